What follows belongs to an exercise in optimizing a design on an open flow for small area; a production flow would make more cautious choices.
Function was checked by simulation only, so behaviour that the tests miss may differ from the original.
The runs stand in the order in which they began. Some may have run side by side, so a run need not build on the results above it, and the first need not be the original design.
The series may have gaps, and a smaller design here may also do less where the tests do not look.
The clock port is modelled as an ideal driver; clocking choices that lean on that would not hold on a real chip.
Power figures rest on the tool's default switching activity, not on a simulated workload.

<file path="flow/config.mk">
export PLATFORM = sky130hd
export DESIGN_NAME = lab_3_register_file
export DESIGN_NICKNAME = lab_3_register_file
export VERILOG_FILES = /design/flow/design.v
export SDC_FILE = /design/flow/constraint.sdc
export NUM_CORES = 4
export LEC_CHECK = 0
export CAP_MARGIN = 20
export CORE_MARGIN = 2
export CORE_UTILIZATION = 30
export SETUP_SLACK_MARGIN = 0.3
export SLEW_MARGIN = 20
</file>
<file path="flow/run.sh">
#!/bin/bash
# synth_recipe.tcl (not shown) runs the flow's synth.tcl, then flattens the netlist and writes it again
# the make line also repeats each setting of config.mk as NAME=value (left out here)
make -C /OpenROAD-flow-scripts/flow DESIGN_CONFIG=/design/flow/config.mk WORK_HOME=/design/flow/orfs CLKGATE_MAP_FILE= SYNTH_SCRIPT=/design/flow/synth_recipe.tcl finish
</file>
<file path="flow/constraint.sdc">
create_clock -name core_clock -period 6.0 [get_ports {CLK}]
set_input_delay 1.2000 -clock core_clock [delete_from_list [all_inputs] [get_ports {CLK}]]
set_output_delay 1.2000 -clock core_clock [all_outputs]
set_load 0.01 [all_outputs]
</file>
<file path="flow/design.v">
module decoder (d0, d1, d2, d3, d4, d5, d6, d7,
                d8, d9, d10, d11, d12, d13, d14, d15, 
                d16, d17, d18, d19, d20, d21, d22, d23,
		d24, d25, d26, d27, d28, d29, d30, d31, 
		selector, enable);
 input enable;					 
 input  [4:0] selector;
 output reg     d0, d1, d2, d3, d4, d5, d6, d7,
  	        d8, d9, d10, d11, d12, d13, d14, d15, 
   	        d16, d17, d18, d19, d20, d21, d22, d23,
	        d24, d25, d26, d27, d28, d29, d30, d31;
 always @(*) begin
  {d31,d30,d29,d28,d27,d26,d25,d24,d23,d22,d21,d20,d19,d18,d17,d16,d15,d14,d13,d12,d11,d10,d9,d8,d7,d6,d5,d4,d3,d2,d1,d0} = 32'b00000000000000000000000000000000;
  if (enable == 1'b1)
  case({selector})
        5'b00000: {d31,d30,d29,d28,d27,d26,d25,d24,d23,d22,d21,d20,d19,d18,d17,d16,d15,d14,d13,d12,d11,d10,d9,d8,d7,d6,d5,d4,d3,d2,d1,d0} = 32'b00000000000000000000000000000000;
	5'b00001: {d31,d30,d29,d28,d27,d26,d25,d24,d23,d22,d21,d20,d19,d18,d17,d16,d15,d14,d13,d12,d11,d10,d9,d8,d7,d6,d5,d4,d3,d2,d1,d0} = 32'b00000000000000000000000000000010;
	5'b00010: {d31,d30,d29,d28,d27,d26,d25,d24,d23,d22,d21,d20,d19,d18,d17,d16,d15,d14,d13,d12,d11,d10,d9,d8,d7,d6,d5,d4,d3,d2,d1,d0} = 32'b00000000000000000000000000000100;
	5'b00011: {d31,d30,d29,d28,d27,d26,d25,d24,d23,d22,d21,d20,d19,d18,d17,d16,d15,d14,d13,d12,d11,d10,d9,d8,d7,d6,d5,d4,d3,d2,d1,d0} = 32'b00000000000000000000000000001000;
	5'b00100: {d31,d30,d29,d28,d27,d26,d25,d24,d23,d22,d21,d20,d19,d18,d17,d16,d15,d14,d13,d12,d11,d10,d9,d8,d7,d6,d5,d4,d3,d2,d1,d0} = 32'b00000000000000000000000000010000;
	5'b00101: {d31,d30,d29,d28,d27,d26,d25,d24,d23,d22,d21,d20,d19,d18,d17,d16,d15,d14,d13,d12,d11,d10,d9,d8,d7,d6,d5,d4,d3,d2,d1,d0} = 32'b00000000000000000000000000100000;
	5'b00110: {d31,d30,d29,d28,d27,d26,d25,d24,d23,d22,d21,d20,d19,d18,d17,d16,d15,d14,d13,d12,d11,d10,d9,d8,d7,d6,d5,d4,d3,d2,d1,d0} = 32'b00000000000000000000000001000000;
	5'b00111: {d31,d30,d29,d28,d27,d26,d25,d24,d23,d22,d21,d20,d19,d18,d17,d16,d15,d14,d13,d12,d11,d10,d9,d8,d7,d6,d5,d4,d3,d2,d1,d0} = 32'b00000000000000000000000010000000;
	5'b01000: {d31,d30,d29,d28,d27,d26,d25,d24,d23,d22,d21,d20,d19,d18,d17,d16,d15,d14,d13,d12,d11,d10,d9,d8,d7,d6,d5,d4,d3,d2,d1,d0} = 32'b00000000000000000000000100000000;
	5'b01001: {d31,d30,d29,d28,d27,d26,d25,d24,d23,d22,d21,d20,d19,d18,d17,d16,d15,d14,d13,d12,d11,d10,d9,d8,d7,d6,d5,d4,d3,d2,d1,d0} = 32'b00000000000000000000001000000000;
	5'b01010: {d31,d30,d29,d28,d27,d26,d25,d24,d23,d22,d21,d20,d19,d18,d17,d16,d15,d14,d13,d12,d11,d10,d9,d8,d7,d6,d5,d4,d3,d2,d1,d0} = 32'b00000000000000000000010000000000;
	5'b01011: {d31,d30,d29,d28,d27,d26,d25,d24,d23,d22,d21,d20,d19,d18,d17,d16,d15,d14,d13,d12,d11,d10,d9,d8,d7,d6,d5,d4,d3,d2,d1,d0} = 32'b00000000000000000000100000000000;
	5'b01100: {d31,d30,d29,d28,d27,d26,d25,d24,d23,d22,d21,d20,d19,d18,d17,d16,d15,d14,d13,d12,d11,d10,d9,d8,d7,d6,d5,d4,d3,d2,d1,d0} = 32'b00000000000000000001000000000000;
	5'b01101: {d31,d30,d29,d28,d27,d26,d25,d24,d23,d22,d21,d20,d19,d18,d17,d16,d15,d14,d13,d12,d11,d10,d9,d8,d7,d6,d5,d4,d3,d2,d1,d0} = 32'b00000000000000000010000000000000;
	5'b01110: {d31,d30,d29,d28,d27,d26,d25,d24,d23,d22,d21,d20,d19,d18,d17,d16,d15,d14,d13,d12,d11,d10,d9,d8,d7,d6,d5,d4,d3,d2,d1,d0} = 32'b00000000000000000100000000000000;
	5'b01111: {d31,d30,d29,d28,d27,d26,d25,d24,d23,d22,d21,d20,d19,d18,d17,d16,d15,d14,d13,d12,d11,d10,d9,d8,d7,d6,d5,d4,d3,d2,d1,d0} = 32'b00000000000000001000000000000000;
	5'b10000: {d31,d30,d29,d28,d27,d26,d25,d24,d23,d22,d21,d20,d19,d18,d17,d16,d15,d14,d13,d12,d11,d10,d9,d8,d7,d6,d5,d4,d3,d2,d1,d0} = 32'b00000000000000010000000000000000;
	5'b10001: {d31,d30,d29,d28,d27,d26,d25,d24,d23,d22,d21,d20,d19,d18,d17,d16,d15,d14,d13,d12,d11,d10,d9,d8,d7,d6,d5,d4,d3,d2,d1,d0} = 32'b00000000000000100000000000000000;
	5'b10010: {d31,d30,d29,d28,d27,d26,d25,d24,d23,d22,d21,d20,d19,d18,d17,d16,d15,d14,d13,d12,d11,d10,d9,d8,d7,d6,d5,d4,d3,d2,d1,d0} = 32'b00000000000001000000000000000000;
	5'b10011: {d31,d30,d29,d28,d27,d26,d25,d24,d23,d22,d21,d20,d19,d18,d17,d16,d15,d14,d13,d12,d11,d10,d9,d8,d7,d6,d5,d4,d3,d2,d1,d0} = 32'b00000000000010000000000000000000;
	5'b10100: {d31,d30,d29,d28,d27,d26,d25,d24,d23,d22,d21,d20,d19,d18,d17,d16,d15,d14,d13,d12,d11,d10,d9,d8,d7,d6,d5,d4,d3,d2,d1,d0} = 32'b00000000000100000000000000000000;
	5'b10101: {d31,d30,d29,d28,d27,d26,d25,d24,d23,d22,d21,d20,d19,d18,d17,d16,d15,d14,d13,d12,d11,d10,d9,d8,d7,d6,d5,d4,d3,d2,d1,d0} = 32'b00000000001000000000000000000000;
	5'b10110: {d31,d30,d29,d28,d27,d26,d25,d24,d23,d22,d21,d20,d19,d18,d17,d16,d15,d14,d13,d12,d11,d10,d9,d8,d7,d6,d5,d4,d3,d2,d1,d0} = 32'b00000000010000000000000000000000;
	5'b10111: {d31,d30,d29,d28,d27,d26,d25,d24,d23,d22,d21,d20,d19,d18,d17,d16,d15,d14,d13,d12,d11,d10,d9,d8,d7,d6,d5,d4,d3,d2,d1,d0} = 32'b00000000100000000000000000000000;
	5'b11000: {d31,d30,d29,d28,d27,d26,d25,d24,d23,d22,d21,d20,d19,d18,d17,d16,d15,d14,d13,d12,d11,d10,d9,d8,d7,d6,d5,d4,d3,d2,d1,d0} = 32'b00000001000000000000000000000000;
	5'b11001: {d31,d30,d29,d28,d27,d26,d25,d24,d23,d22,d21,d20,d19,d18,d17,d16,d15,d14,d13,d12,d11,d10,d9,d8,d7,d6,d5,d4,d3,d2,d1,d0} = 32'b00000010000000000000000000000000;
	5'b11010: {d31,d30,d29,d28,d27,d26,d25,d24,d23,d22,d21,d20,d19,d18,d17,d16,d15,d14,d13,d12,d11,d10,d9,d8,d7,d6,d5,d4,d3,d2,d1,d0} = 32'b00000100000000000000000000000000;
	5'b11011: {d31,d30,d29,d28,d27,d26,d25,d24,d23,d22,d21,d20,d19,d18,d17,d16,d15,d14,d13,d12,d11,d10,d9,d8,d7,d6,d5,d4,d3,d2,d1,d0} = 32'b00001000000000000000000000000000;
	5'b11100: {d31,d30,d29,d28,d27,d26,d25,d24,d23,d22,d21,d20,d19,d18,d17,d16,d15,d14,d13,d12,d11,d10,d9,d8,d7,d6,d5,d4,d3,d2,d1,d0} = 32'b00010000000000000000000000000000;
	5'b11101: {d31,d30,d29,d28,d27,d26,d25,d24,d23,d22,d21,d20,d19,d18,d17,d16,d15,d14,d13,d12,d11,d10,d9,d8,d7,d6,d5,d4,d3,d2,d1,d0} = 32'b00100000000000000000000000000000;
	5'b11110: {d31,d30,d29,d28,d27,d26,d25,d24,d23,d22,d21,d20,d19,d18,d17,d16,d15,d14,d13,d12,d11,d10,d9,d8,d7,d6,d5,d4,d3,d2,d1,d0} = 32'b01000000000000000000000000000000;
	5'b11111: {d31,d30,d29,d28,d27,d26,d25,d24,d23,d22,d21,d20,d19,d18,d17,d16,d15,d14,d13,d12,d11,d10,d9,d8,d7,d6,d5,d4,d3,d2,d1,d0} = 32'b10000000000000000000000000000000;
	default: {d31,d30,d29,d28,d27,d26,d25,d24,d23,d22,d21,d20,d19,d18,d17,d16,d15,d14,d13,d12,d11,d10,d9,d8,d7,d6,d5,d4,d3,d2,d1,d0} = 32'bxxxxxxxxxxxxxxxxxxxxxxxxxxxxxxxx;
	endcase
	if (enable == 0) {d31,d30,d29,d28,d27,d26,d25,d24,d23,d22,d21,d20,d19,d18,d17,d16,d15,d14,d13,d12,d11,d10,d9,d8,d7,d6,d5,d4,d3,d2,d1,d0} = 32'b00000000000000000000000000000000;
	end
endmodule 
module register (Dout, Din, load, CLK, reset);
 input  	      CLK, reset;
 input 		[31:0]Din, load;
 output reg     [31:0]Dout;
  always @(posedge CLK or posedge reset) begin
    if (reset)
	  Dout[31:0] <= 0;
	else if (load)
	  Dout[31:0] <= Din[31:0];
	else
	  Dout[31:0] <= Dout[31:0];
  end
endmodule
module mux (mux_out, selector, reg0,reg1,reg2,reg3,reg4,reg5,reg6,reg7,
			       reg8,reg9,reg10,reg11,reg12,reg13,reg14,reg15,
			       reg16,reg17,reg18,reg19,reg20,reg21,reg22,reg23,
			       reg24,reg25,reg26,reg27,reg28,reg29,reg30,reg31);
 input      [31:0] reg0,reg1,reg2,reg3,reg4,reg5,reg6,reg7,
		   reg8,reg9,reg10,reg11,reg12,reg13,reg14,reg15,
		   reg16,reg17,reg18,reg19,reg20,reg21,reg22,reg23,
		   reg24,reg25,reg26,reg27,reg28,reg29,reg30,reg31;
 input      [4:0]  selector;
 output reg [31:0] mux_out;
 always @(*) begin
 case (selector)
  5'b00000 : mux_out =  reg0;
  5'b00001 : mux_out =  reg1;
  5'b00010 : mux_out =  reg2;
  5'b00011 : mux_out =  reg3;
  5'b00100 : mux_out =  reg4;
  5'b00101 : mux_out =  reg5;
  5'b00110 : mux_out =  reg6;
  5'b00111 : mux_out =  reg7;
  5'b01000 : mux_out =  reg8;
  5'b01001 : mux_out =  reg9;
  5'b01010 : mux_out = reg10;
  5'b01011 : mux_out = reg11;
  5'b01100 : mux_out = reg12;
  5'b01101 : mux_out = reg13;
  5'b01110 : mux_out = reg14;
  5'b01111 : mux_out = reg15;
  5'b10000 : mux_out = reg16;
  5'b10001 : mux_out = reg17;
  5'b10010 : mux_out = reg18;
  5'b10011 : mux_out = reg19;
  5'b10100 : mux_out = reg20;
  5'b10101 : mux_out = reg21;
  5'b10110 : mux_out = reg22;
  5'b10111 : mux_out = reg23;
  5'b11000 : mux_out = reg24;
  5'b11001 : mux_out = reg25;
  5'b11010 : mux_out = reg26;
  5'b11011 : mux_out = reg27;
  5'b11100 : mux_out = reg28;
  5'b11101 : mux_out = reg29;
  5'b11110 : mux_out = reg30;
  5'b11111 : mux_out = reg31;
 endcase
 end
endmodule 
module lab_3_register_file (Da, Db, Dc, CLK, reset, rs1, rs2, rd, wenable);
 input  wire CLK, reset, wenable;
 input  wire [4:0] rs1, rs2, rd;
 input  wire [31:0] Dc;
 output wire [31:0] Da, Db;
 wire        load0, load1, load2, load3, load4, load5, load6, load7,
	     load8, load9, load10, load11, load12, load13, load14, load15,
	     load16, load17, load18, load19, load20, load21, load22, load23,
	     load24, load25, load26, load27, load28, load29, load30, load31;
 wire [31:0] reg0, reg1, reg2, reg3, reg4, reg5, reg6, reg7,
	     reg8, reg9, reg10, reg11, reg12, reg13, reg14, reg15,
	     reg16, reg17, reg18, reg19, reg20, reg21, reg22, reg23,
   	     reg24, reg25, reg26, reg27, reg28, reg29, reg30, reg31;
 decoder decoder1 (.d0(load0), .d1(load1), .d2(load2), .d3(load3), .d4(load4), .d5(load5), .d6(load6), .d7(load7),
						 .d8(load8), .d9(load9), .d10(load10), .d11(load11), .d12(load12), .d13(load13), .d14(load14), .d15(load15), 
						 .d16(load16), .d17(load17), .d18(load18), .d19(load19), .d20(load20), .d21(load21), .d22(load22), .d23(load23),
						 .d24(load24), .d25(load25), .d26(load26), .d27(load27), .d28(load28), .d29(load29), .d30(load30), .d31(load31), 
						 .selector(rd), .enable(wenable));
 register register00 (.Dout(reg0),  .Din(Dc), .load(load0),  .CLK(CLK), .reset(reset));
 register register01 (.Dout(reg1),  .Din(Dc), .load(load1),  .CLK(CLK), .reset(reset));
 register register02 (.Dout(reg2),  .Din(Dc), .load(load2),  .CLK(CLK), .reset(reset));
 register register03 (.Dout(reg3),  .Din(Dc), .load(load3),  .CLK(CLK), .reset(reset));
 register register04 (.Dout(reg4),  .Din(Dc), .load(load4),  .CLK(CLK), .reset(reset));
 register register05 (.Dout(reg5),  .Din(Dc), .load(load5),  .CLK(CLK), .reset(reset));
 register register06 (.Dout(reg6),  .Din(Dc), .load(load6),  .CLK(CLK), .reset(reset));
 register register07 (.Dout(reg7),  .Din(Dc), .load(load7),  .CLK(CLK), .reset(reset));
 register register08 (.Dout(reg8),  .Din(Dc), .load(load8),  .CLK(CLK), .reset(reset));
 register register09 (.Dout(reg9),  .Din(Dc), .load(load9),  .CLK(CLK), .reset(reset));
 register register10 (.Dout(reg10), .Din(Dc), .load(load10), .CLK(CLK), .reset(reset));
 register register11 (.Dout(reg11), .Din(Dc), .load(load11), .CLK(CLK), .reset(reset));
 register register12 (.Dout(reg12), .Din(Dc), .load(load12), .CLK(CLK), .reset(reset));
 register register13 (.Dout(reg13), .Din(Dc), .load(load13), .CLK(CLK), .reset(reset));
 register register14 (.Dout(reg14), .Din(Dc), .load(load14), .CLK(CLK), .reset(reset));
 register register15 (.Dout(reg15), .Din(Dc), .load(load15), .CLK(CLK), .reset(reset));
 register register16 (.Dout(reg16), .Din(Dc), .load(load16), .CLK(CLK), .reset(reset));
 register register17 (.Dout(reg17), .Din(Dc), .load(load17), .CLK(CLK), .reset(reset));
 register register18 (.Dout(reg18), .Din(Dc), .load(load18), .CLK(CLK), .reset(reset));
 register register19 (.Dout(reg19), .Din(Dc), .load(load19), .CLK(CLK), .reset(reset));
 register register20 (.Dout(reg20), .Din(Dc), .load(load20), .CLK(CLK), .reset(reset));
 register register21 (.Dout(reg21), .Din(Dc), .load(load21), .CLK(CLK), .reset(reset));
 register register22 (.Dout(reg22), .Din(Dc), .load(load22), .CLK(CLK), .reset(reset));
 register register23 (.Dout(reg23), .Din(Dc), .load(load23), .CLK(CLK), .reset(reset));
 register register24 (.Dout(reg24), .Din(Dc), .load(load24), .CLK(CLK), .reset(reset));
 register register25 (.Dout(reg25), .Din(Dc), .load(load25), .CLK(CLK), .reset(reset));
 register register26 (.Dout(reg26), .Din(Dc), .load(load26), .CLK(CLK), .reset(reset));
 register register27 (.Dout(reg27), .Din(Dc), .load(load27), .CLK(CLK), .reset(reset));
 register register28 (.Dout(reg28), .Din(Dc), .load(load28), .CLK(CLK), .reset(reset));
 register register29 (.Dout(reg29), .Din(Dc), .load(load29), .CLK(CLK), .reset(reset));
 register register30 (.Dout(reg30), .Din(Dc), .load(load30), .CLK(CLK), .reset(reset));
 register register31 (.Dout(reg31), .Din(Dc), .load(load31), .CLK(CLK), .reset(reset));
 mux muxA (.mux_out(Da), .selector(rs1), .reg0(reg0),.reg1(reg1),.reg2(reg2),.reg3(reg3),.reg4(reg4),.reg5(reg5),.reg6(reg6),.reg7(reg7),
													  .reg8(reg8),.reg9(reg9),.reg10(reg10),.reg11(reg11),.reg12(reg12),.reg13(reg13),.reg14(reg14),.reg15(reg15),
											        .reg16(reg16),.reg17(reg17),.reg18(reg18),.reg19(reg19),.reg20(reg20),.reg21(reg21),.reg22(reg22),.reg23(reg23),
													  .reg24(reg24),.reg25(reg25),.reg26(reg26),.reg27(reg27),.reg28(reg28),.reg29(reg29),.reg30(reg30),.reg31(reg31));
 mux muxB (.mux_out(Db), .selector(rs2), .reg0(reg0),.reg1(reg1),.reg2(reg2),.reg3(reg3),.reg4(reg4),.reg5(reg5),.reg6(reg6),.reg7(reg7),
													  .reg8(reg8),.reg9(reg9),.reg10(reg10),.reg11(reg11),.reg12(reg12),.reg13(reg13),.reg14(reg14),.reg15(reg15),
													  .reg16(reg16),.reg17(reg17),.reg18(reg18),.reg19(reg19),.reg20(reg20),.reg21(reg21),.reg22(reg22),.reg23(reg23),
													  .reg24(reg24),.reg25(reg25),.reg26(reg26),.reg27(reg27),.reg28(reg28),.reg29(reg29),.reg30(reg30),.reg31(reg31));
endmodule 
</file>
==> run summary, run 1 <==
The maximum number of pins on one net before global-route repair is 140. Relative to the synthesized area, the layout overhead comes to 18.8%. In this run the critical register-to-register path is captured at register01.Dout[28]$_DFFE_PP0P_.

On the final layout, the worst clock skew is 0 ns. The async set-reset flop share out of synthesis is 1.00. Setup repair after global routing could not meet its margin everywhere. The flow ran to the end and the layout has no timing, DRC or antenna violations. CTS placed an instance of sky130_fd_sc_hd__clkbuf_16 at the clock tree root.

The CTS H-tree depth came out at 3. The final setup violation count is 0. STA classifies the critical path endpoint as an output pin. Wires add up to 253000 µm. The average routed wire per standard cell is 38.1 µm.

The number of CTS-inserted buffers came out at 104. The post-route minimum period came out at 5.76 ns. Each instance of the synthesized netlist takes up on average 11.8 µm².

The share of synthesized area occupied by flip-flops and latches is 0.493. After global routing the overflow that remains totals 0. The synthesized design contains 0 enable-type register cells. The arrival time reported for the critical path endpoint is 4.56 ns.

The total routing usage reported by global routing is 0.289. The path with the worst hold slack has its endpoint at register23.Dout[23]$_DFFE_PP0P_. Of the available clock period, the critical path in the final layout requires 0.960. The synthesized flop and latch total is 992. The height of the die came out at 414 µm. Of all nets on the critical path, the largest fanout is 28. The number of cells on the worst reg-to-reg path came out at 1. The via count of the first global-routing pass came out at 43.1k. The hold-fix buffer count after cts came out at 0. The global placer's final weighted congestion is 0.994.

The post-route DRC violation count came out at 0. STA classifies the critical path startpoint as a primary input. The beginning of the worst hold path is register23.Dout[23]$_DFFE_PP0P_.

The worst setup path startpoint is rs1[2]. In the final timing run, aggregate negative setup slack is 0 ns. The worst register-to-register path begins at register01.Dout[28]$_DFFE_PP0P_. The I/O pin count is 114. sky130_fd_sc_hd__dfrtp_1 takes more of the synthesized area than any other cell.

The clock latency of the later-clocked register in the worst-skew pair is 0.76 ns. The floorplan has 150 rows. The total vias in the final route is 44.6k. For the pin with the worst max-slew slack, the measured transition is 1.19 ns. sky130_fd_sc_hd__mux2_2 is the most common cell in the netlist. The post-route non-filler standard cell count came out at 6652.

The wire length of the first global-routing pass came out at 349000 µm. In the synthesized netlist the dominant register cell turns out to be sky130_fd_sc_hd__dfrtp_1. The number of cells on the worst hold path is 1.

The critical path class is primary input to output pin. After clock tree synthesis, the clock-pin slew on the worst setup and hold paths is 0.06 ns. The number of input and output port buffers inserted came out at 113. In this run the power density over the cells is 318 mW/mm². The average via count per standard cell is 6.71. In the synthesized netlist, the cells that appear most often are sky130_fd_sc_hd__mux2_2 (1001), sky130_fd_sc_hd__dfrtp_1 (992), sky130_fd_sc_hd__a22oi_1 (600). The initial standard-cell utilization of the core is 0.302.

The die area came out at 0.171 mm². The static leakage power is 0.0269 µW. The maximum resistive drop on vdd is 0.253 mV. The register-to-register setup slack came out at 5.14 ns.

The number of antenna violations at the first check in global routing is 23. Ranked by total cell area, the synthesized netlist is headed by sky130_fd_sc_hd__dfrtp_1 (49%), sky130_fd_sc_hd__mux2_2 (22%), sky130_fd_sc_hd__a22oi_1 (8.9%), sky130_fd_sc_hd__and3_1 (4.7%), sky130_fd_sc_hd__clkbuf_1 (2.6%). In this run the worst hold path is classified as register to register. The floorplan core area is 0.167 mm².

The final number of max-transition violations came out at 0. The die width is 414 µm. The post-synthesis instance total came out at 4254.

The number of hold violations in the final report is 0. The share of Yosys cell area claimed by the top area cell type came out at 0.493. Before antenna repair, the detailed router went through 10 iterations. The share of cells above drive strength 1 is 0.372. The worst path required time came out at 4.80 ns. The tightest slew margin relative to the limit came out at 0.204. The remaining antenna violation count after routing is 0.

The clock tree from TritonCTS is done. The net count of the finished layout came out at 4390. Once detailed placement completed, the half-perimeter wirelength came to 158000 µm.

The number of placed instances, taps included is 6404. For this design, the sink count on the clock tree is 992. Max-cap violations in this run came to 0. The largest buffer count on any clock path is 3. The combined area of all synthesized cells came out at 0.0504 mm². After synthesis, the netlist uses 65 different library cells. The total of warnings raised by yosys came out at 35. The maximum clock frequency came out at 0.174 GHz. The detailed router finished its first iteration with 6920 violations.
-- timing repair --
action	in CTS	in global routing
pin swaps	6	7
buffers inserted	18	12
cloned	0	2
resized for setup	25	47
setup endpoints to repair	55	53
-- report_power, final --
part / switching [µW] / leakage (µW) / internal (µW)
logic: 1440 / 0.0125 / 1540
clock network: 2980 / 0.00170 / 3800
registers: 1260 / 0.0127 / 8000
-- per-stage QoR --
| step | util | power (µW) | area (µm²) | setup WS [ns] | hold slack (ns) |
|---|---|---|---|---|---|
| 6_report | 0.358 | 19000 | 59800 | 0.240 | 0.518 |
| 5_1_grt | 0.358 | 19600 | 59800 | 0.255 | 0.532 |
| 2_1_floorplan | - | 10700 | 50400 | -8.87 | 0.485 |
| 3_3_place_gp | 0.333 | 12100 | 55700 | -0.252 | 0.496 |
| 4_1_cts | 0.356 | 18900 | 59500 | 0.257 | 0.516 |
| 3_5_place_dp | 0.333 | 12200 | 55700 | -0.248 | 0.502 |
-- cells in the final DEF (no fill, tap or decap), types with 7 or more instances in the layout --
cell,instances
sky130_fd_sc_hd__mux2i_1,9
sky130_fd_sc_hd__nor3_2,8
sky130_fd_sc_hd__nand3b_1,16
sky130_fd_sc_hd__and3_1,377
sky130_fd_sc_hd__a32oi_1,9
sky130_fd_sc_hd__nand4_1,72
sky130_fd_sc_hd__buf_2,7
sky130_fd_sc_hd__nand3_1,206
sky130_fd_sc_hd__dfrtp_1,992
sky130_fd_sc_hd__clkinv_2,13
sky130_fd_sc_hd__a2111oi_1,23
sky130_fd_sc_hd__and2_2,19
sky130_fd_sc_hd__mux2_2,1001
sky130_fd_sc_hd__buf_4,252
sky130_fd_sc_hd__buf_12,61
sky130_fd_sc_hd__bufinv_16,7
sky130_fd_sc_hd__o21ai_0,8
sky130_fd_sc_hd__nand2_2,13
sky130_fd_sc_hd__or4_4,11
sky130_fd_sc_hd__a22oi_1,600
sky130_fd_sc_hd__clkbuf_16,105
sky130_fd_sc_hd__a2bb2oi_1,16
sky130_fd_sc_hd__a22o_1,17
sky130_fd_sc_hd__clkinvlp_4,8
sky130_fd_sc_hd__clkbuf_1,30
sky130_fd_sc_hd__a222oi_1,31
sky130_fd_sc_hd__nand2_1,42
sky130_fd_sc_hd__a21oi_1,9
sky130_fd_sc_hd__nor2_4,38
sky130_fd_sc_hd__diode_2,21
sky130_fd_sc_hd__clkbuf_8,22
sky130_fd_sc_hd__a2111oi_2,19
sky130_fd_sc_hd__clkdlybuf4s50_1,104
sky130_fd_sc_hd__or4_1,51
sky130_fd_sc_hd__a2111oi_0,83
-- kinds of logic (layout without fill, tap and decap cells) --
kind of cell / Yosys count / in the layout / synth area share
DFF: 992 / 992 / 0.493
and+or+nand+nor: 942 / 943 / 0.111
AOI/OAI and AO/OA: 849 / 849 / 0.133
muxes: 1010 / 1010 / 0.226
buffers and inverters: 461 / 633 / 0.0378
other: 0 / 21 / 0
-- worst max-delay path, cell delays in order --
cell	delay [ns]
sky130_fd_sc_hd__clkdlybuf4s50_1	0.45
sky130_fd_sc_hd__buf_12	0.18
sky130_fd_sc_hd__and2_4	0.34
sky130_fd_sc_hd__and2_2	0.31
sky130_fd_sc_hd__buf_12	0.20
sky130_fd_sc_hd__a2111oi_1	0.62
sky130_fd_sc_hd__nand3_1	0.16
sky130_fd_sc_hd__or4_1	0.50
sky130_fd_sc_hd__clkdlybuf4s50_1	0.51
-- layout make-up --
| cell class | count | area, µm² |
|---|---|---|
| fill | 16356 | 107000 |
| multi-input combinational | 2802 | 24300 |
| inverter | 6 | 26.3 |
| clock inverter | 37 | 490 |
| timing repair buffer | 434 | 4330 |
| tap | 2204 | 2760 |
| clock buffer | 156 | 3020 |
| sequential | 992 | 24800 |
| antenna | 21 | 52.6 |
-- per-layer routing --
layer  part of all wire  vias up  GRT usage
met1               0.36    22792      0.354
met4              0.089       20      0.211
li1                   -    16692          -
met2               0.42     3849      0.416
met5             0.0011        -    0.00735
met3               0.13     1289      0.104
-- worst max path at each step --
| stage | end | slack (ns) | depth (start not counted) |
|---|---|---|---|
| global route | Db[13] | 0.26 | 8 |
| finish | Da[27] | 0.24 | 9 |
| global placement | Da[20] | -0.25 | 9 |
| floorplan | register01.Dout[0]$_DFFE_PP0P_ | -8.87 | 1 |
| detailed placement | Da[20] | -0.25 | 9 |
| CTS | Db[30] | 0.26 | 10 |
==> run 2: changes to the inputs <==
==> flow/design.v (replaced) <==
module wdec (
  input  wire        enable,
  input  wire [4:0]  selector,
  output wire [31:1] load,
  output wire [31:1] load_n
);
  genvar i;
  generate
    for (i = 1; i < 32; i = i + 1) begin : g
      assign load[i]   = enable & (selector == i);
      assign load_n[i] = ~(enable & (selector == i));
    end
  endgenerate
endmodule
module rdec (
  input  wire [4:0]  selector,
  input  wire [31:1] valid,
  output wire [31:1] sel
);
  genvar i;
  generate
    for (i = 1; i < 32; i = i + 1) begin : g
      assign sel[i] = valid[i] & (selector == i);
    end
  endgenerate
endmodule
module hold_bit (
  input  wire load,
  input  wire load_n,
  input  wire din,
  input  wire q,
  output wire d
);
  assign d = (load & din) | (load_n & q);
endmodule
module aoi3 (
  input  wire s0, d0, s1, d1, s2, d2,
  output wire y
);
  assign y = ~((s0 & d0) | (s1 & d1) | (s2 & d2));
endmodule
module nand_1 (
  input  wire s0, d0,
  output wire y
);
  assign y = ~(s0 & d0);
endmodule
module nand11 (
  input  wire [10:0] a,
  output wire        y
);
  assign y = ~(&a);
endmodule
module mux_bit (
  input  wire [31:1] sel,
  input  wire [31:1] data,
  output wire        y
);
  wire [10:0] t;
  genvar k;
  generate
    for (k = 0; k < 10; k = k + 1) begin : g
      aoi3 u (.s0(sel[3*k+1]), .d0(data[3*k+1]),
               .s1(sel[3*k+2]), .d1(data[3*k+2]),
               .s2(sel[3*k+3]), .d2(data[3*k+3]), .y(t[k]));
    end
  endgenerate
  nand_1 u31 (.s0(sel[31]), .d0(data[31]), .y(t[10]));
  nand11 uo (.a(t), .y(y));
endmodule
module lab_3_register_file (Da, Db, Dc, CLK, reset, rs1, rs2, rd, wenable);
 input  wire CLK, reset, wenable;
 input  wire [4:0] rs1, rs2, rd;
 input  wire [31:0] Dc;
 output wire [31:0] Da, Db;
 wire [31:1] load, load_n, sel1, sel2;
 reg  [31:1] valid;
 wdec decw (.enable(wenable), .selector(rd), .load(load), .load_n(load_n));
 rdec dec1 (.selector(rs1), .valid(valid), .sel(sel1));
 rdec dec2 (.selector(rs2), .valid(valid), .sel(sel2));
 always @(posedge CLK or posedge reset)
   if (reset) valid <= 31'd0;
   else       valid <= valid | load;
 wire [31:1] col [0:31];
 genvar i, b;
 generate
   for (i = 1; i < 32; i = i + 1) begin : r
     reg  [31:0] q;
     wire [31:0] d;
     for (b = 0; b < 32; b = b + 1) begin : h
       hold_bit hb (.load(load[i]), .load_n(load_n[i]), .din(Dc[b]), .q(q[b]), .d(d[b]));
       assign col[b][i] = q[b];
     end
     always @(posedge CLK) q <= d;
   end
   for (b = 0; b < 32; b = b + 1) begin : c
     mux_bit ma (.sel(sel1), .data(col[b]), .y(Da[b]));
     mux_bit mb (.sel(sel2), .data(col[b]), .y(Db[b]));
   end
 endgenerate
endmodule
--- a/flow/config.mk
+++ b/flow/config.mk
@@ -7,6 +7,8 @@
 export LEC_CHECK = 0
 export CAP_MARGIN = 20
 export CORE_MARGIN = 2
-export CORE_UTILIZATION = 30
+export CORE_UTILIZATION = 50
 export SETUP_SLACK_MARGIN = 0.3
 export SLEW_MARGIN = 20
+export SYNTH_HIERARCHICAL = 1
+export SYNTH_MINIMUM_KEEP_SIZE = 0
==> run 2 against run 1 <==
Net effect: sequential power is essentially flat; worst setup slack gained 0.15 ns; cell count shrank 29%; critical endpoint is now Db[4]; total power shrank 2.2%; wire length shrank 23%; final area shrank 21%; die area shrank 53%; maximum frequency grew 2.8%; sequential cell count grew 31; critical path depth shrank 1; largest power group unchanged; hold slack lost 0.048 ns.
==> run summary, run 2 <==
Buffers inserted during clock tree synthesis total 105. The final setup violation count came out at 0. The number of hold buffers added after CTS was 0. For this run, asynchronously set or reset flops after synthesis account for 0.0303. The arrival time reported for the critical path endpoint came out at 4.41 ns. The flow ran to the end and the layout has no timing, DRC or antenna violations.

The final wirelength came out at 195000 µm. The overflow left after global routing is 0. The class of the tightest hold or removal check is register to register.

The share of synthesized area occupied by flip-flops and latches came out at 0.532. The clock passes through at most 3 buffers. The final core utilization came out at 0.612. The portion of the clock cycle consumed by the worst path in the final layout is 0.934.

The die area is 0.0799 mm². The routed length on met3 is 31100 µm. The worst path needs 5.61 ns of the cycle, external delays included.

The synthesized design spends more area on one cell type than any other, namely sky130_fd_sc_hd__dfxtp_1. The global placer's final weighted congestion came out at 0.948. In the final design database the tool counted 3642 nets. The number of hold violations in the final report came out at 0. The routed metal-1 wirelength came out at 68300 µm. The total routing usage reported by global routing came out at 0.470. The pre-CTS worst setup slack is 0.0982 ns. After filler insertion, the fill cell instance count of the layout stands at 6087. In this run, the number of DRC markers left after iteration 0 of detailed routing was 10.5k. The combined area of all synthesized cells came out at 0.0388 mm².

The leading register cell type out of synthesis is sky130_fd_sc_hd__dfxtp_1. The setup check on the worst reg-to-reg path leaves a slack of 5.23 ns. The clock net in this run drives a total of 1023 sinks.

The power density over cell area is 393 mW/mm². The growth of design area from synthesis to finish came out at 21.8%. The final number of max-transition violations is 0. In this run the remaining antenna-violating nets after routing total 0. For the worst-skew pair, the clock arrives at the later sink with an insertion delay of 0.67 ns.

The average via count per standard cell came out at 8.56. The root buffer cell is sky130_fd_sc_hd__clkbuf_16. The via count of the first global-routing pass came out at 38.7k. The post-synthesis instance total is 3197. The average routed wire per standard cell is 41.3 µm. The design draws 18600 µW. The analysis attributes to cell leakage a power of 0.0193 µW. The share of synthesized area in the top cell type comes to 0.512. Setup repair after global routing left no endpoint under its margin.

The highest metal layer used by the detailed router is met5. r.q holds more flip-flops than any other register. In this run the worst path has a maximum fanout of 32.

The clock-pin slew reported for the worst setup and hold paths after clock tree synthesis is 0.06 ns. The synthesized netlist contains 30 unique library cells. The total vias in the final route is 40.5k.

The maximum clock frequency came out at 0.178 GHz. The critical path class is primary input to output pin. The number of antenna violations at the first check in global routing is 15. The tightest hold margin came out at 0.469 ns.

The smallest setup slack after layout is 0.395 ns. The largest registers in the layout are r.q (992), valid (31). The height of the die came out at 283 µm. The worst clock skew on the final layout came out at 0 ns.

During I/O placement, the number of pins put on the boundary was 114. The first detailed-routing pass took 13 iterations. The wire-length estimate of the detail-placed layout is 109000 µm.

STA classifies the critical path endpoint as an output pin. The number of rows in the core area came out at 102. The sequential cell area is 0.0206 mm². The share of cells above drive strength 1 is 0.122. The die width is 283 µm. Setup total negative slack on the finished layout was measured at 0 ns. The worst path required time came out at 4.80 ns. The register with the most flip-flops in the layout has 992 of them. The worst setup path is launched from a primary input. After detailed routing, the number of remaining DRC violations is 0.

The average instance in the mapped netlist occupies 12.1 µm². Leaving out fill and tap cells, the most frequent cells in the layout are sky130_fd_sc_hd__a22o_1 (992), sky130_fd_sc_hd__dfxtp_1 (992), sky130_fd_sc_hd__a222oi_1 (640), sky130_fd_sc_hd__buf_4 (139), sky130_fd_sc_hd__nand4_1 (129). Wire segments on met2 add up to 78900 µm in the final route. The number of synthesized flops with an enable pin came out at 0. The H-tree was split into 3 levels.

Summing all multi-input logic gate instances after layout gives 0.0184 mm². In this run the post-CTS setup repair buffer count came out at 0. The floorplan core area came out at 0.0772 mm². The maximum number of pins on one net before global-route repair is 34. After synthesis, the cell types taking the most area are sky130_fd_sc_hd__dfxtp_1 (51%), sky130_fd_sc_hd__a22o_1 (22%), sky130_fd_sc_hd__a222oi_1 (17%), sky130_fd_sc_hd__nand4_1 (2.1%), sky130_fd_sc_hd__dfrtp_1 (2.0%). The number of input and output port buffers inserted came out at 113.

The synthesized flop and latch total is 1023. The maximum resistive drop on vdd is 0.287 mV. TritonCTS built the clock tree.

The first global-routing pass estimated 272000 µm of wire. For this configuration, the core starts out at a cell density of 0.503. Ranked by instance count, the synthesized netlist is headed by sky130_fd_sc_hd__a22o_1 (992), sky130_fd_sc_hd__dfxtp_1 (992), sky130_fd_sc_hd__a222oi_1 (640). The max-cap violation count is 0. The worst pin sits at a relative slew slack of 0.158.

For the pin with the worst max-slew slack, the measured transition is 1.26 ns. The total of warnings raised by yosys is 7.
run 2: cell count changes after synthesis, moves of 348 or more:
cell and change:
sky130_fd_sc_hd__a222oi_1 +609, sky130_fd_sc_hd__a22o_1 +975, sky130_fd_sc_hd__a22oi_1 -600, sky130_fd_sc_hd__clkbuf_1 -348, sky130_fd_sc_hd__dfrtp_1 -961, sky130_fd_sc_hd__dfxtp_1 +992
sky130_fd_sc_hd__mux2_2 -1001
run 2: stage by stage:
step | instances | cell area (µm²)
2_1_floorplan | 3197 | 38800
3_3_place_gp | 4515 | 43200
3_5_place_dp | 4519 | 43300
4_1_cts | 4713 | 47000
5_1_grt | 4719 | 47300
6_report | 4729 | 47300
run 2: path summary, 6_finish.rpt:
kind,depth (start not counted),endpoint,from
worst min register to register,1,valid[26]$_DFF_PP0_,valid[26]$_DFF_PP0_
min in group asynchronous,3,valid[15]$_DFF_PP0_,reset
worst max register to register,1,valid[8]$_DFF_PP0_,valid[8]$_DFF_PP0_
max in group asynchronous,3,valid[10]$_DFF_PP0_,reset
worst min-delay path,1,valid[26]$_DFF_PP0_,valid[26]$_DFF_PP0_
worst max-delay path,8,Db[4],rs2[1]
run 2: power by group:
| part | total (µW) | switching (µW) | internal, µW | leakage (µW) |
|---|---|---|---|---|
| clock network | 7110 | 2880 | 4230 | 0.00184 |
| registers | 9290 | 1130 | 8170 | 0.00861 |
| logic | 2200 | 1000 | 1200 | 0.00882 |
run 2: layout make-up:
type | instances | area share
Tap cell | 1040 | 0.0275
Clock inverter | 43 | 0.0127
Timing Repair Buffer | 298 | 0.0663
Antenna cell | 10 | 0.000529
Clock buffer | 151 | 0.0663
Multi-Input combinational cell | 2163 | 0.390
Inverter | 1 | 0.0000794
Sequential cell | 1023 | 0.436
run 2: per-layer routing:
metal / vias to the layer above / GRT usage
met5: - / 0.00183
met4: 12 / 0.356
met3: 1130 / 0.174
met2: 4223 / 0.659
met1: 19514 / 0.584
li1: 15623 / -
run 2: timing repair:
item / CTS / global route
pin swaps: 6 / 5
cloned: 0 / 0
gates resized for setup: 5 / 20
endpoints found under the setup margin: 19 / 39
run 2: cell families after synthesis:
| logic type | after synthesis | share of synthesized area |
|---|---|---|
| and+or+nand+nor | 531 | 0.0783 |
| DFF | 1023 | 0.532 |
| buffers and inverters | 11 | 0.00119 |
| AOI/OAI and AO/OA | 1632 | 0.389 |
run 2: per-module statistics from Yosys (local to each module, per instance), excerpt:
module               area [µm²]  copies in the design
wdec                        492                     1
aoi3                       10.0                   640
nand11                     23.8                    64
rdec                        318                     2
hold_bit                   8.76                   992
lab_3_register_file       20800                     1
nand_1                     3.75                    64
run 2: critical path, stage by stage:
cell and delay, ns:
sky130_fd_sc_hd__dlymetal6s2s_1 0.24, sky130_fd_sc_hd__and3b_2 0.29, sky130_fd_sc_hd__and3_1 0.17, sky130_fd_sc_hd__buf_4 0.29
sky130_fd_sc_hd__a222oi_1 0.41, sky130_fd_sc_hd__nand4_1 0.69, sky130_fd_sc_hd__or3_1 0.60, sky130_fd_sc_hd__clkdlybuf4s50_1 0.49
==> run 3: changes to the inputs <==
==> flow/flow/run.sh (new file) <==
#!/bin/bash
# Layout flow: the standard synthesis and layout (standard.sh), with
#  - port buffers of the smallest buffer cell instead of the default choice,
#  - clock tree synthesis without dummy loads and with larger leaf clusters
#    of clkbuf_8, and no repair_timing right after CTS (the design has
#    slack; later stages still repair timing as usual).
# Each step's full output goes to its own log here; ORFS also keeps its
# per-stage logs under orfs/logs.
set -euo pipefail
bash standard.sh synth > synth.log 2>&1
bash standard.sh \
  "BUFFER_PORTS_ARGS=-buffer_cell sky130_fd_sc_hd__buf_1" \
  "CTS_ARGS=-sink_clustering_enable -repair_clock_nets -dont_use_dummy_load -buf_list sky130_fd_sc_hd__clkbuf_8 -sink_clustering_size 18 -sink_clustering_max_diameter 80" \
  SKIP_CTS_REPAIR_TIMING=1 \
  finish > layout.log 2>&1
==> flow/standard.sh (new file) <==
#!/bin/bash
# synth_recipe.tcl (not shown) runs the flow's synth.tcl, then flattens the netlist and writes it again
# the make line also repeats each setting of config.mk as NAME=value (left out here)
make -C /OpenROAD-flow-scripts/flow DESIGN_CONFIG=/design/flow/config.mk WORK_HOME=/design/flow/orfs CLKGATE_MAP_FILE= SYNTH_SCRIPT=/design/flow/synth_recipe.tcl "${@:-finish}"
--- a/flow/config.mk
+++ b/flow/config.mk
@@ -5,10 +5,11 @@
 export SDC_FILE = /design/flow/constraint.sdc
 export NUM_CORES = 4
 export LEC_CHECK = 0
-export CAP_MARGIN = 20
+export CAP_MARGIN = 10
 export CORE_MARGIN = 2
 export CORE_UTILIZATION = 50
-export SETUP_SLACK_MARGIN = 0.3
-export SLEW_MARGIN = 20
+export GPL_TIMING_DRIVEN = 0
+export SETUP_SLACK_MARGIN = 0.1
+export SLEW_MARGIN = 10
 export SYNTH_HIERARCHICAL = 1
 export SYNTH_MINIMUM_KEEP_SIZE = 0
removed: flow/run.sh
==> run 3 against run 2 <==
Net effect: clock skew unchanged; sequential power is 0.5% lower; hold slack better by 0.015 ns; worst setup slack gained 0.26 ns; final area down 5.1%; cell count fell by 3.6%; non-clock buffer count decreased by 46; synthesized area did not move; critical path type unchanged; maximum frequency grew 4.9%; die area is the same; synthesized cell count did not move; register-to-register slack hardly changed.
==> run summary, run 3 <==
The run finished with no timing, DRC or antenna violations. The tightest hold margin came out at 0.484 ns. The path with the worst hold slack has its endpoint at valid[9]$_DFF_PP0_. Of all nets on the critical path, the largest fanout is 19. Among all stages on the critical path, the largest delay is contributed by sky130_fd_sc_hd__nand4_1.

The post-route minimum period came out at 5.34 ns. Setup total negative slack on the finished layout was measured at 0 ns. Relative to the synthesized area, the layout overhead comes to 15.6%. The number of distinct library cell variants in the gate-level netlist after synthesis is 30. The worst hold path begins at valid[9]$_DFF_PP0_. The worst setup path is captured at an output pin.

In this run the clock root is driven by a sky130_fd_sc_hd__clkbuf_8. For this run the aggregate overflow at the end of global routing stands at 0. The critical path class is primary input to output pin. The I/O pin count came out at 114. The critical path starts at rs1[1]. Traced cell by cell, the critical path runs through buf_1, and3b_2, and3_2, buf_12, a222oi_1, nand4_1, or3_1, buf_1. The total chip power is 14600 µW. The share of synthesized area occupied by flip-flops and latches came out at 0.532. The leading register cell type out of synthesis is sky130_fd_sc_hd__dfxtp_1. The synthesized flop and latch total came out at 1023. The height of the die is 283 µm.

The async set-reset flop share out of synthesis is 0.0303. The register-to-register setup slack is 5.23 ns. The largest registers in the layout are r.q (992), valid (31). TritonCTS built the clock tree. The number of cells on the worst reg-to-reg path is 1. After detailed routing, the total wire length is 195000 µm.

The final core utilization came out at 0.581. Yosys printed 7 warnings. The clock latency of the later-clocked register in the worst-skew pair came out at 0.70 ns. Routability-driven placement finished with a final weighted congestion of 0.929. Dividing the final minimum period by the clock period gives 0.890. The detail route stage leaves a number of antenna-violating nets equal to 0.

The startpoint identified for the worst register-to-register timing path is valid[12]$_DFF_PP0_. On the critical path the largest part of the delay comes from simple AND/OR/NAND/NOR gates. The number of hold violations in the final report is 0.

The die width is 283 µm. The CTS H-tree depth is 3. The pre-antenna-repair detailed-routing pass consisted of 15 iterations. The endpoint identified for the worst register-to-register timing path is valid[12]$_DFF_PP0_. The first global-routing pass estimated 271000 µm of wire. The max-cap violation count is 0. The number of clock sinks is 1023. The average routed wire per standard cell came out at 42.7 µm. The die area is 0.0799 mm².

The final number of max-transition violations came out at 0. The final non-filler cell area came out at 0.0449 mm². r.q holds more flip-flops than any other register.

The library cells used most frequently in the layout, excluding fill and tap cells, are sky130_fd_sc_hd__a22o_1 (992), sky130_fd_sc_hd__dfxtp_1 (992), sky130_fd_sc_hd__a222oi_1 (640), sky130_fd_sc_hd__nand4_1 (129), sky130_fd_sc_hd__buf_1 (82). The sum of net half-perimeters after detailed placement is 126000 µm. The kind of start point of the critical path is a primary input.

The per-instance average area after synthesis came out at 12.1 µm². The number of cells on the worst hold path came out at 1. The class of the tightest hold or removal check is register to register. The power density over cell area came out at 325 mW/mm².

For this configuration, the core starts out at a cell density of 0.503. The total vias in the final route came out at 39.8k. Setup repair after global routing left no endpoint under its margin.

The clock passes through at most 3 buffers. The total area inside the core boundary comes to 0.0772 mm². Based on the critical path, the design can be clocked at up to 0.187 GHz.

The number of CTS-inserted buffers is 67. In the post-synthesis netlist, the biggest area contributors are sky130_fd_sc_hd__dfxtp_1 (51%), sky130_fd_sc_hd__a22o_1 (22%), sky130_fd_sc_hd__a222oi_1 (17%), sky130_fd_sc_hd__nand4_1 (2.1%), sky130_fd_sc_hd__dfrtp_1 (2.0%). The number of input and output port buffers inserted is 113.

For the pin with the worst max-slew slack, the measured transition is 1.11 ns. The average via count per standard cell is 8.74. The post-route DRC violation count came out at 0.

The number of DRC markers in iteration 0 is 9815. The number of synthesized flops with an enable pin is 0. The final setup violation count is 0.

The largest total area in the synthesized netlist belongs to sky130_fd_sc_hd__dfxtp_1. The delay of the slowest critical-path stage is 0.61 ns. The combined area of all synthesized cells is 0.0388 mm². The sum of buffers and inverters on the critical path came out at 3. The worst path required time came out at 4.80 ns. The flip-flop count of the largest register after layout came out at 992. The cell seen most often among critical-path stages is sky130_fd_sc_hd__buf_1.

Entering global routing, the biggest net connects 32 pins. The tightest slew margin relative to the limit came out at 0.261. The via count of the first global-routing pass came out at 38.9k. The arrival time reported for the critical path endpoint is 4.14 ns. The share of Yosys cell area claimed by the top area cell type came out at 0.512. The number of rows in the core area is 102. The commonest cells after synthesis are sky130_fd_sc_hd__a22o_1 (992), sky130_fd_sc_hd__dfxtp_1 (992), sky130_fd_sc_hd__a222oi_1 (640). The clock arrives with 0 ns of skew. The clock-pin slew reported for the worst setup and hold paths after clock tree synthesis is 0.11 ns.

The post-synthesis instance total came out at 3197. The maximum resistive drop on vdd is 0.185 mV. The share of cells above drive strength 1 is 0.107. The net count of the finished layout is 3558. The number of antenna violations at the first check in global routing was 16. For this run, the total global-route usage over all layers was measured as 0.468.

The static leakage power is 0.0178 µW. The cell area after placement is 0.0439 mm².
-- run 3: worst max-delay path by stage --
stage	end	slack, ns	cells after the start
2_1_floorplan	Da[0]	2.06	5
3_3_place_gp	Db[14]	0.18	7
3_5_place_dp	Db[16]	0.87	8
4_1_cts	Db[16]	0.87	8
5_1_grt	Db[29]	0.60	8
6_report	Da[1]	0.66	8
-- run 3: layout make-up --
| cell class | count | area, µm² |
|---|---|---|
| inverter | 1 | 3.75 |
| fill | 6332 | 32300 |
| multi-input combinational | 2163 | 18500 |
| sequential | 1023 | 20600 |
| tap | 1040 | 1300 |
| clock buffer | 67 | 922 |
| timing repair buffer | 242 | 3410 |
| antenna | 13 | 32.5 |
| buffer | 10 | 42.5 |
-- run 3: Yosys stat by module (local to each module, per instance), a selection --
module / copies in the design / cells / cell area, µm²
nand11: 64 / 4 / 23.8
hold_bit: 992 / 1 / 8.76
lab_3_register_file: 1 / 1055 / 20800
aoi3: 640 / 1 / 10.0
wdec: 1 / 96 / 492
rdec: 2 / 47 / 318
nand_1: 64 / 1 / 3.75
-- run 3: routing by layer --
layer / routed length, µm / part of all wire / track usage / up-vias
met4: 16200 / 0.083 / 0.340 / 12
met5: 81 / 0.00042 / 0.00672 / -
li1: - / - / - / 15346
met1: 67300 / 0.35 / 0.575 / 19476
met3: 32300 / 0.17 / 0.195 / 944
met2: 78800 / 0.40 / 0.653 / 4045
-- run 3: per-stage QoR --
stage | cells | worst slack, ns
after floorplan | 3197 | 2.06
after global placement | 4350 | 0.176
after detailed placement | 4479 | 0.873
after CTS | 4546 | 0.865
after global routing | 4548 | 0.602
final | 4559 | 0.659
-- run 3: cells by family after synthesis --
kind of cell | count (synthesis) | share of synthesized area
AND/OR/NAND/NOR | 531 | 0.0783
buffers and inverters | 11 | 0.00119
AO/OA/AOI/OAI | 1632 | 0.389
flip-flops | 1023 | 0.532
-- run 3: where the power goes --
group	leakage [µW]	total [µW]	internal (µW)	switching, µW
sequential	0.00861	9240	8150	1090
clock	0.000482	3240	1010	2230
combinational	0.00875	2100	1090	1010
total	0.0178	14600	10300	4320
==> run 4: changes to the inputs <==
==> flow/design.v (replaced) <==
module pre4 (
  input  wire       en,
  input  wire [1:0] a,
  output wire [3:0] y
);
  assign y[0] = en & ~a[1] & ~a[0];
  assign y[1] = en & ~a[1] &  a[0];
  assign y[2] = en &  a[1] & ~a[0];
  assign y[3] = en &  a[1] &  a[0];
endmodule
module pre8 (
  input  wire [2:0] a,
  output wire [7:0] y
);
  genvar j;
  generate
    for (j = 0; j < 8; j = j + 1) begin : g
      assign y[j] = (a == j);
    end
  endgenerate
endmodule
module wline (
  input  wire hi,
  input  wire lo,
  output wire load,
  output wire load_n
);
  assign load_n = ~(hi & lo);
  assign load   = ~load_n;
endmodule
module rline (
  input  wire hi,
  input  wire lo,
  input  wire valid,
  output wire sel
);
  assign sel = hi & lo & valid;
endmodule
module wdec (
  input  wire        enable,
  input  wire [4:0]  selector,
  output wire [31:1] load,
  output wire [31:1] load_n
);
  wire [3:0] hi;
  wire [7:0] lo;
  pre4 ph (.en(enable), .a(selector[4:3]), .y(hi));
  pre8 pl (.a(selector[2:0]), .y(lo));
  genvar i;
  generate
    for (i = 1; i < 32; i = i + 1) begin : g
      wline u (.hi(hi[i/8]), .lo(lo[i%8]), .load(load[i]), .load_n(load_n[i]));
    end
  endgenerate
endmodule
module or31 (
  input  wire [31:1] a,
  output wire        y
);
  assign y = |a;
endmodule
module and2m (
  input  wire a,
  input  wire b,
  output wire y
);
  assign y = a & b;
endmodule
module rdec (
  input  wire [4:0]  selector,
  input  wire [31:1] valid,
  input  wire        phase,
  output wire [31:1] sel,
  output wire        flip
);
  wire [3:0] hi;
  wire [7:0] lo;
  wire       any;
  pre4 ph (.en(1'b1), .a(selector[4:3]), .y(hi));
  pre8 pl (.a(selector[2:0]), .y(lo));
  genvar i;
  generate
    for (i = 1; i < 32; i = i + 1) begin : g
      rline u (.hi(hi[i/8]), .lo(lo[i%8]), .valid(valid[i]), .sel(sel[i]));
    end
  endgenerate
  or31 uo (.a(sel), .y(any));
  and2m uf (.a(phase), .b(any), .y(flip));
endmodule
module hold_bit (
  input  wire load,
  input  wire load_n,
  input  wire din,
  input  wire q,
  output wire d
);
  assign d = ~((load_n | din) & (load | q));
endmodule
module wpol (
  input  wire a,
  input  wire phase,
  output wire y
);
  assign y = a ^ phase;
endmodule
module aoi3 (
  input  wire s0, d0, s1, d1, s2, d2,
  output wire y
);
  assign y = ~((s0 & d0) | (s1 & d1) | (s2 & d2));
endmodule
module nand_1 (
  input  wire s0, d0,
  output wire y
);
  assign y = ~(s0 & d0);
endmodule
module nand4m (
  input  wire [3:0] a,
  output wire       y
);
  assign y = ~(&a);
endmodule
module nand3m (
  input  wire [2:0] a,
  output wire       y
);
  assign y = ~(&a);
endmodule
module nor3m (
  input  wire [2:0] a,
  output wire       y
);
  assign y = ~(|a);
endmodule
module xnor2m (
  input  wire a,
  input  wire b,
  output wire y
);
  assign y = ~(a ^ b);
endmodule
module mux_bit (
  input  wire [31:1] sel,
  input  wire [31:1] data,
  input  wire        flip,
  output wire        y
);
  wire [10:0] t;
  genvar k;
  generate
    for (k = 0; k < 10; k = k + 1) begin : g
      aoi3 u (.s0(sel[3*k+1]), .d0(data[3*k+1]),
               .s1(sel[3*k+2]), .d1(data[3*k+2]),
               .s2(sel[3*k+3]), .d2(data[3*k+3]), .y(t[k]));
    end
  endgenerate
  nand_1 u31 (.s0(sel[31]), .d0(data[31]), .y(t[10]));
  wire [2:0] u;
  wire       n;
  nand4m o0 (.a(t[3:0]),  .y(u[0]));
  nand4m o1 (.a(t[7:4]),  .y(u[1]));
  nand3m o2 (.a(t[10:8]), .y(u[2]));
  nor3m  o3 (.a(u), .y(n));
  xnor2m o4 (.a(n), .b(flip), .y(y));
endmodule
module lab_3_register_file (Da, Db, Dc, CLK, reset, rs1, rs2, rd, wenable);
 input  wire CLK, reset, wenable;
 input  wire [4:0] rs1, rs2, rd;
 input  wire [31:0] Dc;
 output wire [31:0] Da, Db;
 wire [31:1] load, load_n, sel1, sel2;
 wire        flip1, flip2;
 wire [31:0] wd;
 reg  [31:1] valid;
 reg         phase;
 wdec decw (.enable(wenable), .selector(rd), .load(load), .load_n(load_n));
 rdec dec1 (.selector(rs1), .valid(valid), .phase(phase), .sel(sel1), .flip(flip1));
 rdec dec2 (.selector(rs2), .valid(valid), .phase(phase), .sel(sel2), .flip(flip2));
 always @(posedge CLK or posedge reset)
   if (reset) begin
     valid <= 31'd0;
     phase <= 1'b0;
   end else begin
     valid <= valid | load;
     phase <= ~phase;
   end
 wire [31:1] col [0:31];
 genvar i, b;
 generate
   for (b = 0; b < 32; b = b + 1) begin : w
     wpol wp (.a(Dc[b]), .phase(phase), .y(wd[b]));
   end
   for (i = 1; i < 32; i = i + 1) begin : r
     reg  [31:0] q;
     wire [31:0] d;
     for (b = 0; b < 32; b = b + 1) begin : h
       hold_bit hb (.load(load[i]), .load_n(load_n[i]), .din(wd[b]), .q(q[b]), .d(d[b]));
       assign col[b][i] = q[b];
     end
     always @(posedge CLK) q <= d;
   end
   for (b = 0; b < 32; b = b + 1) begin : c
     mux_bit ma (.sel(sel1), .data(col[b]), .flip(flip1), .y(Da[b]));
     mux_bit mb (.sel(sel2), .data(col[b]), .flip(flip2), .y(Db[b]));
   end
 endgenerate
endmodule
==> flow/flow/run.sh (replaced) <==
#!/bin/bash
# Layout flow: the standard synthesis and layout (standard.sh), with
#  - before floorplanning, combinational cells that synthesis upsized are
#    set back to their smallest drive strength (flow/downsize.tcl),
#  - port buffers of the smallest buffer cell instead of the default choice,
#  - before ORFS's repair_design, slow nets are fixed by sizing their
#    drivers within their cell family (flow/fixnets.tcl),
#  - clock tree synthesis without dummy loads, with leaf clusters of up to
#    8 flip-flops on clkbuf_4, no repair_timing right after CTS (the design
#    has slack; later stages still repair timing), and clock buffers whose
#    flip-flops see a slow clock edge upsized (flow/clkfix.tcl).
# Each step's full output goes to its own log here; ORFS also keeps its
# per-stage logs under orfs/logs.
set -euo pipefail
F=$(pwd)/flow
bash standard.sh synth > synth.log 2>&1
bash standard.sh \
  "PRE_FLOORPLAN_TCL=$F/downsize.tcl" \
  "BUFFER_PORTS_ARGS=-buffer_cell sky130_fd_sc_hd__buf_1" \
  "PRE_RESIZE_TCL=$F/fixnets.tcl" \
  "CTS_ARGS=-sink_clustering_enable -repair_clock_nets -dont_use_dummy_load -buf_list sky130_fd_sc_hd__clkbuf_4 -sink_clustering_size 8 -sink_clustering_max_diameter 50" \
  "POST_CTS_TCL=$F/clkfix.tcl" \
  SKIP_CTS_REPAIR_TIMING=1 \
  finish > layout.log 2>&1
==> flow/flow/clkfix.tcl (new file) <==
# After CTS: upsize (within the clkbuf family) each clock buffer that
# drives a flip-flop clock pin whose estimated slew is above the target,
# then legalize the placement again.
set clk_target 0.100
set db [ord::get_db]
proc clk_next {name} {
  set order {sky130_fd_sc_hd__clkbuf_1 sky130_fd_sc_hd__clkbuf_2 sky130_fd_sc_hd__clkbuf_4 sky130_fd_sc_hd__clkbuf_8 sky130_fd_sc_hd__clkbuf_16}
  set i [lsearch $order $name]
  if {$i < 0 || $i == [llength $order] - 1} { return "" }
  return [lindex $order [expr {$i + 1}]]
}
set total 0
for {set it 0} {$it < 4} {incr it} {
  estimate_parasitics -placement
  array unset drv
  foreach pin [all_registers -clock_pins] {
    set s 0
    foreach e {rise fall} { set x [get_property $pin slew_max_$e]; if {$x > $s} { set s $x } }
    if {$s <= $clk_target} continue
    set net [get_nets -of $pin]
    foreach d [get_pins -of $net -filter "direction==output"] { set drv([get_full_name [get_cells -of $d]]) 1 }
  }
  set n 0
  foreach i [array names drv] {
    set c [get_cells $i]
    set nx [clk_next [get_property $c ref_name]]
    if {$nx eq ""} continue
    replace_cell $c $nx
    incr n
  }
  puts "clkfix: pass $it upsized $n clock buffers"
  incr total $n
  if {$n == 0} break
}
estimate_parasitics -placement
puts "clkfix: upsized $total in all"
detailed_placement
check_placement -verbose
==> flow/flow/downsize.tcl (new file) <==
# Before floorplanning: give every combinational cell that synthesis
# upsized the smallest drive strength of its cell family (same function
# and pins). The later repair steps resize again wherever timing, slew or
# capacitance need it. Flip-flops and latches are left as synthesized.
set db [ord::get_db]
set block [ord::get_db_block]
array set best {}
foreach lib [$db getLibs] {
  foreach m [$lib getMasters] {
    set n [$m getName]
    if {![regexp {^(sky130_fd_sc_hd__[a-z0-9]+)_([0-9]+)$} $n -> base sz]} continue
    set a [expr {[$m getWidth] * [$m getHeight]}]
    if {![info exists best($base)] || $a < [lindex $best($base) 1] ||
        ($a == [lindex $best($base) 1] && $sz == 1)} {
      set best($base) [list $m $a]
    }
  }
}
set dont [list]
foreach c $::env(DONT_USE_CELLS) { lappend dont $c }
set n 0
foreach inst [$block getInsts] {
  set m [$inst getMaster]
  set name [$m getName]
  if {![regexp {^(sky130_fd_sc_hd__[a-z0-9]+)_([0-9]+)$} $name -> base sz]} continue
  if {[regexp {__(df|dl|sdf|edf|sedf|conb|clk)} $name]} continue
  set b [lindex $best($base) 0]
  if {$b eq "" || [$b getName] eq $name} continue
  if {[lsearch -exact $dont [$b getName]] >= 0} continue
  if {[lindex $best($base) 1] >= [expr {[$m getWidth] * [$m getHeight]}]} continue
  $inst swapMaster $b
  incr n
}
puts "downsize: $n cells swapped to a smaller drive strength"
==> flow/flow/fixnets.tcl (new file) <==
# Before ORFS's repair_design (after global placement): for every
# single-output cell whose output slew is above 75% of the library's
# 1.5 ns max_transition, give it the smallest drive strength of its own
# cell family that brings the slew under that. ORFS's repair_design then
# handles whatever is left (it otherwise buffers these nets with chains of
# very large buffers). Flip-flops are left as synthesized.
estimate_parasitics -placement
set fix_slew [expr {1.5 * 0.75}]
set db [ord::get_db]
proc fam_sizes {name} {
  global db
  if {![regexp {^(sky130_fd_sc_hd__[a-z0-9]+)_([0-9]+)$} $name -> base sz]} { return {} }
  set l {}
  foreach lib [$db getLibs] {
    foreach m [$lib getMasters] {
      if {[regexp "^${base}_(\[0-9\]+)\$" [$m getName] -> s]} {
        lappend l [list $s [$m getName] [expr {[$m getWidth] * [$m getHeight]}]]
      }
    }
  }
  return [lsort -integer -index 2 [lsort -integer -index 0 $l]]
}
proc slew_ok {pin} {
  global fix_slew
  return [expr {[get_property $pin slew_max] <= $fix_slew}]
}
set fixed 0
set left 0
foreach inst [get_cells *] {
  set ref [get_property $inst ref_name]
  if {[regexp {__(df|dl|sdf|edf|sedf|conb|tap|fill|decap)} $ref]} continue
  set outs [get_pins -of $inst -filter "direction==output"]
  if {[llength $outs] != 1} continue
  set op [lindex $outs 0]
  if {[slew_ok $op]} continue
  set done 0
  foreach f [fam_sizes $ref] {
    replace_cell $inst [lindex $f 1]
    if {[slew_ok $op]} { set done 1; break }
  }
  if {$done} { incr fixed } else { incr left }
}
puts "fixnets: resized $fixed drivers, $left left to repair_design"
==> run 4 against run 3 <==
Net effect: the flow now stops in placement repair (3_4_place_resized); synthesized cell count increased by 2.9%.
==> run summary, run 4 <==
The flow did not finish. The flow stopped in placement repair (3_4_place_resized). The first error in the log reads "Error: resize.tcl, 5 can't read ”fix_slew”: no such variable". The number of distinct library cell variants in the gate-level netlist after synthesis is 25. By area the synthesized netlist is led by sky130_fd_sc_hd__dfxtp_1 (53%), sky130_fd_sc_hd__a222oi_1 (17%), sky130_fd_sc_hd__o22ai_1 (17%), sky130_fd_sc_hd__nand4_1 (2.2%), sky130_fd_sc_hd__dfrtp_1 (2.1%). Summed over all instances, the cell type with the most area after synthesis is sky130_fd_sc_hd__dfxtp_1. The post-synthesis instance total is 3289. From left edge to right edge, the die measures 276 µm. Counting flops and latches in the post-synthesis netlist gives 1024. The initial standard-cell utilization of the core came out at 0.507.

The number of input and output port buffers inserted came out at 113. The total of warnings raised by yosys is 7. By count the netlist is led by sky130_fd_sc_hd__dfxtp_1 (992), sky130_fd_sc_hd__o22ai_1 (992), sky130_fd_sc_hd__a222oi_1 (640). The share of Yosys cell area claimed by the top area cell type came out at 0.530. The area figure in the yosys stat output came out at 0.0375 mm².

Of all flip-flops after synthesis, the portion carrying an async set or reset was 0.0313. The I/O pin count is 114. The height of the die came out at 276 µm. The share of synthesized area occupied by flip-flops and latches came out at 0.551. The number of synthesized flops with an enable pin came out at 0. For this run, the leading register cell type out of synthesis is sky130_fd_sc_hd__dfxtp_1. The global placer's final weighted congestion is 0.945.

After floorplanning, the core was divided into 99 placement rows.
[run 4: cell count changes after synthesis, moves of 9 or more]
| cell | change |
|---|---|
| sky130_fd_sc_hd__nor2_1 | -36 |
| sky130_fd_sc_hd__and2_1 | +28 |
| sky130_fd_sc_hd__nor3b_1 | +9 |
| sky130_fd_sc_hd__nor2b_1 | -10 |
| sky130_fd_sc_hd__xor2_1 | +32 |
| sky130_fd_sc_hd__or3_1 | -64 |
| sky130_fd_sc_hd__a22o_1 | -992 |
| sky130_fd_sc_hd__nor4_1 | +12 |
| sky130_fd_sc_hd__o22ai_1 | +992 |
| sky130_fd_sc_hd__nor3_2 | +64 |
| sky130_fd_sc_hd__xnor2_1 | +64 |
[run 4: cell families after synthesis]
logic type / after synthesis / share of synthesized area
compound gates: 1632 / 0.336
xor+xnor: 96 / 0.0224
buf+inv: 2 / 0.000200
flops: 1024 / 0.551
other cells: 2 / 0.000200
simple gates: 533 / 0.0896
[run 4: through the flow]
stage / instance area (µm²) / worst slack [ns] / hold slack [ns]
after floorplan: 37100 / 0.754 / 0.439
after global placement: 38800 / -2.68 / 0.448
[run 4: worst max-delay path by stage]
stage,startpoint,cells after the start,endpoint
after floorplan,rs1[3],7,Da[0]
after global placement,rs1[2],9,Da[13]
[run 4: power groups by stage]
stage / Combinational [µW] / Clock [µW] / Sequential, µW
3_3_place_gp: 1960 / 0 / 9640
2_1_floorplan: 1380 / 0 / 9480
[run 4: per-module statistics from Yosys (local to each module, per instance), excerpt]
module,flip-flops and latches,cells inside,cell area (µm²)
rline,0,1,6.26
pre8,0,8,65.1
wpol,0,1,8.76
rdec,0,1,3.75
or31,0,10,72.6
nand_1,0,1,3.75
nand3m,0,1,5.00
nand4m,0,1,6.26
hold_bit,0,1,6.26
wline,0,2,10.0
==> run 5: changes to the inputs <==
--- a/flow/flow/clkfix.tcl
+++ b/flow/flow/clkfix.tcl
@@ -2,7 +2,7 @@
 # drives a flip-flop clock pin whose estimated slew is above the target,
 # then legalize the placement again.
 set clk_target 0.100
-set db [ord::get_db]
+
 proc clk_next {name} {
   set order {sky130_fd_sc_hd__clkbuf_1 sky130_fd_sc_hd__clkbuf_2 sky130_fd_sc_hd__clkbuf_4 sky130_fd_sc_hd__clkbuf_8 sky130_fd_sc_hd__clkbuf_16}
   set i [lsearch $order $name]
--- a/flow/flow/fixnets.tcl
+++ b/flow/flow/fixnets.tcl
@@ -5,13 +5,12 @@
 # handles whatever is left (it otherwise buffers these nets with chains of
 # very large buffers). Flip-flops are left as synthesized.
 estimate_parasitics -placement
-set fix_slew [expr {1.5 * 0.75}]
-set db [ord::get_db]
+set ::fix_slew [expr {1.5 * 0.75}]
+set ::db [ord::get_db]
 proc fam_sizes {name} {
-  global db
   if {![regexp {^(sky130_fd_sc_hd__[a-z0-9]+)_([0-9]+)$} $name -> base sz]} { return {} }
   set l {}
-  foreach lib [$db getLibs] {
+  foreach lib [$::db getLibs] {
     foreach m [$lib getMasters] {
       if {[regexp "^${base}_(\[0-9\]+)\$" [$m getName] -> s]} {
         lappend l [list $s [$m getName] [expr {[$m getWidth] * [$m getHeight]}]]
@@ -21,8 +20,7 @@
   return [lsort -integer -index 2 [lsort -integer -index 0 $l]]
 }
 proc slew_ok {pin} {
-  global fix_slew
-  return [expr {[get_property $pin slew_max] <= $fix_slew}]
+  return [expr {[get_property $pin slew_max] <= $::fix_slew}]
 }
 set fixed 0
 set left 0
==> run 5 against run 4 <==
Net effect: the layout now fails its checks (setup timing); synthesized cell count did not move.
==> run summary, run 5 <==
The worst hold path belongs to the class primary input to asynchronous set/reset pin. The detail route stage leaves a number of antenna-violating nets equal to 0. The first global-routing pass estimated 275000 µm of wire. The commonest cells after synthesis are sky130_fd_sc_hd__dfxtp_1 (992), sky130_fd_sc_hd__o22ai_1 (992), sky130_fd_sc_hd__a222oi_1 (640). The flow ran to the end, but the layout failed its checks. Counting flops per register, the top entry is r.q.

Walking the worst path, the cells encountered are buf_1, nor3b_2, and3_4, nor4_1, nand4_1, and2_4, xnor2_1, buf_1. The critical path class is primary input to output pin. STA classifies the critical path startpoint as a primary input. The sum of buffers and inverters on the critical path came out at 2. The sum of net half-perimeters after detailed placement came out at 105000 µm. TritonCTS built the clock tree. Entering global routing, the biggest net connects 34 pins.

The area figure in the yosys stat output is 0.0375 mm². The number of antenna violations at the first check in global routing is 12. The total of warnings raised by yosys came out at 7. The async set-reset flop share out of synthesis came out at 0.0313. For this run, the share of the core covered by cells in the final layout is 0.562.

The post-route minimum period came out at 6.27 ns. The share of the Yosys chip area taken by registers is 0.551. The height of the die came out at 276 µm. The final setup violation count is 25. The critical register-to-register path endpoint is r[22].q[26]$_DFF_P_. The number of DRC markers in iteration 0 is 11.7k. The post-route non-filler standard cell count came out at 4533. Of the post-synthesis cell area, the dominant cell type holds 0.530. The number of clock sinks is 1024. The smallest setup slack after layout is -0.269 ns.

The setup total negative slack came out at -3.49 ns. The die area came out at 0.0764 mm². The initial standard-cell utilization of the core came out at 0.507. Across all layers, the routed design uses 40.9k vias. The arrival time reported for the critical path endpoint is 5.07 ns. The number of placed instances, taps included is 4369. The number of cells on the worst reg-to-reg path came out at 4.

The slew at the pin closest to its max-slew limit came out at 1.39 ns. For this design, the slowest cell found on the critical path is sky130_fd_sc_hd__nor3b_2. In this run the tool buffered the top-level ports with 113 buffer cells. The synthesized design spends more area on one cell type than any other, namely sky130_fd_sc_hd__dfxtp_1. The total area inside the core boundary comes to 0.0732 mm². Setup slack on the worst reg-to-reg path comes out at 2.86 ns.

The die width came out at 276 µm. The iteration count of the initial detailed-routing pass is 17. Counting buffers and inverters, the worst setup path is 8 cells deep. The max-cap violation count is 0. The worst setup path startpoint is rs1[2]. The top cell family by delay on the critical path is simple AND/OR/NAND/NOR gates. The worst path required time is 4.80 ns. The average routed wire per standard cell came out at 44.6 µm. The number of distinct library cell variants in the gate-level netlist after synthesis came out at 25. The clock-pin slew reported for the worst setup and hold paths after clock tree synthesis is 0.10 ns. The via count of the first global-routing pass is 38.8k. Static timing analysis puts the maximum clock frequency at 0.160 GHz. The maximum resistive drop on vdd is 0.183 mV. For this run, the total global-route usage over all layers was measured as 0.494. The top cell types in the final layout, fill and taps aside, are sky130_fd_sc_hd__o22ai_1 (992), sky130_fd_sc_hd__dfxtp_1 (992), sky130_fd_sc_hd__a222oi_1 (640), sky130_fd_sc_hd__clkbuf_4 (145), sky130_fd_sc_hd__nand4_1 (130).

The number of hold violations in the final report is 0. The largest registers in the layout are r.q (992), valid (31), phase (1). By area the synthesized netlist is led by sky130_fd_sc_hd__dfxtp_1 (53%), sky130_fd_sc_hd__a222oi_1 (17%), sky130_fd_sc_hd__o22ai_1 (17%), sky130_fd_sc_hd__nand4_1 (2.2%), sky130_fd_sc_hd__dfrtp_1 (2.1%). The checks that failed were setup timing. The synthesized flop and latch total came out at 1024. 114 I/O pins were placed. The biggest fanout along the worst timing path is 33. The post-synthesis instance total is 3289. The register with the most flip-flops in the layout has 992 of them. The share of cells above drive strength 1 is 0.0923. The average via count per standard cell is 9.03.

The overflow left after global routing came out at 0. Dividing total power by cell area gives a power density of 378 mW/mm². Of the available clock period, the critical path in the final layout requires 1.04.

The clock latency of the later-clocked register in the worst-skew pair is 1.11 ns. The number of rows in the core area is 99. The tightest slew margin relative to the limit came out at 0.0707. For this design the static power due to leakage is 0.0141 µW. The number of synthesized flops with an enable pin came out at 0.

The most numerous cell type found on the critical path is sky130_fd_sc_hd__buf_1. The final number of max-transition violations is 0. The delay of the slowest critical-path stage came out at 0.92 ns. Summing all placed instances gives a cell area of 0.0396 mm². The post-route DRC violation count is 0. Among all flip-flop cells after synthesis, the most frequent one is sky130_fd_sc_hd__dfxtp_1. The pre-CTS worst setup slack came out at -0.244 ns. The worst clock skew on the final layout came out at 0.0723 ns. STA classifies the critical path endpoint as an output pin.

The finished cells cover 0.0411 mm². The routed design has 202000 µm of wire. The net count of the finished layout is 3617. The last element of the critical path is Da[11]. The startpoint of the worst register-to-register path is phase$_DFF_PP0_. At the end of routability-driven placement, the weighted congestion stood at 0.945.
run 5: cell counts after synthesis:
Identical to the previous run, type by type.
run 5: cell type report:
cell class	count	area, µm²
well taps	959	1200
flip-flops and latches	1024	20700
multi-input cells	2274	17600
fillers	6260	32100
diodes	9	22.5
inverters	2	7.51
repair buffers	118	554
clock buffers	147	1120
run 5: worst min path at each step:
stage / end / cells past startpoint
2_1_floorplan: valid[10]$_DFF_PP0_ / 1
3_3_place_gp: r[6].q[11]$_DFF_P_ / 1
3_5_place_dp: r[4].q[2]$_DFF_P_ / 1
5_1_grt: valid[9]$_DFF_PP0_ / 2
6_report: valid[9]$_DFF_PP0_ / 2
run 5: routing by layer:
| layer | GRT usage | share of wire | vias to the layer above |
|---|---|---|---|
| met3 | 0.228 | 0.18 | 1071 |
| met2 | 0.685 | 0.40 | 4437 |
| met5 | 0.0113 | 0.00027 | - |
| met1 | 0.596 | 0.33 | 19730 |
| met4 | 0.363 | 0.085 | 8 |
| li1 | - | - | 15666 |
run 5: where the power goes:
group / leakage [µW] / switching, µW / internal (µW)
logic: 0.00451 / 1310 / 941
clock network: 0.000682 / 2420 / 1140
registers: 0.00888 / 1290 / 8460
run 5: metrics by stage:
step                hold slack [ns]  power (µW)
floorplan                     0.439       10900
global placement              0.448       11600
global route                  0.272       16000
detailed placement            0.458       11900
finish                        0.223       15600
run 5: logic make-up (layout without fill, tap and decap cells):
logic type,after synthesis,count (layout),share of synthesized area
compound gates,1632,1632,0.336
xor+xnor,96,96,0.0224
buf+inv,2,267,0.000200
flops,1024,1024,0.551
other cells,2,17,0.000200
simple gates,533,538,0.0896
run 5: worst reg2reg max path, cell delays in order (launching register included):
cell                      delay [ns]
sky130_fd_sc_hd__dfrtp_4        0.96
sky130_fd_sc_hd__buf_12         0.33
sky130_fd_sc_hd__buf_16         0.30
sky130_fd_sc_hd__xor2_4         1.06
sky130_fd_sc_hd__o22ai_1        0.31
run 5: Yosys stat by module, one instance, submodules excluded, a selection:
module,copies in the design,flip-flops and latches,cell area [µm²]
and2m,2,0,6.26
aoi3,640,0,10.0
xnor2m,64,0,8.76
wline,31,0,10.0
hold_bit,992,0,6.26
rdec,2,0,3.75
pre4,3,0,37.5
pre8,3,0,65.1
==> run 6: changes to the inputs <==
--- a/flow/design.v
+++ b/flow/design.v
@@ -7,6 +7,15 @@
   assign y[1] = en & ~a[1] &  a[0];
   assign y[2] = en &  a[1] & ~a[0];
   assign y[3] = en &  a[1] &  a[0];
+endmodule
+module pre4r (
+  input  wire [1:0] a,
+  output wire [3:0] y
+);
+  assign y[0] = ~a[1] & ~a[0];
+  assign y[1] = ~a[1] &  a[0];
+  assign y[2] =  a[1] & ~a[0];
+  assign y[3] =  a[1] &  a[0];
 endmodule
 module pre8 (
   input  wire [2:0] a,
@@ -53,11 +62,19 @@
     end
   endgenerate
 endmodule
-module or31 (
-  input  wire [31:1] a,
-  output wire        y
-);
-  assign y = |a;
+module mux4m (
+  input  wire [3:0] d,
+  input  wire [1:0] s,
+  output wire       y
+);
+  assign y = d[s];
+endmodule
+module mux2m (
+  input  wire [1:0] d,
+  input  wire       s,
+  output wire       y
+);
+  assign y = d[s];
 endmodule
 module and2m (
   input  wire a,
@@ -65,6 +82,25 @@
   output wire y
 );
   assign y = a & b;
+endmodule
+module vsel (
+  input  wire [4:0]  selector,
+  input  wire [31:1] valid,
+  output wire        y
+);
+  wire [31:0] v = {valid, 1'b0};
+  wire [7:0]  l1;
+  wire [1:0]  l2;
+  genvar k;
+  generate
+    for (k = 0; k < 8; k = k + 1) begin : a
+      mux4m m (.d(v[4*k +: 4]), .s(selector[1:0]), .y(l1[k]));
+    end
+    for (k = 0; k < 2; k = k + 1) begin : b
+      mux4m m (.d(l1[4*k +: 4]), .s(selector[3:2]), .y(l2[k]));
+    end
+  endgenerate
+  mux2m m3 (.d(l2), .s(selector[4]), .y(y));
 endmodule
 module rdec (
   input  wire [4:0]  selector,
@@ -76,7 +112,7 @@
   wire [3:0] hi;
   wire [7:0] lo;
   wire       any;
-  pre4 ph (.en(1'b1), .a(selector[4:3]), .y(hi));
+  pre4r ph (.a(selector[4:3]), .y(hi));
   pre8 pl (.a(selector[2:0]), .y(lo));
   genvar i;
   generate
@@ -84,7 +120,7 @@
       rline u (.hi(hi[i/8]), .lo(lo[i%8]), .valid(valid[i]), .sel(sel[i]));
     end
   endgenerate
-  or31 uo (.a(sel), .y(any));
+  vsel uv (.selector(selector), .valid(valid), .y(any));
   and2m uf (.a(phase), .b(any), .y(flip));
 endmodule
 module hold_bit (
--- a/flow/flow/run.sh
+++ b/flow/flow/run.sh
@@ -6,9 +6,8 @@
 #  - before ORFS's repair_design, slow nets are fixed by sizing their
 #    drivers within their cell family (flow/fixnets.tcl),
 #  - clock tree synthesis without dummy loads, with leaf clusters of up to
-#    8 flip-flops on clkbuf_4, no repair_timing right after CTS (the design
-#    has slack; later stages still repair timing), and clock buffers whose
-#    flip-flops see a slow clock edge upsized (flow/clkfix.tcl).
+#    8 flip-flops on clkbuf_4, and clock buffers whose flip-flops see a
+#    slow clock edge upsized (flow/clkfix.tcl).
 # Each step's full output goes to its own log here; ORFS also keeps its
 # per-stage logs under orfs/logs.
 set -euo pipefail
@@ -20,5 +19,4 @@
   "PRE_RESIZE_TCL=$F/fixnets.tcl" \
   "CTS_ARGS=-sink_clustering_enable -repair_clock_nets -dont_use_dummy_load -buf_list sky130_fd_sc_hd__clkbuf_4 -sink_clustering_size 8 -sink_clustering_max_diameter 50" \
   "POST_CTS_TCL=$F/clkfix.tcl" \
-  SKIP_CTS_REPAIR_TIMING=1 \
   finish > layout.log 2>&1
--- a/flow/config.mk
+++ b/flow/config.mk
@@ -9,7 +9,7 @@
 export CORE_MARGIN = 2
 export CORE_UTILIZATION = 50
 export GPL_TIMING_DRIVEN = 0
-export SETUP_SLACK_MARGIN = 0.1
+export SETUP_SLACK_MARGIN = 0.3
 export SLEW_MARGIN = 10
 export SYNTH_HIERARCHICAL = 1
 export SYNTH_MINIMUM_KEEP_SIZE = 0
==> run 6 against run 5 <==
Net effect: the run now finishes clean; clock skew is 0.035 ns higher; sequential cell count stayed put; synthesized cell count hardly changed; wire length is 5.2% lower; final area is 0.45% higher; clock-buffer cell count is 2 higher; sequential power hardly changed; cell count is 0.20% higher; non-clock buffer count is 3 lower; global-route usage is 2.2 points lower; hold slack better by 0.020 ns; clock power hardly changed; largest power group unchanged.
==> run summary, run 6 <==
The run finished with no timing, DRC or antenna violations. The worst setup path is of the primary input to output pin kind. The most critical setup path has its startpoint at rs2[0]. The portion of the clock cycle consumed by the worst path in the final layout came out at 0.947. The detailed router placed 40.7k vias in this run.

The share of cells above drive strength 1 came out at 0.0965. The initial utilization of the core area, before any placement, comes to 0.504. The worst path required time is 4.80 ns. The number of synthesized flops with an enable pin is 0. Dividing total power by cell area gives a power density of 387 mW/mm². Summed over all cells, the static leakage comes to 0.0141 µW. TritonCTS built the clock tree.

The first detailed-routing pass took 13 iterations. For the worst flop-to-flop path, the logic depth is 4. Wires add up to 192000 µm. The delay of the slowest critical-path stage came out at 1.06 ns.

The count of fill cells added during filler insertion came out at 6522. The remaining antenna violation count after routing came out at 0. Data arrives at the worst endpoint at 4.48 ns. During synthesis, Yosys emitted a total of 7 warnings. In the post-synthesis netlist, the biggest area contributors are sky130_fd_sc_hd__dfxtp_1 (53%), sky130_fd_sc_hd__a222oi_1 (17%), sky130_fd_sc_hd__o22ai_1 (16%), sky130_fd_sc_hd__dfrtp_1 (2.1%), sky130_fd_sc_hd__nand4_1 (2.1%). The cell area after placement is 0.0400 mm². Hold timing on the final database bottoms out at a slack of 0.243 ns. The chip area line in the Yosys stat output reads 0.0378 mm². The share of synthesized area occupied by flip-flops and latches came out at 0.547.

The synthesized design spends more area on one cell type than any other, namely sky130_fd_sc_hd__dfxtp_1. The share of total power in combinational logic is 0.169. From bottom edge to top edge, the die measures 278 µm.

The maximum number of pins on one net before global-route repair came out at 34. The average via count per standard cell came out at 8.97. The synthesized flop and latch total came out at 1024.

The maximum clock frequency came out at 0.176 GHz. Setup repair after global routing left no endpoint under its margin. Cell internal power was estimated by the tool at 10800 µW. The max-cap violation count is 0.

The commonest cells after synthesis are sky130_fd_sc_hd__dfxtp_1 (992), sky130_fd_sc_hd__o22ai_1 (992), sky130_fd_sc_hd__a222oi_1 (640). The final number of max-transition violations is 0. The switching fraction of total power is 0.328. The final setup violation count is 0.

The library cells used most frequently in the layout, excluding fill and tap cells, are sky130_fd_sc_hd__o22ai_1 (992), sky130_fd_sc_hd__dfxtp_1 (992), sky130_fd_sc_hd__a222oi_1 (640), sky130_fd_sc_hd__clkbuf_4 (149), sky130_fd_sc_hd__nand4_1 (128). The share of total power dissipated in the clock network is 0.220. In the synthesized netlist the dominant register cell turns out to be sky130_fd_sc_hd__dfxtp_1.

The clock drives 1024 sinks. The global placer's final weighted congestion is 0.960. The register-to-register setup slack came out at 3.12 ns.

The worst clock skew on the final layout came out at 0.107 ns. The die width came out at 278 µm. The clock-pin slew reported for the worst setup and hold paths after clock tree synthesis came out at 0.10 ns. The number of antenna violations at the first check in global routing came out at 17. The share of synthesized area in the top cell type comes to 0.525. The wire length of the first global-routing pass came out at 267000 µm. The path class of the tightest hold or removal check is primary input to asynchronous set/reset pin. The post-route minimum period is 5.68 ns. The total routing usage reported by global routing came out at 0.472. Summed over all nets, the switching power comes to 5250 µW. In this run, placement finished with an instance count of 4375. The later pin in the worst-skew pair is clocked with a latency of 1.04 ns. The endpoint identified for the worst register-to-register timing path is r[4].q[11]$_DFF_P_. The slew at the pin closest to its max-slew limit came out at 1.41 ns.

The final non-filler cell area is 0.0413 mm². The overflow left after global routing is 0. STA classifies the critical path endpoint as an output pin.

STA classifies the critical path startpoint as a primary input. The largest individual stage delay along the critical path comes from the cell sky130_fd_sc_hd__and3_2. Synthesis produced a netlist whose cell count is 3291. The post-route non-filler standard cell count came out at 4542. The tightest slew margin relative to the limit came out at 0.0626.

In the final layout, the registers with the most flip-flops are r.q (992), valid (31), phase (1). The sum of net half-perimeters after detailed placement is 102000 µm. The sequential group share of total power is 0.611. The register with the most flip-flops is r.q.

The via count of the first global-routing pass was 39.1k. Along the worst path, the maximum fanout reaches 32. Walking the worst path, the cells encountered are clkdlybuf4s15_2, nor3b_1, and3_2, a222oi_1, nand4_1, nor3_1, xnor2_1, buf_1. The total chip power is 16000 µW.

The die area is 0.0771 mm². For this design the top-level I/O count stands at 114. Measured on the finished design, the core utilization comes to 0.556. The flip-flop count of the largest register after layout came out at 992. The number of hold violations in the final report is 0. The maximum resistive drop on vdd is 0.267 mV.

The floorplan core area came out at 0.0743 mm². After synthesis, the share of flip-flops with an asynchronous set or reset is 0.0313. The number of rows in the core area is 100. The post-route DRC violation count came out at 0.

In this run the tool buffered the top-level ports with 113 buffer cells. The number of DRC markers in iteration 0 came out at 11.0k. The startpoint of the worst register-to-register path is phase$_DFF_PP0_.

The average routed wire per standard cell is 42.2 µm. The net count of the finished layout came out at 3607. The number of distinct library cell variants in the gate-level netlist after synthesis is 27.
## run 6: stage by stage
| stage | setup WS [ns] | TNS (ns) |
|---|---|---|
| floorplan | 1.32 | 0 |
| global placement | -0.781 | -29.57 |
| detailed placement | -0.0492 | -0.0492 |
| global route | 0.295 | 0 |
| finish | 0.318 | 0 |
## run 6: worst max-delay path by stage
| stage | cells past startpoint | end | slack, ns |
|---|---|---|---|
| global placement | 7 | Db[21] | -0.78 |
| finish | 8 | Db[21] | 0.32 |
| global route | 8 | Db[21] | 0.30 |
| detailed placement | 8 | Da[0] | -0.05 |
| floorplan | 5 | Da[0] | 1.32 |
## run 6: modules after synthesis, one instance, submodules excluded, excerpt
module / flops+latches / area, µm²
lab_3_register_file: 1024 / 20900
pre8: 0 / 65.1
pre4: 0 / 37.5
pre4r: 0 / 26.3
mux4m: 0 / 22.5
mux2m: 0 / 15.0
nor3m: 0 / 10.0
wpol: 0 / 8.76
rline: 0 / 6.26
hold_bit: 0 / 6.26
## run 6: power by group through the flow
stage | combinational, µW | sequential [µW] | clock, µW
after floorplan | 1730 | 9500 | 0
after global placement | 2440 | 9670 | 0
after detailed placement | 2570 | 9810 | 0
after global routing | 2830 | 9930 | 3760
final | 2710 | 9770 | 3520
## run 6: per-layer routing
metal	track usage	routed length, µm
met1	0.580	66100
met2	0.656	76400
met3	0.233	35600
met4	0.288	13000
met5	0.0256	561
## run 6: cell type report
cell class	instances	area, µm²	area share
antenna	18	45.0	0.00109
clock buffer	149	1120	0.0271
inverter	2	7.51	0.000182
multi-input combinational	2265	17800	0.431
sequential	1024	20700	0.500
tap	969	1210	0.0293
timing repair buffer	115	488	0.0118
## run 6: logic make-up (layout without fill, tap and decap cells)
logic type      Yosys count  after routing  share of synthesized area
buf+inv                   2            266                   0.000199
other cells               2             20                   0.000199
simple gates            513            513                     0.0844
flops                  1024           1024                      0.547
compound gates         1632           1632                      0.334
xor+xnor                 96             96                     0.0222
mux                      22             22                     0.0127
## run 6: critical path, delay by kind of cell
kind / cells / cell delay [ns]
buffers and inverters: 2 / 0.60
AOI/OAI and AO/OA: 1 / 0.16
and+or+nand+nor: 4 / 2.05
xor gates and xnor gates: 1 / 0.45
==> run 7: changes to the inputs <==
--- a/flow/config.mk
+++ b/flow/config.mk
@@ -9,7 +9,7 @@
 export CORE_MARGIN = 2
 export CORE_UTILIZATION = 50
 export GPL_TIMING_DRIVEN = 0
-export SETUP_SLACK_MARGIN = 0.3
+export SETUP_SLACK_MARGIN = 0.5
 export SLEW_MARGIN = 10
 export SYNTH_HIERARCHICAL = 1
 export SYNTH_MINIMUM_KEEP_SIZE = 0
==> run 7 against run 6 <==
Net effect: via count fell by 0.35%; largest power group unchanged; combinational power barely moved; critical path depth did not move; clock skew fell by 0.011 ns.
==> run summary, run 7 <==
Summing all non-filler instances in the final layout gives an area of 0.0414 mm². The area figure in the yosys stat output came out at 0.0378 mm². Setup violations remaining at the end of the flow were counted as 0. The post-route minimum period is 5.66 ns.

For this block, the initial DRC count from the detailed router was 10.6k. The share of Yosys cell area claimed by the top area cell type came out at 0.525. The setup path with the least slack is of type primary input to output pin. The global placer's final weighted congestion came out at 0.960.

The wire length of the first global-routing pass is 267000 µm. The floorplan core area came out at 0.0743 mm². The path class of the tightest hold or removal check is primary input to asynchronous set/reset pin. The clock latency of the later-clocked register in the worst-skew pair is 1.04 ns. The average routed wire per standard cell came out at 42.4 µm. The static leakage power is 0.0141 µW.

The register with the most flip-flops in the final layout is r.q. The worst clock skew on the final layout came out at 0.0963 ns. The initialized floorplan defines 100 standard-cell rows. After legalization and detailed placement, the total HPWL measured 102000 µm. The maximum number of pins on one net before global-route repair is 34. On the critical path, the stage with the largest delay is an instance of sky130_fd_sc_hd__and3_2. The overflow left after global routing is 0.

The slew at the pin closest to its max-slew limit is 1.32 ns. Walking the worst path, the cells encountered are buf_1, and2_1, and3_2, a222oi_1, nand3_1, nor3_1, xnor2_1, buf_1. The leading register cell type out of synthesis is sky130_fd_sc_hd__dfxtp_1. The initial standard-cell utilization of the core came out at 0.504. In this design, the critical path's most frequently occurring cell is sky130_fd_sc_hd__buf_1. The power density over cell area is 387 mW/mm².

Of the available clock period, the critical path in the final layout requires 0.943. Synthesis produced a netlist whose cell count is 3291. The post-route non-filler standard cell count is 4540. The delay of the slowest critical-path stage came out at 1.00 ns. The share of cells above drive strength 1 came out at 0.0987. Once placement finished, the instance area stood at 0.0400 mm². The via count of the first global-routing pass came out at 39.2k. The die covers 0.0771 mm². The clock-pin slew reported for the worst setup and hold paths after clock tree synthesis is 0.10 ns. The number of antenna violations at the first check in global routing came to 17. The remaining antenna violation count after routing came out at 0.

CTS saw 1024 sinks. Ranked by instance count, the synthesized netlist is headed by sky130_fd_sc_hd__dfxtp_1 (992), sky130_fd_sc_hd__o22ai_1 (992), sky130_fd_sc_hd__a222oi_1 (640). STA classifies the critical path endpoint as an output pin. The number of placed instances, taps included came out at 4375. In the layout the commonest cells are sky130_fd_sc_hd__o22ai_1 (992), sky130_fd_sc_hd__dfxtp_1 (992), sky130_fd_sc_hd__a222oi_1 (640), sky130_fd_sc_hd__clkbuf_4 (149), sky130_fd_sc_hd__nand4_1 (128).

Of all cell types, the one taking the most synthesized area is sky130_fd_sc_hd__dfxtp_1. The number of input and output port buffers inserted came out at 113. The largest registers in the layout are r.q (992), valid (31), phase (1). The pre-CTS worst setup slack is -0.0492 ns.

The net count of the finished layout is 3608. The detailed router placed 40.6k vias in this run. The max-cap violation count is 0. The average via count per standard cell came out at 8.94.

The maximum resistive drop on vdd came out at 0.267 mV. Setup repair after global routing left no endpoint under its margin. The I/O pin count came out at 114. In this run the tightest slew margin relative to its limit is 0.120. The run finished with no timing, DRC or antenna violations.

The async set-reset flop share out of synthesis is 0.0313. Summed over all layers, the routed wires come to 192000 µm. STA classifies the critical path startpoint as a primary input. The final number of max-transition violations came out at 0. The number of synthesized flops with an enable pin is 0. Sorting the synthesized cells by area gives the leading types as sky130_fd_sc_hd__dfxtp_1 (53%), sky130_fd_sc_hd__a222oi_1 (17%), sky130_fd_sc_hd__o22ai_1 (16%), sky130_fd_sc_hd__dfrtp_1 (2.1%), sky130_fd_sc_hd__nand4_1 (2.1%).

The worst path required time came out at 4.80 ns. For the worst setup path, the data arrival time is 4.46 ns. The number of distinct library cell variants in the gate-level netlist after synthesis came out at 27. The die width came out at 278 µm.

The post-route DRC violation count is 0. The iteration count of the initial detailed-routing pass came out at 14. Timing would allow up to 0.177 GHz.

The flip-flop count of the largest register after layout came out at 992. The total routing usage reported by global routing is 0.472. Of all nets on the critical path, the largest fanout is 32. The height of the die is 278 µm.

TritonCTS built the clock tree. The total of warnings raised by yosys is 7. The synthesized flop and latch total came out at 1024. The smallest setup slack after layout came out at 0.344 ns. The number of hold violations in the final report was 0. Adding up every negative setup slack in the final design gives 0 ns. The share of synthesized area occupied by flip-flops and latches came out at 0.547.
run 7: layer usage:
metal	vias to the layer above	wire, µm	global-route usage
met3	1018	36300	0.241
met2	4288	76500	0.655
li1	15675	-	-
met5	-	248	0.0156
met4	19	13200	0.289
met1	19583	66000	0.578
run 7: layout make-up:
cell class                      count  area [µm²]
Inverter                            2        7.51
Tap cell                          969        1210
Timing Repair Buffer              115         477
Fill cell                        6521       32900
Antenna cell                       15        37.5
Multi-Input combinational cell   2266       17900
Sequential cell                  1024       20700
Clock buffer                      149        1120
run 7: logic make-up (layout without fill, tap and decap cells):
| group | Yosys count | count (layout) | synth area share |
|---|---|---|---|
| AO/OA/AOI/OAI | 1632 | 1632 | 0.334 |
| AND/OR/NAND/NOR | 513 | 514 | 0.0844 |
| other | 2 | 17 | 0.000199 |
| flip-flops | 1024 | 1024 | 0.547 |
| buffers and inverters | 2 | 266 | 0.000199 |
| XOR/XNOR | 96 | 96 | 0.0222 |
| multiplexers | 22 | 22 | 0.0127 |
run 7: per-module statistics from Yosys (local to each module, per instance), a selection:
module / times used / flops+latches / cells / area [µm²]
nor3m: 64 / 0 / 1 / 10.0
pre8: 3 / 0 / 8 / 65.1
vsel: 2 / 0 / 1 / 3.75
nand4m: 128 / 0 / 1 / 6.26
mux2m: 2 / 0 / 1 / 15.0
mux4m: 20 / 0 / 1 / 22.5
nand3m: 64 / 0 / 1 / 5.00
and2m: 2 / 0 / 1 / 6.26
run 7: through the flow:
step / total power [µW] / hold WS (ns) / util
after floorplan: 11200 / 0.441 / -
after global placement: 12100 / 0.448 / 0.526
after detailed placement: 12400 / 0.458 / 0.538
after global routing: 16500 / 0.286 / 0.556
final: 16000 / 0.249 / 0.557
run 7: final timing paths:
path | start | slack [ns] | to | cells after the start
max | rs2[4] | 0.34 | Db[21] | 8
min | reset | 0.25 | valid[20]$_DFF_PP0_ | 2
max reg2reg | phase$_DFF_PP0_ | 3.12 | r[2].q[11]$_DFF_P_ | 4
min reg2reg | r[30].q[24]$_DFF_P_ | 0.48 | r[30].q[24]$_DFF_P_ | 1
max in group asynchronous | reset | 5.23 | phase$_DFF_PP0_ | 2
min in group core_clock | r[30].q[24]$_DFF_P_ | 0.48 | r[30].q[24]$_DFF_P_ | 1
run 7: critical path, delay by kind of cell:
kind / cells / cell delay, ns
compound gates: 1 / 0.23
xor+xnor: 1 / 0.52
buf+inv: 2 / 0.48
simple gates: 4 / 1.94
run 7: where the power goes:
part / internal, µW / switching (µW) / total (µW)
combinational: 1160 / 1550 / 2710
clock: 1140 / 2390 / 3530
sequential: 8460 / 1320 / 9780
total: 10800 / 5260 / 16000
==> run 8: changes to the inputs <==
==> flow/flow/run.sh (replaced) <==
#!/bin/bash
# Layout flow: the standard synthesis and layout (standard.sh), with
#  - before floorplanning, combinational cells that synthesis upsized are
#    set back to their smallest drive strength (flow/downsize.tcl),
#  - port buffers of the smallest buffer cell instead of the default choice,
#  - before ORFS's repair_design, slow nets are fixed by sizing their
#    drivers within their cell family or by one small buffer, whichever
#    is smaller (flow/fixnets.tcl),
#  - clock tree synthesis without dummy loads, with leaf clusters of up to
#    9 flip-flops on clkbuf_4, and clock buffers whose flip-flops see a
#    slow clock edge upsized (flow/clkfix.tcl).
# Each step's full output goes to its own log here; ORFS also keeps its
# per-stage logs under orfs/logs.
set -euo pipefail
F=$(pwd)/flow
bash standard.sh synth > synth.log 2>&1
bash standard.sh \
  "PRE_FLOORPLAN_TCL=$F/downsize.tcl" \
  "BUFFER_PORTS_ARGS=-buffer_cell sky130_fd_sc_hd__buf_1" \
  "PRE_RESIZE_TCL=$F/fixnets.tcl" \
  "CTS_ARGS=-sink_clustering_enable -repair_clock_nets -dont_use_dummy_load -buf_list sky130_fd_sc_hd__clkbuf_4 -sink_clustering_size 9 -sink_clustering_max_diameter 50" \
  "POST_CTS_TCL=$F/clkfix.tcl" \
  finish > layout.log 2>&1
--- a/flow/flow/clkfix.tcl
+++ b/flow/flow/clkfix.tcl
@@ -1,7 +1,7 @@
 # After CTS: upsize (within the clkbuf family) each clock buffer that
 # drives a flip-flop clock pin whose estimated slew is above the target,
 # then legalize the placement again.
-set clk_target 0.100
+set clk_target 0.108
 
 proc clk_next {name} {
   set order {sky130_fd_sc_hd__clkbuf_1 sky130_fd_sc_hd__clkbuf_2 sky130_fd_sc_hd__clkbuf_4 sky130_fd_sc_hd__clkbuf_8 sky130_fd_sc_hd__clkbuf_16}
==> flow/flow/fixnets.tcl (replaced) <==
estimate_parasitics -placement
set ::fix_slew [expr {1.5 * 0.75}]
set ::db [ord::get_db]
proc fam_sizes {name} {
  if {![regexp {^(sky130_fd_sc_hd__[a-z0-9]+)_([0-9]+)$} $name -> base sz]} { return {} }
  set l {}
  foreach lib [$::db getLibs] {
    foreach m [$lib getMasters] {
      if {[regexp "^${base}_(\[0-9\]+)\$" [$m getName] -> s]} {
        lappend l [list $s [$m getName] [expr {[$m getWidth] * [$m getHeight] / 1e6}]]
      }
    }
  }
  return [lsort -real -index 2 [lsort -integer -index 0 $l]]
}
proc cell_area {name} {
  set m [$::db findMaster $name]
  return [expr {[$m getWidth] * [$m getHeight] / 1e6}]
}
proc slew_ok {pin} {
  return [expr {[get_property $pin slew_max] <= $::fix_slew}]
}
set bufs {sky130_fd_sc_hd__buf_2 sky130_fd_sc_hd__buf_4 sky130_fd_sc_hd__buf_6 sky130_fd_sc_hd__buf_8 sky130_fd_sc_hd__buf_12 sky130_fd_sc_hd__buf_16}
set fixed 0
set buffered 0
set left 0
foreach inst [get_cells *] {
  set ref [get_property $inst ref_name]
  if {[regexp {__(df|dl|sdf|edf|sedf|conb|tap|fill|decap)} $ref]} continue
  set outs [get_pins -of $inst -filter "direction==output"]
  if {[llength $outs] != 1} continue
  set op [lindex $outs 0]
  if {[slew_ok $op]} continue
  set a0 [cell_area $ref]
  # fix 1: size within the family
  set fam ""
  foreach f [fam_sizes $ref] {
    replace_cell $inst [lindex $f 1]
    if {[slew_ok $op]} { set fam [lindex $f 1]; break }
  }
  set fam_cost [expr {$fam eq "" ? 1e9 : [cell_area $fam] - $a0}]
  if {$fam_cost <= [cell_area sky130_fd_sc_hd__buf_2]} { incr fixed; continue }
  # fix 2: original size plus one buffer
  replace_cell $inst $ref
  set net [get_full_name [get_nets -of $op]]
  estimate_parasitics -placement
  insert_buffer -buffer_cell sky130_fd_sc_hd__buf_2 -net $net
  estimate_parasitics -placement
  set bcell [get_cells -of [get_pins -of [get_nets -of $op] -filter "direction==input"]]
  set bpin [get_pins -of $bcell -filter "direction==output"]
  set bok ""
  foreach b $bufs {
    replace_cell $bcell $b
    if {[slew_ok $bpin] && [slew_ok $op]} { set bok $b; break }
  }
  if {$bok ne "" && [cell_area $bok] < $fam_cost} { incr buffered; continue }
  estimate_parasitics -placement
  remove_buffers [list $bcell]
  estimate_parasitics -placement
  if {$fam ne ""} { replace_cell $inst $fam; incr fixed } else { incr left }
}
estimate_parasitics -placement
puts "fixnets: resized $fixed drivers, buffered $buffered nets, $left left to repair_design"
--- a/flow/config.mk
+++ b/flow/config.mk
@@ -9,7 +9,7 @@
 export CORE_MARGIN = 2
 export CORE_UTILIZATION = 50
 export GPL_TIMING_DRIVEN = 0
-export SETUP_SLACK_MARGIN = 0.5
+export SETUP_SLACK_MARGIN = 0.3
 export SLEW_MARGIN = 10
 export SYNTH_HIERARCHICAL = 1
 export SYNTH_MINIMUM_KEEP_SIZE = 0
==> run 8 against run 7 <==
Net effect: still clean on timing, DRC and antenna; maximum frequency fell by 1.6%; first-iteration DRC count is 4.5% higher; global-route usage decreased by 0.28 points; sequential share of layout area grew 0.75 points; critical path depth unchanged; hold slack got worse by 0.014 ns; final area shrank 1.5%; worst setup slack worse by 0.091 ns; clock skew is 0.026 ns lower; cell count is 0.44% higher; sequential cell count stayed put.
==> run summary, run 8 <==
The portion of the clock cycle consumed by the worst path in the final layout is 0.958. The remaining antenna violation count after routing is 0. The area figure in the yosys stat output came out at 0.0378 mm². The worst pin sits at a relative slew slack of 0.119. The number of rows in the core area is 100. The cell area after placement is 0.0395 mm². The flow ran to the end and the layout has no timing, DRC or antenna violations. The final non-filler cell area came out at 0.0408 mm². VDD sags by at most 0.212 mV. The most congested layer reported by global routing is met2.

The path class of the tightest hold or removal check is primary input to asynchronous set/reset pin. The clock-pin slew reported for the worst setup and hold paths after clock tree synthesis came out at 0.10 ns. The top cell family by delay on the critical path is simple AND/OR/NAND/NOR gates.

The floorplan core area came out at 0.0743 mm². sky130_fd_sc_hd__dfxtp_1 takes more of the synthesized area than any other cell. Synthesis inferred 1024 register bits. The worst setup path is launched from a primary input. The total vias in the final route came out at 40.9k.

The register with the most flip-flops in the layout has 992 of them. The arrival time reported for the critical path endpoint is 4.55 ns. The worst clock skew on the final layout is 0.0704 ns. The final number of max-transition violations came out at 0. The number of DRC markers in iteration 0 is 11.0k. The worst path required time came out at 4.80 ns.

The average via count per standard cell is 8.97. In the layout the commonest cells are sky130_fd_sc_hd__o22ai_1 (992), sky130_fd_sc_hd__dfxtp_1 (992), sky130_fd_sc_hd__a222oi_1 (640), sky130_fd_sc_hd__clkbuf_4 (139), sky130_fd_sc_hd__nand4_1 (128). Dividing the detail-routed wire length by the instance count gives 42.0 µm. The wire length of the first global-routing pass came out at 266000 µm. The slowest library cell on the worst path is sky130_fd_sc_hd__and3_2. The type of destination of the critical path is an output pin.

The critical path class is primary input to output pin. Overall power consumption after layout is estimated at 15900 µW. The largest registers in the layout are r.q (992), valid (31), phase (1).

Of the synthesized area, sequential elements account for 0.547. The iteration count of the initial detailed-routing pass is 14. The final setup violation count came out at 0. In the synthesized netlist the dominant register cell turns out to be sky130_fd_sc_hd__dfxtp_1. The total routing usage reported by global routing came out at 0.470.

The number of antenna violations at the first check in global routing is 19. The signal on the critical path passes through clkdlybuf4s15_2, nor3b_1, and3_2, a222oi_1, nand4_1, nor3_1, xnor2_1, buf_1. The delay of the slowest critical-path stage came out at 1.09 ns.

The total of warnings raised by yosys is 7. r.q holds more flip-flops than any other register. The net count of the finished layout is 3630. The number of input and output port buffers inserted came out at 113. The smallest clock period supported by the final layout is computed as 5.75 ns.

The die width came out at 278 µm. The number of clock sinks is 1024. After detailed routing, the number of remaining DRC violations is 0. The sum of net half-perimeters after detailed placement came out at 101000 µm. The number of distinct library cell variants in the gate-level netlist after synthesis came out at 27. The final wirelength is 191000 µm. In the final layout, the share of cells above drive strength 1 is 0.0931.

The share of Yosys cell area claimed by the top area cell type came out at 0.525. The overflow left after global routing came out at 0. Entering global routing, the biggest net connects 34 pins.

The via count of the first global-routing pass is 39.2k. The number of hold violations in the final report came out at 0. Sorting the synthesized cells by area gives the leading types as sky130_fd_sc_hd__dfxtp_1 (53%), sky130_fd_sc_hd__a222oi_1 (17%), sky130_fd_sc_hd__o22ai_1 (16%), sky130_fd_sc_hd__dfrtp_1 (2.1%), sky130_fd_sc_hd__nand4_1 (2.1%). The tool flagged a number of max-cap violations equal to 0. The initial standard-cell utilization of the core came out at 0.504. The sum of buffers and inverters on the critical path came out at 2. The height of the die is 278 µm. For this design the top-level I/O count stands at 114.

TritonCTS built the clock tree. The biggest fanout along the worst timing path is 32. The clock latency of the later-clocked register in the worst-skew pair came out at 1.03 ns. The async set-reset flop share out of synthesis is 0.0313. The die covers 0.0771 mm². The met2 track demand over resource in global routing is 0.643. The slew at the pin closest to its max-slew limit is 1.32 ns.

Static timing analysis puts the maximum clock frequency at 0.174 GHz. The met3 capacity usage during global routing came out at 0.247. The static leakage power came out at 0.0141 µW. Synthesis produced 3291 cells. The global routing usage on met1 is 0.575. Setup repair after global routing could not meet its margin everywhere. The commonest cells after synthesis are sky130_fd_sc_hd__dfxtp_1 (992), sky130_fd_sc_hd__o22ai_1 (992), sky130_fd_sc_hd__a222oi_1 (640).

In this run the power density over the cells is 390 mW/mm². The global placer's final weighted congestion came out at 0.960. The number of synthesized flops with an enable pin came out at 0. At the end of the flow the core is filled with cells to 0.548.
-- run 8: modules after synthesis, one instance, submodules excluded, a selection --
module  copies in the design  area (µm²)  cells inside  flip-flops and latches
pre4                       1        37.5             4                       0
xnor2m                    64        8.76             1                       0
pre4r                      2        26.3             4                       0
aoi3                     640        10.0             1                       0
nand3m                    64        5.00             1                       0
vsel                       2        3.75             1                       0
mux2m                      2        15.0             1                       0
-- run 8: cell type report, without the clock buffers --
| type | count | area [µm²] |
|---|---|---|
| antenna | 13 | 32.5 |
| fill | 6554 | 33600 |
| inverter | 2 | 7.51 |
| multi-input combinational | 2265 | 17200 |
| sequential | 1024 | 20700 |
| tap | 969 | 1210 |
| timing repair buffer | 147 | 626 |
-- run 8: metrics by stage --
step / worst slack, ns / TNS [ns] / hold slack (ns) / instances
after floorplan: 1.32 / 0 / 0.441 / 3291
after global placement: -0.781 / -29.57 / 0.448 / 4373
after detailed placement: -0.0458 / -0.0458 / 0.459 / 4407
after global routing: 0.289 / 0 / 0.282 / 4549
final: 0.253 / 0 / 0.235 / 4560
-- run 8: final timing paths --
| kind | start | end | slack, ns | cells past startpoint |
|---|---|---|---|---|
| setup / recovery | rs2[0] | Db[21] | 0.25 | 8 |
| min in group core_clock | r[29].q[24]$_DFF_P_ | r[29].q[24]$_DFF_P_ | 0.48 | 1 |
| hold reg to reg | r[29].q[24]$_DFF_P_ | r[29].q[24]$_DFF_P_ | 0.48 | 1 |
| hold / removal | reset | valid[7]$_DFF_PP0_ | 0.24 | 2 |
| max in group asynchronous | reset | valid[9]$_DFF_PP0_ | 5.24 | 2 |
| setup reg to reg | phase$_DFF_PP0_ | r[7].q[7]$_DFF_P_ | 3.84 | 4 |
-- run 8: routing by layer --
metal / share of wire / up-vias
met5: 0.0014 / -
met4: 0.068 / 17
met3: 0.19 / 1020
met2: 0.40 / 4396
met1: 0.35 / 19732
li1: - / 15723
-- run 8: power breakdown --
group	internal (µW)	leakage [µW]	switching, µW
Combinational	1160	0.00453	1540
Clock	1080	0.000647	2370
Sequential	8460	0.00888	1310
Total	10700	0.0141	5220
-- run 8: cell families after synthesis --
logic type	count (synthesis)	synth area share
buffers and inverters	2	0.000199
other	2	0.000199
XOR/XNOR	96	0.0222
multiplexers	22	0.0127
AO/OA/AOI/OAI	1632	0.334
flip-flops	1024	0.547
AND/OR/NAND/NOR	513	0.0844
==> run 9: changes to the inputs <==
--- a/flow/design.v
+++ b/flow/design.v
@@ -62,20 +62,6 @@
     end
   endgenerate
 endmodule
-module mux4m (
-  input  wire [3:0] d,
-  input  wire [1:0] s,
-  output wire       y
-);
-  assign y = d[s];
-endmodule
-module mux2m (
-  input  wire [1:0] d,
-  input  wire       s,
-  output wire       y
-);
-  assign y = d[s];
-endmodule
 module and2m (
   input  wire a,
   input  wire b,
@@ -83,24 +69,52 @@
 );
   assign y = a & b;
 endmodule
+module aoi222 (
+  input  wire a0, b0, a1, b1, a2, b2,
+  output wire y
+);
+  assign y = ~((a0 & b0) | (a1 & b1) | (a2 & b2));
+endmodule
+module aoi22 (
+  input  wire a0, b0, a1, b1,
+  output wire y
+);
+  assign y = ~((a0 & b0) | (a1 & b1));
+endmodule
+module nand3d (
+  input  wire [2:0] a,
+  output wire       y
+);
+  assign y = ~(&a);
+endmodule
+module nand2d (
+  input  wire [1:0] a,
+  output wire       y
+);
+  assign y = ~(&a);
+endmodule
 module vsel (
-  input  wire [4:0]  selector,
+  input  wire [3:0]  hi,
+  input  wire [7:0]  lo,
   input  wire [31:1] valid,
   output wire        y
 );
   wire [31:0] v = {valid, 1'b0};
-  wire [7:0]  l1;
-  wire [1:0]  l2;
+  wire [3:0]  g;
+  wire [1:0]  h;
   genvar k;
   generate
-    for (k = 0; k < 8; k = k + 1) begin : a
-      mux4m m (.d(v[4*k +: 4]), .s(selector[1:0]), .y(l1[k]));
-    end
-    for (k = 0; k < 2; k = k + 1) begin : b
-      mux4m m (.d(l1[4*k +: 4]), .s(selector[3:2]), .y(l2[k]));
-    end
-  endgenerate
-  mux2m m3 (.d(l2), .s(selector[4]), .y(y));
+    for (k = 0; k < 4; k = k + 1) begin : a
+      wire [2:0] t;
+      aoi222 u0 (.a0(lo[0]), .b0(v[8*k+0]), .a1(lo[1]), .b1(v[8*k+1]), .a2(lo[2]), .b2(v[8*k+2]), .y(t[0]));
+      aoi222 u1 (.a0(lo[3]), .b0(v[8*k+3]), .a1(lo[4]), .b1(v[8*k+4]), .a2(lo[5]), .b2(v[8*k+5]), .y(t[1]));
+      aoi22  u2 (.a0(lo[6]), .b0(v[8*k+6]), .a1(lo[7]), .b1(v[8*k+7]), .y(t[2]));
+      nand3d u3 (.a(t), .y(g[k]));
+    end
+  endgenerate
+  aoi22  h0 (.a0(hi[0]), .b0(g[0]), .a1(hi[1]), .b1(g[1]), .y(h[0]));
+  aoi22  h1 (.a0(hi[2]), .b0(g[2]), .a1(hi[3]), .b1(g[3]), .y(h[1]));
+  nand2d ho (.a(h), .y(y));
 endmodule
 module rdec (
   input  wire [4:0]  selector,
@@ -120,7 +134,7 @@
       rline u (.hi(hi[i/8]), .lo(lo[i%8]), .valid(valid[i]), .sel(sel[i]));
     end
   endgenerate
-  vsel uv (.selector(selector), .valid(valid), .y(any));
+  vsel uv (.hi(hi), .lo(lo), .valid(valid), .y(any));
   and2m uf (.a(phase), .b(any), .y(flip));
 endmodule
 module hold_bit (
==> run 9 against run 8 <==
Net effect: now fails the layout checks on capacitance limit; sequential share of layout area up 0.35 points; cell count grew 0.18%; final area down 0.68%; critical path depth stayed put; global-route usage up 0.070 points; sequential cell count unchanged; core utilization is 0.19 points lower; wire length shrank 0.37%; hold slack better by 0.018 ns; largest cell class unchanged; largest power group unchanged.
==> run summary, run 9 <==
In the layout the commonest cells are sky130_fd_sc_hd__o22ai_1 (992), sky130_fd_sc_hd__dfxtp_1 (992), sky130_fd_sc_hd__a222oi_1 (656), sky130_fd_sc_hd__clkbuf_4 (134), sky130_fd_sc_hd__nand4_1 (128). The average via count per standard cell is 9.00. TritonCTS built the clock tree.

The die area is 0.0767 mm². In this run the power density over the cells is 386 mW/mm². The number of antenna violations at the first check in global routing came out at 9. The startpoint of the worst register-to-register path is phase$_DFF_PP0_. The number of input and output port buffers inserted is 113. The biggest fanout along the worst timing path came out at 32.

The share of cells above drive strength 1 came out at 0.0844. The worst hold path belongs to the class primary input to asynchronous set/reset pin. The highest metal layer used by the detailed router is met5.

The post-route DRC violation count is 0. The routed length on met3 is 36600 µm. At the pin with the least slew margin, the transition time is 1.48 ns. On the final layout, the worst clock skew is 0.0704 ns.

The first detailed-routing pass took 27 iterations. The first global-routing pass estimated 267000 µm of wire. The worst path in the final design needs a cycle of 5.80 ns, including I/O delays and setup. The number of cells on the worst reg-to-reg path is 4. The number of clock sinks came out at 1024. In the final design database the tool counted 3640 nets. Setup repair after global routing left no endpoint under its margin.

The final core utilization is 0.547. Based on the critical path, the design can be clocked at up to 0.172 GHz. The via count of the first global-routing pass is 39.2k. The number of hold violations in the final report is 0.

The flip-flop count of the largest register after layout came out at 992. The worst setup path is launched from a primary input. The clock latency of the later-clocked register in the worst-skew pair came out at 1.05 ns. The type of destination of the critical path is an output pin. The global placer's final weighted congestion came out at 0.975. The final wirelength came out at 191000 µm. The total vias in the final route came out at 41.1k. The maximum resistive drop on vdd is 0.197 mV. The height of the die is 277 µm.

The static leakage power is 0.0139 µW. The critical path is of the primary input to output pin type. In this design, the critical path's most frequently occurring cell is sky130_fd_sc_hd__buf_1.

The arrival time reported for the critical path endpoint came out at 4.60 ns. The initial standard-cell utilization of the core came out at 0.503. The pre-CTS worst setup slack came out at 0.184 ns. Row generation in the floorplan step produced 100 rows. After routing the design area is 0.0405 mm². The tightest hold margin came out at 0.253 ns. The overflow left after global routing is 0. Setup violations remaining at the end of the flow were counted as 0. For this run, the total global-route usage over all layers was measured as 0.470. The floorplan core area came out at 0.0741 mm². The worst path required time is 4.80 ns.

On the worst path, the slowest cell contributes a delay of 1.05 ns. The die width is 277 µm. The cell area after placement came out at 0.0393 mm². The routed metal-1 wirelength is 65600 µm. The worst register-to-register path ends at r[30].q[2]$_DFF_P_. In the final routed layout, each cell accounts on average for 41.7 µm. The maximum number of pins on one net before global-route repair came out at 34. Wire segments on met2 add up to 74800 µm in the final route. The clock-pin slew reported for the worst setup and hold paths after clock tree synthesis is 0.11 ns. After technology mapping, the gate count stands at 3307.

The worst register-to-register path has a setup slack of 3.86 ns. The register with the most flip-flops is r.q. The flow ran to the end, but the layout failed its checks. In this run, the number of DRC markers left after iteration 0 of detailed routing was 10.6k. Across the run, the number of max-cap violations was 1. The total chip power is 15600 µW. For this design, the slowest cell found on the critical path is sky130_fd_sc_hd__and3_2.

The violated checks flagged are capacitance limit. The detail route stage leaves a number of antenna-violating nets equal to 0. The smallest setup slack after layout is 0.198 ns. In the final layout, the registers with the most flip-flops are r.q (992), valid (31), phase (1). Traced cell by cell, the critical path runs through buf_1, nor2b_1, and3_2, a222oi_1, nand4_1, nor3_1, xnor2_1, buf_1. The sum of net half-perimeters after detailed placement came out at 98800 µm. The portion of the clock cycle consumed by the worst path in the final layout came out at 0.967. The final number of max-transition violations is 0. The I/O pin count came out at 114. The tightest slew margin relative to the limit came out at 0.00691. The Yosys step of the flow raised 7 warnings.
==> run 9: power by group <==
group          internal [µW]  switching [µW]
logic                   1060            1410
clock network           1040            2350
registers               8460            1310
==> run 9: stage by stage <==
stage / TNS (ns) / std cells
after detailed placement: 0 / 4422
after floorplan: 0 / 3307
after global placement: -30.52 / 4389
after global routing: 0 / 4559
final: 0 / 4568
==> run 9: worst max-delay path: cells and delay by family <==
family,cells,cell delay (ns)
AOI/OAI and AO/OA,1,0.31
xor gates and xnor gates,1,0.50
and+or+nand+nor,4,2.04
buffers and inverters,2,0.54
==> run 9: worst max-delay path by stage <==
stage	from	to	cells after the start
3_3_place_gp	rs2[1]	Db[28]	9
6_report	rs2[4]	Db[29]	8
3_5_place_dp	rs1[1]	Da[28]	8
5_1_grt	rs2[4]	Db[15]	8
2_1_floorplan	rs1[2]	Da[0]	7
==> run 9: per-layer routing <==
layer,vias to the layer above,global-route usage
met2,4566,0.644
met1,19736,0.592
li1,15809,-
met3,981,0.228
met5,-,0.00375
met4,8,0.286
==> run 9: layout make-up, without the clock buffers <==
type / instances / area (µm²)
diodes: 11 / 27.5
fillers: 6444 / 33600
inverters: 2 / 7.51
multi-input cells: 2281 / 17000
flip-flops and latches: 1024 / 20700
well taps: 969 / 1210
repair buffers: 146 / 604
==> run 10: changes to the inputs <==
--- a/flow/config.mk
+++ b/flow/config.mk
@@ -5,7 +5,7 @@
 export SDC_FILE = /design/flow/constraint.sdc
 export NUM_CORES = 4
 export LEC_CHECK = 0
-export CAP_MARGIN = 10
+export CAP_MARGIN = 25
 export CORE_MARGIN = 2
 export CORE_UTILIZATION = 50
 export GPL_TIMING_DRIVEN = 0
==> run 10 against run 9 <==
Net effect: sequential cell count unchanged; clock skew down 0.015 ns; worst setup slack worse by 0.020 ns; critical endpoint unchanged; highest routed layer unchanged; now clean on timing, DRC and antenna; sequential share of layout area down 0.72 points; combinational power about the same; final area up 1.4%; critical path depth up 1; total power about the same.
==> run summary, run 10 <==
The tightest hold margin came out at 0.227 ns. From bottom edge to top edge, the die measures 277 µm. The final core utilization came out at 0.554. The final number of max-transition violations came out at 0. Setup repair after global routing left no endpoint under its margin. The static leakage power came out at 0.0142 µW. Dividing the detail-routed wire length by the instance count gives 41.3 µm. The maximum number of pins on one net before global-route repair came out at 34. The final layout contains 3670 nets. In this run the critical register-to-register path is captured at r[26].q[2]$_DFF_P_. The clock-pin slew reported for the worst setup and hold paths after clock tree synthesis is 0.10 ns. The library cells used most frequently in the layout, excluding fill and tap cells, are sky130_fd_sc_hd__o22ai_1 (992), sky130_fd_sc_hd__dfxtp_1 (992), sky130_fd_sc_hd__a222oi_1 (656), sky130_fd_sc_hd__clkbuf_4 (133), sky130_fd_sc_hd__nand4_1 (128).

The clock latency of the later-clocked register in the worst-skew pair came out at 1.09 ns. The filler cells instantiated in the layout total 6451. Across the run, the number of max-cap violations was 0. For this run, the detailed router's first-pass iteration total came to 14. The number of DRC markers in iteration 0 came out at 11.6k. The critical path class is primary input to output pin. The final non-filler cell area is 0.0411 mm². The number of antenna violations at the first check in global routing is 7. The post-synthesis instance total is 3307. The post-route minimum period came out at 5.82 ns. Yosys printed 7 warnings.

The maximum resistive drop on vdd is 0.205 mV. The clock drives 1024 sinks. The tightest slew margin relative to the limit came out at 0.147. The floorplan core area is 0.0741 mm². Counting stages on the worst path, the most repeated cell is sky130_fd_sc_hd__buf_1. The maximum clock frequency is 0.172 GHz. The final wirelength is 190000 µm. The total routing usage reported by global routing is 0.468. The register-to-register setup slack is 3.82 ns. The power density over cell area is 381 mW/mm². The number of rows in the core area is 100. STA classifies the critical path startpoint as a primary input. The arrival time reported for the critical path endpoint came out at 4.62 ns. The clock tree from TritonCTS is done. For the worst flop-to-flop path, the logic depth is 4. The worst clock skew on the final layout came out at 0.0553 ns. The share of cells above drive strength 1 came out at 0.0907. The finished layout holds 4600 standard cells, fillers aside. In this run the critical register-to-register path is launched from phase$_DFF_PP0_. The first global-routing pass estimated 266000 µm of wire. At the end of routability-driven placement, the weighted congestion stood at 0.975. The number of placed instances, taps included, is 4423.

The via count of the first global-routing pass came out at 39.3k. The portion of the clock cycle consumed by the worst path in the final layout is 0.970. The number of input and output port buffers inserted is 113. The biggest fanout along the worst timing path came out at 22. Traced cell by cell, the critical path runs through buf_1, nor3b_1, and3_2, buf_12, a222oi_1, nand4_1, nor3_1, xnor2_1, buf_1.

Setup violations remaining at the end of the flow were counted as 0. The floorplan step defined a die boundary enclosing 0.0767 mm². The remaining antenna violation count after routing came out at 0. The worst path required time is 4.80 ns. For this run, the slowest stage of the critical path takes 0.97 ns.

The total overflow left after global routing is 0. Using the TritonRoute via totals, the vias-per-cell ratio works out to 8.95. The path class of the tightest hold or removal check is primary input to asynchronous set/reset pin.

The flip-flop count of the largest register after layout is 992. For the pin with the worst max-slew slack, the measured transition is 1.28 ns. The die width is 277 µm. The number of hold violations in the final report is 0. The largest registers in the layout are r.q (992), valid (31), phase (1).

The sum of net half-perimeters after detailed placement is 98700 µm. Ranked by flip-flop count, first place goes to r.q. The total vias in the final route is 41.1k. STA classifies the critical path endpoint as an output pin. The initial standard-cell utilization of the core is 0.503. The I/O pin count is 114. Once placement finished, the instance area stood at 0.0393 mm². The slowest library cell on the worst path is sky130_fd_sc_hd__nor3b_1. In the routed design, unresolved DRC markers number 0. Summed over all failing endpoints, the final setup total negative slack is 0 ns. The run finished with no timing, DRC or antenna violations.
## run 10: changes by cell type in the layout (fill, tap and decap cells not counted), sizes merged
cell / delta
buf: +31
diode: +2
clkbuf: -1
## run 10: power by group
group | internal (µW) | leakage (µW) | switching (µW)
logic | 1070 | 0.00472 | 1420
registers | 8460 | 0.00888 | 1310
clock network | 1040 | 0.000619 | 2340
total | 10600 | 0.0142 | 5070
## run 10: per-layer routing
layer  GRT usage  part of all wire  routed length, µm  up-vias
met5           0           0.00017                 33        -
met4       0.290             0.072              13700        6
met3       0.226              0.18              35000      986
met2       0.642              0.40              75200     4443
met1       0.586              0.35              66000    19836
li1            -                 -                  -    15877
## run 10: metrics by stage
stage	worst slack (ns)	total power, µW
2_1_floorplan	1.38	11100
3_3_place_gp	-0.833	11900
3_5_place_dp	0.158	12200
5_1_grt	0.275	16100
6_report	0.178	15600
## run 10: how the worst max path moves through the flow
stage,startpoint,end
final,rs2[2],Db[29]
after global routing,rs2[2],Db[29]
after detailed placement,rs1[0],Da[29]
after global placement,rs2[1],Db[28]
after floorplan,rs1[2],Da[0]
## run 10: worst max-delay path, delay by kind of cell
family / cells / cell delay (ns)
buf+inv: 3 / 0.76
compound gates: 1 / 0.13
xor+xnor: 1 / 0.52
simple gates: 4 / 1.99
## run 10: layout make-up, without the clock buffers
| cell class | count | area [µm²] | share of cell area |
|---|---|---|---|
| Multi-Input combinational cell | 2281 | 16900 | 0.412 |
| Inverter | 2 | 7.51 | 0.000183 |
| Timing Repair Buffer | 177 | 1220 | 0.0298 |
| Sequential cell | 1024 | 20700 | 0.503 |
| Tap cell | 969 | 1210 | 0.0295 |
| Antenna cell | 13 | 32.5 | 0.000792 |
==> run 11: changes to the inputs <==
--- a/flow/flow/fixnets.tcl
+++ b/flow/flow/fixnets.tcl
@@ -17,8 +17,28 @@
   set m [$::db findMaster $name]
   return [expr {[$m getWidth] * [$m getHeight] / 1e6}]
 }
+set ::fix_cap 0.65
+# max_capacitance of each cell's outputs, from the liberty files
+array set ::maxcap {}
+foreach libf $::env(LIB_FILES) {
+  set fh [open $libf r]
+  set cur ""
+  while {[gets $fh line] >= 0} {
+    if {[regexp {^\s*cell\s*\(\s*"?([A-Za-z0-9_]+)"?\s*\)} $line -> c]} { set cur $c; continue }
+    if {$cur ne "" && [regexp {^\s*max_capacitance\s*:\s*([0-9.eE+-]+)} $line -> v]} {
+      if {![info exists ::maxcap($cur)] || $v < $::maxcap($cur)} { set ::maxcap($cur) $v }
+    }
+  }
+  close $fh
+}
 proc slew_ok {pin} {
-  return [expr {[get_property $pin slew_max] <= $::fix_slew}]
+  if {[get_property $pin slew_max] > $::fix_slew} { return 0 }
+  set cell [get_property [get_cells -of $pin] ref_name]
+  if {[info exists ::maxcap($cell)]} {
+    set c [sta::Net_capacitance [get_nets -of $pin] [sta::cmd_scene] max]
+    if {$c > $::fix_cap * $::maxcap($cell) * 1e-12} { return 0 }
+  }
+  return 1
 }
 set bufs {sky130_fd_sc_hd__buf_2 sky130_fd_sc_hd__buf_4 sky130_fd_sc_hd__buf_6 sky130_fd_sc_hd__buf_8 sky130_fd_sc_hd__buf_12 sky130_fd_sc_hd__buf_16}
 set fixed 0
--- a/flow/config.mk
+++ b/flow/config.mk
@@ -5,7 +5,7 @@
 export SDC_FILE = /design/flow/constraint.sdc
 export NUM_CORES = 4
 export LEC_CHECK = 0
-export CAP_MARGIN = 25
+export CAP_MARGIN = 10
 export CORE_MARGIN = 2
 export CORE_UTILIZATION = 50
 export GPL_TIMING_DRIVEN = 0
==> run 11 against run 10 <==
Net effect: synthesized cell count did not move; critical path depth shrank 1; critical endpoint is now Db[17]; combinational power is essentially flat; total power barely moved; via count is 0.23% higher; hold slack gained 0.015 ns; register-to-register slack about the same.
==> run summary, run 11 <==
The flow ran to the end and the layout has no timing, DRC or antenna violations. The number of antenna violations at the first check in global routing came out at 9. STA puts the critical path data arrival time at 4.51 ns. The cell area after placement came out at 0.0396 mm². Setup violations remaining at the end of the flow were counted as 0. In the final layout, the registers with the most flip-flops are r.q (992), valid (31), phase (1). After detailed routing, the number of remaining DRC violations is 0. The maximum clock frequency is 0.175 GHz. The iteration count of the initial detailed-routing pass is 15.

The via count of the first global-routing pass is 39.3k. STA classifies the critical path startpoint as a primary input. The final number of max-transition violations was 0. The critical path goes through buf_1, and3b_1, and3_2, a222oi_1, nand4_1, nor3_1, xnor2_1, buf_1. Counting flops per register, the top entry is r.q. The final non-filler cell area came out at 0.0407 mm². The average via count per standard cell is 8.99.

The tightest hold margin is 0.241 ns. The die is 277 µm tall. The worst pin sits at a relative slew slack of 0.212. Setup repair after global routing left no endpoint under its margin. The flip-flop count of the largest register after layout is 992. The worst clock skew on the final layout is 0.0630 ns.

In the layout the commonest cells are sky130_fd_sc_hd__o22ai_1 (992), sky130_fd_sc_hd__dfxtp_1 (992), sky130_fd_sc_hd__a222oi_1 (656), sky130_fd_sc_hd__clkbuf_4 (135), sky130_fd_sc_hd__nand4_1 (128). Routability-driven placement finished with a final weighted congestion of 0.975. The floorplan core area came out at 0.0741 mm². After layout, the minimum clock period comes to 5.71 ns. Entering global routing, the biggest net connects 34 pins.

The total routing usage reported by global routing came out at 0.470. The share of cells above drive strength 1 is 0.0855. In this run the critical register-to-register path is captured at r[25].q[2]$_DFF_P_. By instance count, the cell type seen most on the critical path is sky130_fd_sc_hd__buf_1. For the worst flop-to-flop path, the logic depth is 4. The net count of the finished layout is 3655. The remaining antenna violation count after routing came out at 0. The slowest stage of the critical path belongs to the cell sky130_fd_sc_hd__nand4_1.

The setup total negative slack is 0 ns. For the worst setup path, the data required time is 4.80 ns. The min-delay analysis places its worst path in the category primary input to asynchronous set/reset pin. The portion of the clock cycle consumed by the worst path in the final layout came out at 0.952. The post-synthesis instance total is 3307. For flop-to-flop paths, the worst setup slack is 3.81 ns.

The number of clock sinks came out at 1024. The clock latency of the later-clocked register in the worst-skew pair is 1.10 ns. The I/O pin count is 114.

The maximum resistive drop on vdd came out at 0.213 mV. The total of warnings raised by yosys came out at 7. The clock-pin slew reported for the worst setup and hold paths after clock tree synthesis came out at 0.11 ns. The number of DRC markers in iteration 0 came out at 10.9k.

The total vias in the final route is 41.2k. The type of destination of the critical path is an output pin. The initial utilization of the core area, before any placement, comes to 0.503. The number of rows in the core area came out at 100.

The number of hold violations in the final report is 0. Summed over all cells, the static leakage comes to 0.0141 µW. The delay of the slowest critical-path stage is 0.65 ns. The final wirelength is 191000 µm. The startpoint of the worst register-to-register path is phase$_DFF_PP0_. The power density over cell area came out at 384 mW/mm².

The critical path class is primary input to output pin. The overflow left after global routing is 0. The max-cap violation count came out at 0. Measured along the x axis, the die boundary spans 277 µm.

The average routed wire per standard cell came out at 41.7 µm. TritonCTS built the clock tree. The number of input and output port buffers inserted came out at 113. The biggest fanout along the worst timing path is 32. The wire length of the first global-routing pass came out at 267000 µm. The sum of net half-perimeters after detailed placement is 98800 µm.

At the pin with the least slew margin, the transition time is 1.18 ns. Once layout is complete, the utilization of the core stands at 0.550. The floorplan step defined a die boundary enclosing 0.0767 mm².
## run 11: changes by cell type in the layout (fill, tap and decap cells not counted), sizes merged
cell / previous run / this run
clkbuf: 134 / 136
buf: 177 / 160
## run 11: metrics by stage
stage,power (µW),worst slack [ns],instances
6_report,15600,0.290,4585
5_1_grt,16200,0.310,4579
3_3_place_gp,11900,-0.833,4389
3_5_place_dp,12200,0.138,4436
2_1_floorplan,11100,1.38,3307
## run 11: cell type report, without the clock buffers
type,instances,area [µm²]
inverter,2,7.51
fill,6450,33300
sequential,1024,20700
antenna,13,32.5
multi-input combinational,2281,17100
timing repair buffer,160,674
tap,969,1210
## run 11: worst max path at each step
stage / start / endpoint / slack (ns) / depth (start not counted)
2_1_floorplan: rs1[2] / Da[0] / 1.38 / 7
3_3_place_gp: rs2[1] / Db[28] / -0.83 / 9
3_5_place_dp: rs1[0] / Da[0] / 0.14 / 8
5_1_grt: rs1[4] / Da[0] / 0.31 / 8
6_report: rs2[2] / Db[17] / 0.29 / 8
## run 11: report_power, final
part           leakage, µW  switching [µW]  total (µW)  internal, µW
Combinational      0.00460            1420        2480          1060
Clock             0.000628            2340        3390          1050
Sequential         0.00888            1320        9770          8460
Total               0.0141            5080       15600         10600
## run 11: critical path, delay by kind of cell
family | cells | cell delay (ns)
xor+xnor | 1 | 0.17
buf+inv | 2 | 0.41
simple gates | 4 | 2.17
compound gates | 1 | 0.55
## run 11: layer usage
metal / global-route usage / part of all wire / routed length, µm
met1: 0.589 / 0.34 / 65900
met2: 0.637 / 0.39 / 74800
met3: 0.230 / 0.19 / 36100
met4: 0.304 / 0.075 / 14400
met5: 0 / 0.00075 / 143
==> run 12: changes to the inputs <==
--- a/flow/flow/fixnets.tcl
+++ b/flow/flow/fixnets.tcl
@@ -17,7 +17,7 @@
   set m [$::db findMaster $name]
   return [expr {[$m getWidth] * [$m getHeight] / 1e6}]
 }
-set ::fix_cap 0.65
+set ::fix_cap 0.70
 # max_capacitance of each cell's outputs, from the liberty files
 array set ::maxcap {}
 foreach libf $::env(LIB_FILES) {
==> run 12 against run 11 <==
Net effect: still clean; sequential share of layout area rose by 0.24 points; register-to-register slack barely moved; hold slack improved by 0.044 ns; maximum frequency decreased by 1.5%; clock skew shrank 0.016 ns; die area is the same; total power down 0.14%; global-route usage hardly changed; sequential power is essentially flat; clock power about the same; worst setup slack worse by 0.088 ns; combinational power hardly changed; largest power group unchanged; highest routed layer unchanged.
==> run summary, run 12 <==
The congestion estimate from routability-driven global placement came to 0.975. The clock-pin slew reported for the worst setup and hold paths after clock tree synthesis is 0.09 ns. Clock latency on the worst-skew pair, taken at its later pin, is 1.05 ns. The setup total negative slack came out at 0 ns.

The share of total power dissipated in sequential elements is 0.625. The overflow left after global routing is 0. The maximum resistive drop on vdd is 0.211 mV.

The switching fraction of total power came out at 0.325. In this run the register-to-register setup slack is 3.81 ns. For this design, the sink count on the clock tree is 1024.

The worst setup path is of the primary input to output pin kind. The clock tree from TritonCTS is done. Entering global routing, the biggest net connects 34 pins. The floorplan core area is 0.0741 mm². The cell count after synthesis came out at 3307.

The number of rows in the core area is 100. The sum of net half-perimeters after detailed placement came out at 98700 µm. The average routed wire per standard cell is 41.7 µm. The arrival time reported for the critical path endpoint is 4.60 ns.

The total internal power is 10600 µW. The startpoint of the worst register-to-register path is phase$_DFF_PP0_. Of the cells placed in the final design, the portion with a size suffix greater than 1 is 0.0842. The number of cells on the worst reg-to-reg path came out at 4. The post-route non-filler standard cell count came out at 4579. After detailed placement, the design holds a cell count of 4432. The register with the most flip-flops in the layout has 992 of them. The iteration count of the initial detailed-routing pass is 17.

The average via count per standard cell is 8.98. The net count of the finished layout is 3650. During placement, the flow inserted port buffers numbering 113. The final number of max-transition violations is 0. Dividing total power by cell area gives a power density of 386 mW/mm². The worst pin sits at a relative slew slack of 0.129.

The worst path required time is 4.80 ns. The largest registers in the layout are r.q (992), valid (31), phase (1). The register with the most flip-flops in the final layout is r.q. The maximum clock frequency is 0.172 GHz. The remaining antenna violation count after routing is 0. The number of antenna violations at the first check in global routing is 12. The slowest stage of the critical path is the sky130_fd_sc_hd__nor3_1 cell.

Leaving out fill and tap cells, the most frequent cells in the layout are sky130_fd_sc_hd__o22ai_1 (992), sky130_fd_sc_hd__dfxtp_1 (992), sky130_fd_sc_hd__a222oi_1 (656), sky130_fd_sc_hd__clkbuf_4 (135), sky130_fd_sc_hd__nand4_1 (128). STA classifies the critical path endpoint as an output pin. Setup repair after global routing could not meet its margin everywhere. The pre-CTS worst setup slack is 0.0868 ns.

The total vias in the final route came out at 41.1k. The smallest setup slack after layout came out at 0.202 ns. The total of warnings raised by yosys came out at 7.

Along the worst path, the maximum fanout reaches 32. The delay of the slowest critical-path stage came out at 0.97 ns. Measured along the x axis, the die boundary spans 277 µm. The sum of buffers and inverters on the critical path is 2. The path class of the tightest hold or removal check is primary input to asynchronous set/reset pin.

The critical path goes through buf_1, nor3_1, and3_4, a222oi_1, nand4_1, nor3_1, xnor2_1, buf_1. The slew at the pin closest to its max-slew limit is 1.31 ns. The final wirelength is 191000 µm.

The initial standard-cell utilization of the core came out at 0.503. The share of total power dissipated in the clock network is 0.217. Setup violations remaining at the end of the flow were counted as 0. The wire length of the first global-routing pass is 267000 µm. The tool flagged a number of max-cap violations equal to 0. The final core utilization came out at 0.547. Clock skew on the completed layout was measured at 0.0472 ns. The die covers 0.0767 mm².

After filler insertion, the fill cell instance count of the layout stands at 6555. The height of the die is 277 µm. The flow ran to the end and the layout has no timing, DRC or antenna violations.

The static leakage power is 0.0140 µW. The post-route minimum period came out at 5.80 ns. The critical path ends at Da[28]. The worst setup path is launched from a primary input. The share of total power in combinational logic is 0.158. For this run, the total global-route usage over all layers was measured as 0.470. The number of hold violations in the final report is 0. The worst setup path startpoint is rs1[2]. The via count of the first global-routing pass is 39.7k.

The I/O pin count is 114. The number of DRC markers in iteration 0 came out at 11.6k. The portion of the clock cycle consumed by the worst path in the final layout is 0.966.

The worst register-to-register path ends at r[22].q[2]$_DFF_P_. The power spent charging and discharging nets came out at 5070 µW. The number of cells on the critical path is 8. On the critical path the largest part of the delay comes from simple AND/OR/NAND/NOR gates. The post-route DRC violation count came out at 0.
==> run 12: power groups by stage <==
stage                     Sequential [µW]  Combinational [µW]  Clock [µW]
final                                9770                2470        3390
after floorplan                      9500                1600           0
after global routing                 9930                2590        3610
after global placement               9670                2220           0
after detailed placement             9810                2350           0
==> run 12: worst min-delay path by stage <==
stage,start,end
6_report,reset,phase$_DFF_PP0_
5_1_grt,reset,valid[26]$_DFF_PP0_
3_3_place_gp,r[30].q[24]$_DFF_P_,r[30].q[24]$_DFF_P_
3_5_place_dp,r[12].q[9]$_DFF_P_,r[12].q[9]$_DFF_P_
2_1_floorplan,r[11].q[0]$_DFF_P_,r[11].q[0]$_DFF_P_
==> run 12: worst reg2reg max path, cell delays in order (launching register included) <==
cell and delay [ns]:
sky130_fd_sc_hd__dfrtp_2 0.60, sky130_fd_sc_hd__buf_12 0.26, sky130_fd_sc_hd__xor2_1 0.21, sky130_fd_sc_hd__buf_2 0.71, sky130_fd_sc_hd__o22ai_1 0.23
==> run 12: stage by stage <==
step / power (µW) / hold WS (ns) / cell area [µm²]
3_5_place_dp: 12200 / 0.457 / 39400
6_report: 15600 / 0.285 / 40500
3_3_place_gp: 11900 / 0.448 / 38900
5_1_grt: 16100 / 0.329 / 40500
2_1_floorplan: 11100 / 0.441 / 37300
==> run 12: metal layers <==
metal	GRT usage	routed length [µm]	vias to the layer above
li1	-	-	15843
met1	0.586	65400	19694
met2	0.634	74100	4487
met3	0.233	36200	1079
met4	0.316	15200	12
met5	0.000625	71	-
==> run 12: area by class of cell, without the clock buffers <==
cell class | instances | area [µm²] | share of cell area
Inverter | 2 | 7.51 | 0.000185
Multi-Input combinational cell | 2281 | 17000 | 0.418
Antenna cell | 12 | 30.0 | 0.000741
Timing Repair Buffer | 156 | 654 | 0.0161
Sequential cell | 1024 | 20700 | 0.510
Tap cell | 969 | 1210 | 0.0299

-- port drivers added, routing unchanged --
Ports are ideal in the flow. The routed layouts listed here were re-timed in OpenROAD.
Step 1 assumes that a clkbuf_16 drives the clock port and a buf_2 every other input.
Step 2 adds t to the input delays and takes it off the output delays; t is the mean of the earliest and latest rising clock arrival at the registers after step 1. Input paths then give back, and output paths get back, about the clock's delay inside the block.
Slacks: no drivers / after step 1 / after step 2; pairs: no drivers / after step 1.
run | t, ns | setup slack, ns | worst register clock-pin slew, ns | worst data-port slew with drivers (ns) | cell pins on the clock port's net
run 1 | 0.837 | 0.240 / 0.217 / 0.217 | 0.07 / 0.07 | 0.16 | 1
run 2 | 0.748 | 0.395 / 0.375 / 0.375 | 0.07 / 0.07 | 0.11 | 1
run 3 | 0.787 | 0.659 / 0.623 / 0.623 | 0.12 / 0.12 | 0.16 | 1
run 5 | 1.135 | -0.269 / -0.301 / -0.301 | 0.11 / 0.11 | 0.15 | 1
run 6 | 1.096 | 0.318 / 0.222 / 0.222 | 0.10 / 0.10 | 0.15 | 1
run 7 | 1.104 | 0.344 / 0.207 / 0.207 | 0.10 / 0.10 | 0.15 | 1
run 8 | 1.088 | 0.253 / 0.162 / 0.162 | 0.11 / 0.11 | 0.15 | 1
run 9 | 1.081 | 0.198 / 0.136 / 0.136 | 0.12 / 0.12 | 0.14 | 1
run 10 | 1.118 | 0.178 / 0.054 / 0.054 | 0.11 / 0.11 | 0.13 | 1
run 11 | 1.114 | 0.290 / 0.174 / 0.174 | 0.12 / 0.12 | 0.12 | 1
run 12 | 1.075 | 0.202 / 0.123 / 0.123 | 0.11 / 0.11 | 0.13 | 1
The setup slack of run 7, which loses most, moves by -0.137 ns with the drivers and by -0.137 ns with both steps.
